Context: an optimization exercise on an open-source flow, tuned for small area and a short achievable clock period. The choices shown serve that exercise and are no tape-out recipe. Where RTL was checked, it was by simulation tests only, not by an equivalence proof against the original. The runs stand in the order in which they began. Some may have run side by side, so a run need not build on the results above it, and the first need not be the original design. The series may have gaps, and a smaller design here may also do less where the tests do not look. The RTL of runs 2 and 3 was laid out without a check of its function. The flow treats the clock pin as an ideal source. Dropping or thinning the clock tree relies on that and would not hold on a real chip. Power figures rest on the tool's default switching activity, not on a simulated workload.

--- design/flow/config.mk ---
export PLATFORM = sky130hd
export DESIGN_NAME = Top_level
export DESIGN_NICKNAME = Top_level
export VERILOG_FILES = /design/flow/design.v
export SDC_FILE = /design/flow/constraint.sdc
export NUM_CORES = 4
export LEC_CHECK = 0
export CAP_MARGIN = 20
export CORE_MARGIN = 2
export CORE_UTILIZATION = 40
export PLACE_DENSITY = 0.6
export SETUP_SLACK_MARGIN = 0.5
export SLEW_MARGIN = 20
--- design/flow/constraint.sdc ---
create_clock -name core_clock -period 15.0 [get_ports {clk}]
set_input_delay 3.0000 -clock core_clock [delete_from_list [all_inputs] [get_ports {clk}]]
set_output_delay 3.0000 -clock core_clock [all_outputs]
set_load 0.01 [all_outputs]
--- design/flow/design.v ---
module Adder #(
    parameter N = 32
)(
    input [N-1:0] a, b,
    output [N-1:0] out
);
    assign out = a + b;
endmodule
module Mux2To1 #(
    parameter N = 32
)(
    input [N-1:0] a0, a1,
    input sel,
    output [N-1:0] out
);
    assign out = sel ? a1 : a0;
endmodule
module Register #(
    parameter N = 32
)(
    input clk, rst,
    input [N-1:0] in1,
    input [N-1:0] in2,
    input ld, clr,
    output reg [N-1:0] out1,
    output reg [N-1:0] out2
);
    always @(posedge clk or posedge rst) begin
        if (rst) begin
            out1 <= {N{1'b0}};
            out2 <= {N{1'b0}};
        end
        else if (clr) begin
            out1 <= {N{1'b0}};
            out2 <= {N{1'b0}};
        end
        else if (ld) begin
            out1 <= in1;
            out2 <= in2;
        end
    end
endmodule
module ALU(
    input [31:0] in1, in2,
    input C_in,   
    input [3:0] exe_cmd,
    output reg [31:0] result,
    output reg [3:0] status  
);
    always @(*) begin
        status[3] = 1'b0;  
        status[2] = 1'b0;  
        status[1] = 1'b0;  
        status[0] = 1'b0;  
        case(exe_cmd)
            4'b0001: begin  
                result = in2;
            end
            4'b1001: begin  
                result = ~in2;
            end
            4'b0010: begin  
                {status[1], result} = in1 + in2;
                status[0] = (in1[31] == in2[31] && result[31] != in1[31]);  
            end
            4'b0011: begin  
                {status[1], result} = in1 + in2 + C_in;
                status[0] = (in1[31] == in2[31] && result[31] != in1[31]);  
            end
            4'b0100: begin  
                result = in1 - in2;
                status[1] = (in1 >= in2);  
                status[0] = (in1[31] != in2[31] && result[31] != in1[31]);  
            end
            4'b0101: begin  
                result = in1 - in2 - (C_in ? 0 : 1);
                status[1] = (in1 >= in2) && (C_in || in1 > in2);  
                status[0] = (in1[31] != in2[31] && result[31] != in1[31]);  
            end
            4'b0110: begin  
                result = in1 & in2;
            end
            4'b0111: begin  
                result = in1 | in2;
            end
            4'b1000: begin  
                result = in1 ^ in2;
            end
            default: begin
                result = 32'b0;
            end
        endcase
        status[3] = result[31];
        status[2] = (result == 32'b0);
    end
endmodule
module ConditionCheck(
    input [3:0] cond,
    input [3:0] status_bits,  
    output reg condition_met
);
    wire N, Z, C, V;
    assign N = status_bits[3];
    assign Z = status_bits[2];
    assign C = status_bits[1];
    assign V = status_bits[0];
    always @(*) begin
        case(cond)
            4'b0000: condition_met = Z;                  
            4'b0001: condition_met = ~Z;                 
            4'b0010: condition_met = C;                  
            4'b0011: condition_met = ~C;                 
            4'b0100: condition_met = N;                  
            4'b0101: condition_met = ~N;                 
            4'b0110: condition_met = V;                  
            4'b0111: condition_met = ~V;                 
            4'b1000: condition_met = C & ~Z;             
            4'b1001: condition_met = ~C | Z;             
            4'b1010: condition_met = N == V;             
            4'b1011: condition_met = N != V;             
            4'b1100: condition_met = ~Z & (N == V);      
            4'b1101: condition_met = Z | (N != V);       
            4'b1110: condition_met = 1'b1;               
            default: condition_met = 1'b0;               
        endcase
    end
endmodule
module ControlUnit(
    input [1:0] mode,
    input [3:0] opcode,
    input S_in,
    output reg [3:0] exe_cmd,
    output reg mem_read, mem_write,
    output reg wb_enable, branch_taken,
    output reg status_update
);
    always @(*) begin
        exe_cmd = 4'b0000;
        mem_read = 1'b0;
        mem_write = 1'b0;
        wb_enable = 1'b0;
        branch_taken = 1'b0;
        status_update = 1'b0;
        case(mode)
            2'b00: begin
                case(opcode)
                    4'b1101: begin  
                        exe_cmd = 4'b0001;
                        wb_enable = 1'b1;
                        status_update = S_in;
                    end
                    4'b1111: begin  
                        exe_cmd = 4'b1001;
                        wb_enable = 1'b1;
                        status_update = S_in;
                    end
                    4'b0100: begin  
                        exe_cmd = 4'b0010;
                        wb_enable = 1'b1;
                        status_update = S_in;
                    end
                    4'b0101: begin  
                        exe_cmd = 4'b0011;
                        wb_enable = 1'b1;
                        status_update = S_in;
                    end
                    4'b0010: begin  
                        exe_cmd = 4'b0100;
                        wb_enable = 1'b1;
                        status_update = S_in;
                    end
                    4'b0110: begin  
                        exe_cmd = 4'b0101;
                        wb_enable = 1'b1;
                        status_update = S_in;
                    end
                    4'b0000: begin  
                        exe_cmd = 4'b0110;
                        wb_enable = 1'b1;
                        status_update = S_in;
                    end
                    4'b1100: begin  
                        exe_cmd = 4'b0111;
                        wb_enable = 1'b1;
                        status_update = S_in;
                    end
                    4'b0001: begin  
                        exe_cmd = 4'b1000;
                        wb_enable = 1'b1;
                        status_update = S_in;
                    end
                    4'b1010: begin  
                        exe_cmd = 4'b0100;  
                        status_update = 1'b1;  
                    end
                    4'b1000: begin  
                        exe_cmd = 4'b0110;  
                        status_update = 1'b1;  
                    end
                endcase
            end
            2'b01: begin
                exe_cmd = 4'b0010;  
                if (S_in) begin  
                    mem_read = 1'b1;
                    wb_enable = 1'b1;
                end else begin  
                    mem_write = 1'b1;
                end
            end
            2'b10: begin
                branch_taken = 1'b1;
            end
        endcase
    end
endmodule
module Val2Generator(
    input [11:0] shift_operand,
    input [31:0] val_rm,
    input imm,
    input mem_command,  
    output reg [31:0] val2
);
    wire [7:0] imm_8;
    wire [3:0] rotate_imm;
    wire [4:0] shift_imm;
    wire [1:0] shift;
    assign imm_8 = shift_operand[7:0];
    assign rotate_imm = shift_operand[11:8];
    assign shift_imm = shift_operand[11:7];
    assign shift = shift_operand[6:5];
    reg [31:0] rotated_imm;
    integer i;
    always @(*) begin
        if (mem_command) begin
            val2 = {20'b0, shift_operand};
        end
        else if (imm) begin
            rotated_imm = {24'b0, imm_8};
            for (i = 0; i < 15; i = i + 1) begin
                if (i < rotate_imm) begin
                    rotated_imm = {rotated_imm[1:0], rotated_imm[31:2]};
                    rotated_imm = {rotated_imm[1:0], rotated_imm[31:2]};
                end
            end
            val2 = rotated_imm;
        end
        else begin
            case(shift)
                2'b00: val2 = val_rm << shift_imm;  
                2'b01: val2 = val_rm >> shift_imm;  
                2'b10: val2 = $signed(val_rm) >>> shift_imm;  
                2'b11: begin  
                    val2 = val_rm;
                    for (i = 0; i < 31; i = i + 1) begin
                        if (i < shift_imm)
                            val2 = {val2[0], val2[31:1]};
                    end
                end
            endcase
        end
    end
endmodule
module EXE_stage(
    input clk, rst,
    input [31:0] pc_in,
    input [31:0] val_rn, val_rm,
    input [3:0] exe_cmd,
    input mem_read, mem_write,
    input [23:0] signed_imm_24,
    input [11:0] shift_operand,
    input imm,
    input C_in,  
    output [31:0] alu_result,
    output [31:0] branch_address,
    output [3:0] status_bits
);
    wire [31:0] val2;
    wire mem_command;
    assign mem_command = mem_read | mem_write;
    Val2Generator val2_gen(
        .shift_operand(shift_operand),
        .val_rm(val_rm),
        .imm(imm),
        .mem_command(mem_command),
        .val2(val2)
    );
    ALU alu(
        .in1(val_rn),
        .in2(val2),
        .C_in(C_in),
        .exe_cmd(exe_cmd),
        .result(alu_result),
        .status(status_bits)
    );
    wire [31:0] sign_extended_imm;
    assign sign_extended_imm = {{8{signed_imm_24[23]}}, signed_imm_24} << 2;
    assign branch_address = pc_in + sign_extended_imm;
endmodule
module EXE_stage_reg(
    input clk, rst,
    input freeze,
    input [31:0] pc_in,
    input [31:0] alu_result_in,
    input [31:0] val_rm_in,
    input mem_read_in, mem_write_in, wb_enable_in,
    input [3:0] dest_reg_in,
    output reg [31:0] pc_out,
    output reg [31:0] alu_result_out,
    output reg [31:0] val_rm_out,
    output reg mem_read_out, mem_write_out, wb_enable_out,
    output reg [3:0] dest_reg_out
);
    always @(posedge clk or posedge rst) begin
        if (rst) begin
            pc_out <= 32'b0;
            alu_result_out <= 32'b0;
            val_rm_out <= 32'b0;
            mem_read_out <= 1'b0;
            mem_write_out <= 1'b0;
            wb_enable_out <= 1'b0;
            dest_reg_out <= 4'b0;
        end
        else if (~freeze) begin
            pc_out <= pc_in;
            alu_result_out <= alu_result_in;
            val_rm_out <= val_rm_in;
            mem_read_out <= mem_read_in;
            mem_write_out <= mem_write_in;
            wb_enable_out <= wb_enable_in;
            dest_reg_out <= dest_reg_in;
        end
    end
endmodule
module HazardDetectionUnit(
    input [3:0] src1,         
    input [3:0] src2,         
    input [3:0] exe_dest,     
    input [3:0] mem_dest,     
    input exe_wb_en,          
    input mem_wb_en,          
    input exe_mem_read,       
    input two_src,            
    output reg hazard_detected  
);
    always @(*) begin
        hazard_detected = 1'b0;
        if (exe_mem_read && exe_wb_en && 
            ((exe_dest == src1) || (exe_dest == src2 && two_src))) begin
            hazard_detected = 1'b1;
        end
        else if (exe_wb_en && exe_dest != 4'b0 && 
                ((exe_dest == src1) || (exe_dest == src2 && two_src))) begin
            hazard_detected = 1'b1;
        end
        else if (mem_wb_en && mem_dest != 4'b0 && 
                ((mem_dest == src1) || (mem_dest == src2 && two_src))) begin
            hazard_detected = 1'b1;
        end
    end
endmodule
module RegisterFile(
    input clk, rst,
    input [3:0] src1, src2, dest,
    input [31:0] write_val,
    input write_en,
    output [31:0] reg1, reg2
);
    reg [31:0] registers [0:14];
    integer i;
    assign reg1 = (src1 == 0 || src1 == 15) ? 32'b0 : registers[src1];
    assign reg2 = (src2 == 0 || src2 == 15) ? 32'b0 : registers[src2];
    always @(negedge clk or posedge rst) begin
        if (rst) begin
            for (i = 0; i < 15; i = i + 1) begin
                registers[i] <= i;
            end
        end else if (write_en && dest != 0 && dest != 15) begin
            registers[dest] <= write_val;
        end
    end
endmodule
module ID_stage(
    input clk, rst,
    input [31:0] pc_in,
    input [31:0] instruction,
    input [31:0] wb_value,
    input [3:0] wb_dest,
    input wb_en,
    input [3:0] status_bits,
    output [31:0] pc_out,
    output [31:0] val_rn, val_rm,
    output [3:0] exe_cmd,
    output mem_read, mem_write,
    output wb_enable,
    output branch_taken,
    output status_update,
    output [3:0] dest_reg,
    output [11:0] shift_operand,
    output [23:0] signed_imm_24,
    output imm,
    output two_src,               
    output [3:0] src1, src2       
);
    wire [3:0] rn, rm, rd;
    wire [1:0] mode;
    wire [3:0] opcode;
    wire S;
    wire [3:0] cond;
    wire [3:0] control_exe_cmd;
    wire control_mem_read, control_mem_write;
    wire control_wb_enable, control_branch_taken;
    wire control_status_update;
    wire condition_met;
    assign cond = instruction[31:28];
    assign mode = instruction[27:26];
    assign imm = instruction[25];
    assign opcode = instruction[24:21];
    assign S = instruction[20];
    assign rn = instruction[19:16];
    assign rd = instruction[15:12];
    assign rm = (control_mem_write) ? rd : instruction[3:0];  
    assign shift_operand = instruction[11:0];
    assign signed_imm_24 = instruction[23:0];
    ControlUnit control_unit(
        .mode(mode),
        .opcode(opcode),
        .S_in(S),
        .exe_cmd(control_exe_cmd),
        .mem_read(control_mem_read),
        .mem_write(control_mem_write),
        .wb_enable(control_wb_enable),
        .branch_taken(control_branch_taken),
        .status_update(control_status_update)
    );
    ConditionCheck cond_check(
        .cond(cond),
        .status_bits(status_bits),
        .condition_met(condition_met)
    );
    RegisterFile reg_file(
        .clk(clk),
        .rst(rst),
        .src1(rn),
        .src2(rm),
        .dest(wb_dest),
        .write_val(wb_value),
        .write_en(wb_en),
        .reg1(val_rn),
        .reg2(val_rm)
    );
    assign exe_cmd = condition_met ? control_exe_cmd : 4'b0;
    assign mem_read = condition_met ? control_mem_read : 1'b0;
    assign mem_write = condition_met ? control_mem_write : 1'b0;
    assign wb_enable = condition_met ? control_wb_enable : 1'b0;
    assign branch_taken = condition_met ? control_branch_taken : 1'b0;
    assign status_update = condition_met ? control_status_update : 1'b0;
    assign dest_reg = rd;
    assign pc_out = pc_in;
    assign src1 = rn;
    assign src2 = rm;
    assign two_src = (mode == 2'b00 && opcode != 4'b1101 && opcode != 4'b1111) ||  
                     (mode == 2'b01 && ~S);  
endmodule
module ID_stage_reg (
    input clk, rst, flush,
    input [31:0] pc_in,
    input [31:0] val_rn_in, val_rm_in,
    input [3:0] exe_cmd_in,
    input mem_read_in, mem_write_in,
    input wb_enable_in,
    input branch_taken_in,
    input status_update_in,
    input [3:0] dest_reg_in,
    input [11:0] shift_operand_in,
    input [23:0] signed_imm_24_in,
    input imm_in,
    input [3:0] src1_in, src2_in,
    output reg [31:0] pc_out,
    output reg [31:0] val_rn_out, val_rm_out,
    output reg [3:0] exe_cmd_out,
    output reg mem_read_out, mem_write_out,
    output reg wb_enable_out,
    output reg branch_taken_out,
    output reg status_update_out,
    output reg [3:0] dest_reg_out,
    output reg [11:0] shift_operand_out,
    output reg [23:0] signed_imm_24_out,
    output reg imm_out,
    output reg [3:0] src1_out, src2_out
);
    always @(posedge clk or posedge rst) begin
        if (rst) begin
            pc_out <= 32'b0;
            val_rn_out <= 32'b0;
            val_rm_out <= 32'b0;
            exe_cmd_out <= 4'b0;
            mem_read_out <= 1'b0;
            mem_write_out <= 1'b0;
            wb_enable_out <= 1'b0;
            branch_taken_out <= 1'b0;
            status_update_out <= 1'b0;
            dest_reg_out <= 4'b0;
            shift_operand_out <= 12'b0;
            signed_imm_24_out <= 24'b0;
            imm_out <= 1'b0;
            src1_out <= 4'b0;
            src2_out <= 4'b0;
        end else if (flush) begin
            pc_out <= 32'b0;
            val_rn_out <= 32'b0;
            val_rm_out <= 32'b0;
            exe_cmd_out <= 4'b0;
            mem_read_out <= 1'b0;
            mem_write_out <= 1'b0;
            wb_enable_out <= 1'b0;
            branch_taken_out <= 1'b0;
            status_update_out <= 1'b0;
            dest_reg_out <= 4'b0;
            shift_operand_out <= 12'b0;
            signed_imm_24_out <= 24'b0;
            imm_out <= 1'b0;
            src1_out <= 4'b0;
            src2_out <= 4'b0;
        end else begin
            pc_out <= pc_in;
            val_rn_out <= val_rn_in;
            val_rm_out <= val_rm_in;
            exe_cmd_out <= exe_cmd_in;
            mem_read_out <= mem_read_in;
            mem_write_out <= mem_write_in;
            wb_enable_out <= wb_enable_in;
            branch_taken_out <= branch_taken_in;
            status_update_out <= status_update_in;
            dest_reg_out <= dest_reg_in;
            shift_operand_out <= shift_operand_in;
            signed_imm_24_out <= signed_imm_24_in;
            imm_out <= imm_in;
            src1_out <= src1_in;
            src2_out <= src2_in;
        end
    end
endmodule
module IF_stage(
    input clk, rst,
    input branchTaken, freeze,
    input [31:0] instructionin,
    input [31:0] branchAddress, 
    output [31:0] pc,
    output [31:0] instruction,
    output [31:0] pcpipe
);
    wire [31:0] pcRegIn, pcRegOut, pcAdderOut, IFRegout, instructionout;
    Mux2To1 #(32) pcMux(
        .a0(pcAdderOut),
        .a1(branchAddress),
        .sel(branchTaken),
        .out(pcRegIn)
    );
    Register #(32) PCReg(
        .clk(clk),
        .rst(rst),
        .in1(pcRegIn),
        .in2(),
        .ld(~freeze),
        .clr(1'b0),
        .out1(pcRegOut),
        .out2()
    );
    Adder #(32) PCAdder(
        .a(pcRegOut),
        .b(32'd1),
        .out(pcAdderOut)
    );
     assign pc = pcRegOut;
     assign pcpipe = pcAdderOut;
     assign instruction = instructionin;
endmodule
module IF_stage_reg(
    input clk, rst, freeze, flush,
    input [31:0] branchAddress, 
    input [31:0] pcin, 
    input [31:0] instructionin, 
    output [31:0] pc,
    output [31:0] instruction
);
    wire [31:0] IFRegout, instructionout;
Register #(32) IFReg(
        .clk(clk),
        .rst(rst),
        .in1(pcin),
        .in2(instructionin),
        .ld(~freeze),
        .clr(flush),
        .out1(IFRegout),
        .out2(instructionout)
    );
     assign instruction = instructionout;
     assign pc = IFRegout;
    endmodule
module MEM_stage_reg(
    input clk, rst,
    input [31:0] alu_result_in,
    input [31:0] mem_data_in,
    input mem_read_in, wb_enable_in,
    input [3:0] dest_reg_in,
    output reg [31:0] alu_result_out,
    output reg [31:0] mem_data_out,
    output reg mem_read_out, wb_enable_out,
    output reg [3:0] dest_reg_out
);
    always @(posedge clk or posedge rst) begin
        if (rst) begin
            alu_result_out <= 32'b0;
            mem_data_out <= 32'b0;
            mem_read_out <= 1'b0;
            wb_enable_out <= 1'b0;
            dest_reg_out <= 4'b0;
        end
        else begin
            alu_result_out <= alu_result_in;
            mem_data_out <= mem_data_in;
            mem_read_out <= mem_read_in;
            wb_enable_out <= wb_enable_in;
            dest_reg_out <= dest_reg_in;
        end
    end
endmodule
module WB_stage(
    input [31:0] alu_result,
    input [31:0] mem_data,
    input mem_read,
    output [31:0] wb_value
);
    Mux2To1 #(32) wbMux(
        .a0(alu_result),
        .a1(mem_data),
        .sel(mem_read),
        .out(wb_value)
    );
endmodule
module Top_level(
    input clk, rst,
    output [31:0] imem_addr,
    input  [31:0] imem_data,
    output [31:0] dmem_addr,
    output [31:0] dmem_wdata,
    output dmem_we,
    output dmem_re,
    input  [31:0] dmem_rdata,
    output wb_en,
    output [3:0] wb_dest,
    output [31:0] wb_value
);
    wire hazard_detected;
    wire freeze;
    wire [31:0] pc, instruction, pc_plus_one, pc_if_reg_out, instruction_if_reg_out;
    wire [31:0] id_pc_out;
    wire [31:0] val_rn, val_rm;
    wire [3:0] exe_cmd;
    wire mem_read, mem_write, wb_enable, branch_taken, status_update;
    wire [3:0] dest_reg;
    wire [11:0] shift_operand;
    wire [23:0] signed_imm_24;
    wire imm, two_src;
    wire [3:0] src1, src2;
    wire [31:0] alu_result, branch_addr_calc;
    wire [3:0] status_bits;  
    wire [31:0] id_reg_pc_out, id_reg_val_rn_out, id_reg_val_rm_out;
    wire [3:0] id_reg_exe_cmd_out;
    wire id_reg_mem_read_out, id_reg_mem_write_out, id_reg_wb_enable_out;
    wire id_reg_branch_taken_out, id_reg_status_update_out;
    wire [3:0] id_reg_dest_reg_out;
    wire [11:0] id_reg_shift_operand_out;
    wire [23:0] id_reg_signed_imm_24_out;
    wire id_reg_imm_out;
    wire [3:0] id_reg_src1_out, id_reg_src2_out;
    wire [31:0] exe_reg_pc_out, exe_reg_alu_result_out, exe_reg_val_rm_out;
    wire exe_reg_mem_read_out, exe_reg_mem_write_out, exe_reg_wb_enable_out;
    wire [3:0] exe_reg_dest_reg_out;
    wire [31:0] mem_reg_alu_result_out, mem_reg_mem_data_out;
    wire mem_reg_mem_read_out, mem_reg_wb_enable_out;
    wire [3:0] mem_reg_dest_reg_out;
    wire [31:0] wb_value_int;
    wire exe_branch_taken = id_reg_branch_taken_out;
    assign freeze = hazard_detected & ~exe_branch_taken;
    reg [3:0] status_reg;
    always @(posedge clk or posedge rst) begin
        if (rst)
            status_reg <= 4'b0;
        else if (id_reg_status_update_out)
            status_reg <= status_bits;
    end
    wire [3:0] id_status = id_reg_status_update_out ? status_bits : status_reg;
    HazardDetectionUnit hazard_unit(
        .src1(src1),
        .src2(src2),
        .exe_dest(id_reg_dest_reg_out),
        .mem_dest(exe_reg_dest_reg_out),
        .exe_wb_en(id_reg_wb_enable_out),
        .mem_wb_en(exe_reg_wb_enable_out),
        .exe_mem_read(id_reg_mem_read_out),
        .two_src(two_src),
        .hazard_detected(hazard_detected)
    );
    IF_stage if_stage(
        .clk(clk),
        .rst(rst),
        .branchTaken(exe_branch_taken),
        .freeze(freeze),
        .instructionin(imem_data),
        .branchAddress(branch_addr_calc),
        .pc(pc),
        .instruction(instruction),
        .pcpipe(pc_plus_one)
    );
    IF_stage_reg if_reg(
        .clk(clk),
        .rst(rst),
        .freeze(freeze),
        .flush(exe_branch_taken),
        .branchAddress(branch_addr_calc),
        .pcin(pc_plus_one),
        .instructionin(instruction),
        .pc(pc_if_reg_out),
        .instruction(instruction_if_reg_out)
    );
    ID_stage id_stage(
        .clk(clk),
        .rst(rst),
        .pc_in(pc_if_reg_out),
        .instruction(instruction_if_reg_out),
        .wb_value(wb_value_int),
        .wb_dest(mem_reg_dest_reg_out),
        .wb_en(mem_reg_wb_enable_out),
        .status_bits(id_status),
        .pc_out(id_pc_out),
        .val_rn(val_rn),
        .val_rm(val_rm),
        .exe_cmd(exe_cmd),
        .mem_read(mem_read),
        .mem_write(mem_write),
        .wb_enable(wb_enable),
        .branch_taken(branch_taken),
        .status_update(status_update),
        .dest_reg(dest_reg),
        .shift_operand(shift_operand),
        .signed_imm_24(signed_imm_24),
        .imm(imm),
        .two_src(two_src),
        .src1(src1),
        .src2(src2)
    );
    ID_stage_reg id_reg(
        .clk(clk),
        .rst(rst),
        .flush(hazard_detected | exe_branch_taken),
        .pc_in(id_pc_out),
        .val_rn_in(val_rn),
        .val_rm_in(val_rm),
        .exe_cmd_in(exe_cmd),
        .mem_read_in(mem_read),
        .mem_write_in(mem_write),
        .wb_enable_in(wb_enable),
        .branch_taken_in(branch_taken),
        .status_update_in(status_update),
        .dest_reg_in(dest_reg),
        .shift_operand_in(shift_operand),
        .signed_imm_24_in(signed_imm_24),
        .imm_in(imm),
        .src1_in(src1),
        .src2_in(src2),
        .pc_out(id_reg_pc_out),
        .val_rn_out(id_reg_val_rn_out),
        .val_rm_out(id_reg_val_rm_out),
        .exe_cmd_out(id_reg_exe_cmd_out),
        .mem_read_out(id_reg_mem_read_out),
        .mem_write_out(id_reg_mem_write_out),
        .wb_enable_out(id_reg_wb_enable_out),
        .branch_taken_out(id_reg_branch_taken_out),
        .status_update_out(id_reg_status_update_out),
        .dest_reg_out(id_reg_dest_reg_out),
        .shift_operand_out(id_reg_shift_operand_out),
        .signed_imm_24_out(id_reg_signed_imm_24_out),
        .imm_out(id_reg_imm_out),
        .src1_out(id_reg_src1_out),
        .src2_out(id_reg_src2_out)
    );
    EXE_stage exe_stage(
        .clk(clk),
        .rst(rst),
        .pc_in(id_reg_pc_out),
        .val_rn(id_reg_val_rn_out),
        .val_rm(id_reg_val_rm_out),
        .exe_cmd(id_reg_exe_cmd_out),
        .mem_read(id_reg_mem_read_out),
        .mem_write(id_reg_mem_write_out),
        .signed_imm_24(id_reg_signed_imm_24_out),
        .shift_operand(id_reg_shift_operand_out),
        .imm(id_reg_imm_out),
        .C_in(status_reg[1]),  
        .alu_result(alu_result),
        .branch_address(branch_addr_calc),
        .status_bits(status_bits)
    );
    EXE_stage_reg exe_reg(
        .clk(clk),
        .rst(rst),
        .freeze(1'b0),
        .pc_in(id_reg_pc_out),
        .alu_result_in(alu_result),
        .val_rm_in(id_reg_val_rm_out),
        .mem_read_in(id_reg_mem_read_out),
        .mem_write_in(id_reg_mem_write_out),
        .wb_enable_in(id_reg_wb_enable_out),
        .dest_reg_in(id_reg_dest_reg_out),
        .pc_out(exe_reg_pc_out),
        .alu_result_out(exe_reg_alu_result_out),
        .val_rm_out(exe_reg_val_rm_out),
        .mem_read_out(exe_reg_mem_read_out),
        .mem_write_out(exe_reg_mem_write_out),
        .wb_enable_out(exe_reg_wb_enable_out),
        .dest_reg_out(exe_reg_dest_reg_out)
    );
    assign dmem_addr  = exe_reg_alu_result_out;
    assign dmem_wdata = exe_reg_val_rm_out;
    assign dmem_we    = exe_reg_mem_write_out;
    assign dmem_re    = exe_reg_mem_read_out;
    MEM_stage_reg mem_reg(
        .clk(clk),
        .rst(rst),
        .alu_result_in(exe_reg_alu_result_out),
        .mem_data_in(dmem_rdata),
        .mem_read_in(exe_reg_mem_read_out),
        .wb_enable_in(exe_reg_wb_enable_out),
        .dest_reg_in(exe_reg_dest_reg_out),
        .alu_result_out(mem_reg_alu_result_out),
        .mem_data_out(mem_reg_mem_data_out),
        .mem_read_out(mem_reg_mem_read_out),
        .wb_enable_out(mem_reg_wb_enable_out),
        .dest_reg_out(mem_reg_dest_reg_out)
    );
    WB_stage wb_stage(
        .alu_result(mem_reg_alu_result_out),
        .mem_data(mem_reg_mem_data_out),
        .mem_read(mem_reg_mem_read_out),
        .wb_value(wb_value_int)
    );
    assign imem_addr = pc;
    assign wb_en     = mem_reg_wb_enable_out;
    assign wb_dest   = mem_reg_dest_reg_out;
    assign wb_value  = wb_value_int;
endmodule
--- design/flow/run.sh ---
#!/bin/bash
# synth_recipe.tcl (not shown) runs the flow's synth.tcl, then flattens the netlist and writes it again
# the make line also repeats each setting of config.mk as NAME=value (left out here)
make -C /OpenROAD-flow-scripts/flow DESIGN_CONFIG=/design/flow/config.mk WORK_HOME=/design/flow/orfs CLKGATE_MAP_FILE= SYNTH_SCRIPT=/design/flow/synth_recipe.tcl finish
==> impl_metrics.csv, run 1 <==
group,metric,value,unit
final_layout,regMostFlops,"id_stage.reg_file.registers",
synth,synthesis.nets,7269,
synth,synth_edf_count,0,
worst_setup_path,r2r_setup_slack,950,ps
timing,worst_slew_pin_slew,1320,ps
min_path,hold_depth,0,
floorplan,rows,139,
min_path,min_from,"id_reg.mem_write_out",
clocking,cts-root-buf,"clkbuf_16",
worst_setup_path,worst_ep_required_time,15570,ps
global_routing,grt_usage,0.411,
clocking,cts_max_level,3,
place,numPortBuffers,200,
clocking,worst_skew_pair.late_latency,780,ps
synth,netlist_instances,7069,
global_routing,grt_pass1_wl,442000,um
final_layout,largest_reg_flops,448,
timing,drv_slew,0,
final_layout,final_core_util,0.458,
timing,setup_viol,0,
floorplan,die_h,385,um
clocking,cts_hold_buf,0,
detailed_routing,final_antenna_net_count,0,
synth,async_flop_share,1.00,
worst_setup_path,rr_worst_depth,40,
final_layout,final_common_cell,"nor2_1",
synth,yosysSeqAreaShare,0.353,
power_and_ir_drop,ir_worst_vdd,0.149,mV
synth,synthFlopType,"dfrtn_1",
synth,ys_types,146,
outcome,outcome,"complete, no violations",
final_layout,mostFrequentLayoutCells,"nor2_1, nand2_1, a21oi_1",
detailed_routing,wirelength,312000,um
detailed_routing,dr.pass1.iters,7,
worst_setup_path,slowest_delay,930,ps
floorplan,coreArea,0.144,sq mm
worst_setup_path,startpoint,"id_reg.signed_imm_24_out[7]",
place,place_hpwl,216000,um
timing,period_minus_slack,14050,ps
timing,clock_skew,116,ps
clocking,cts-buffers-inserted,93,
clocking,clockBufferDepth,3,
floorplan,ios,201,
global_routing,grt-ovfl-total,0,
worst_setup_path,worstPathMaxFanout,61,
floorplan,die_x,385,um
power_and_ir_drop,powerDensity,310,mW/mm^2
floorplan,start_util,0.404,
timing,relSlewSlack,0.114,
clocking,post-cts-setup-buffers,0,
global_routing,grt_pass1_vias,59000,
timing,grt_setup_unrepaired,"false",
clocking,clk_pin_slew_worst_paths,60,ps
clocking,cts_tree,"built",
synth,yosys_warnings,12,
timing,final_hold_viol_count,0,
worst_setup_path,r2r_end,"id_reg.mem_read_out",
synth,synth_seq_cells,819,
detailed_routing,vias,62200,
job,maxCapViolCount,0,
global_routing,grt_max_degree,149,
power_and_ir_drop,finalPower,20.4,mW
min_path,hold_path.class,"flop to flop",
final_layout,layout.nets,7276,
place,gp_congestion,1.08,
detailed_routing,viasPerCell,6.86,
floorplan,die_area,0.148,sq mm
final_layout,final_layout_size_suffix_gt1_frac,0.105,
worst_setup_path,worst-setup-path-type,"flop to flop",
clocking,cts-resized-gates,0,
worst_setup_path,critPathCaptureType,"flop",
clocking,cts_sinks,819,
global_routing,antenna_found_initial,24,
detailed_routing,dr.first_iter.drc_count,8972,
worst_setup_path,r2r-start,"id_reg.signed_imm_24_out[7]",
synth,syn_area,0.0581,sq mm
power_and_ir_drop,leakagePower,27.2,nW
final_layout,syn_to_final_growth,13.4,%
worst_setup_path,crit_path_start_kind,"flop",
synth,synth.avg_cell_area,8.22,sq um
worst_setup_path,arrival,14620,ps
timing,post-route-period-util,0.937,
detailed_routing,drc,0,
detailed_routing,wl_per_cell,34.4,um
min_path,min_to,"exe_reg.mem_write_out",
timing,fmax,71.2,MHz
worst_setup_path,cp_slowest_cell,"dfrtp_4",
[how the worst max path moves through the flow]
stage,to,slack (ps),cells past startpoint
after floorplan,id_stage.reg_file.registers[10][0],-6410,1
after global placement,id_reg.exe_cmd_out[3],1760,39
after detailed placement,id_reg.mem_read_out,1750,40
after CTS,id_reg.mem_read_out,1620,40
after global routing,id_reg.mem_read_out,520,40
final,id_reg.mem_read_out,950,40
[cells in the mapped netlist (38+ instances only)]
library cell    n  share of area
nor2_1        877          0.057
nand2_1       687          0.044
a21oi_1       667          0.057
o21ai_0       499          0.043
clkbuf_1      434          0.028
dfrtn_1       420           0.18
dfrtp_1       371           0.16
a221oi_1      246          0.037
inv_1         209          0.014
a22oi_1       171          0.022
a31oi_1       149          0.016
mux2i_1       149          0.026
a22o_1        143          0.022
ha_1          131          0.028
xnor2_1       127          0.019
nand3_1       124          0.011
nor3_1        116          0.010
a211oi_1       94          0.012
and3_1         92         0.0099
o211ai_1       88          0.011
o22ai_1        72         0.0078
xor2_1         69          0.010
nand2b_1       57         0.0061
buf_2          55         0.0047
o21ai_1        42         0.0036
or3_1          42         0.0045
a21o_1         39         0.0050
buf_1          38         0.0025
nand4_1        38         0.0041
[power by group]
group          internal (mW)  switching, mW  total, mW  leakage [nW]
clock network           1.39           1.07       2.46          1.72
logic                   4.29           9.70       14.0          14.9
registers               3.05          0.941       3.99          10.6
[layer usage]
metal	global-route usage	vias up	wire, um
met5	0	-	209
li1	-	26200	-
met3	0.122	1296	36300
met1	0.517	30200	118000
met4	0.286	24	27000
met2	0.605	4457	131000
[metrics by stage]
stage          hold slack, ps  setup slack (ps)  cells   TNS, ps  instance area (sq um)
6_report                  345               952   9070         0                  65800
3_3_place_gp              367              1760   8856         0                  62400
5_1_grt                   342               524   9061         0                  65800
3_5_place_dp              376              1750   8856         0                  62400
2_1_floorplan             348             -6410   7069  -2789920                  58100
4_1_cts                   334              1620   9058         0                  65800
[final cells by class]
type / instances / area (sq um)
multi-input combinational: 5455 / 34600
tap: 1903 / 2380
sequential: 819 / 20600
clock buffer: 131 / 2700
clock inverter: 72 / 678
inverter: 212 / 800
antenna: 11 / 27.5
timing repair buffer: 467 / 4120
fill: 14100 / 78000
[cell families after synthesis]
kind of cell               Yosys count  share of synthesized area
AOI/OAI and AO/OA                 2659                      0.312
and+or+nand+nor                   2266                      0.179
DFF                                819                      0.353
buffers and inverters              795                     0.0590
muxes                              199                     0.0375
xor gates and xnor gates           196                     0.0296
adders and majority gates          135                     0.0294
[critical path: cells and delay by family (launching register included)]
kind	cells	cell delay (ps)
AND/OR/NAND/NOR	13	3950
buffers and inverters	2	450
flip-flops	1	930
multiplexers	1	230
AO/OA/AOI/OAI	23	7830
adder cells (fa/ha/maj)	1	410
==> run 2, diff against run 1 <==
==> design/flow/design.v (replaced) <==
module Top_level(
    input clk, rst,
    output [31:0] imem_addr,
    input  [31:0] imem_data,
    output [31:0] dmem_addr,
    output [31:0] dmem_wdata,
    output dmem_we,
    output dmem_re,
    input  [31:0] dmem_rdata,
    output wb_en,
    output [3:0] wb_dest,
    output [31:0] wb_value
);
    reg  [31:0] pc;
    reg  [31:0] d_pc;           
    reg  [31:0] d_ins;          
    reg  [31:0] e_a;            
    reg  [31:0] e_b;            
    reg  [31:0] e_rm;           
    reg  [3:0]  e_cmd;          
    reg  [3:0]  e_cond;
    reg  [3:0]  e_dest;
    reg         e_wb, e_mr, e_mw, e_br, e_su, e_hz;
    reg  [31:0] m_alu, m_st;
    reg         m_wb, m_mr, m_mw, m_hz;
    reg  [3:0]  m_dest;
    reg         w_en;
    reg  [3:0]  w_dest;
    reg  [31:0] w_val;
    reg  [3:0]  status;         
    reg  [31:0] rf [1:14];
    reg  [14:1] rf_v;           
    wire [3:0] cond = d_ins[31:28];
    wire [1:0] mode = d_ins[27:26];
    wire       ins_i = d_ins[25];
    wire [3:0] opc  = d_ins[24:21];
    wire       ins_s = d_ins[20];
    wire [3:0] rn   = d_ins[19:16];
    wire [3:0] rd   = d_ins[15:12];
    wire is_dp  = (mode == 2'b00);
    wire is_mem = (mode == 2'b01);
    wire is_br  = (mode == 2'b10);
    wire is_str = is_mem & ~ins_s;
    reg       c_wb, c_su, c_inv;
    reg [3:0] c_cmd;
    always @(*) begin
        c_wb  = 1'b0;
        c_su  = 1'b0;
        c_inv = 1'b0;
        c_cmd = 4'b1000;
        if (is_dp) begin
            case (opc)
                4'b1101: begin c_cmd = 4'b0000; c_wb = 1'b1; c_su = ins_s; end  
                4'b1111: begin c_cmd = 4'b0000; c_inv = 1'b1; c_wb = 1'b1; c_su = ins_s; end  
                4'b0100: begin c_cmd = 4'b1000; c_wb = 1'b1; c_su = ins_s; end  
                4'b0101: begin c_cmd = 4'b1001; c_wb = 1'b1; c_su = ins_s; end  
                4'b0010: begin c_cmd = 4'b1010; c_inv = 1'b1; c_wb = 1'b1; c_su = ins_s; end  
                4'b0110: begin c_cmd = 4'b1011; c_inv = 1'b1; c_wb = 1'b1; c_su = ins_s; end  
                4'b0000: begin c_cmd = 4'b0001; c_wb = 1'b1; c_su = ins_s; end  
                4'b1100: begin c_cmd = 4'b0010; c_wb = 1'b1; c_su = ins_s; end  
                4'b0001: begin c_cmd = 4'b0011; c_wb = 1'b1; c_su = ins_s; end  
                4'b1010: begin c_cmd = 4'b1010; c_inv = 1'b1; c_su = 1'b1; end     
                4'b1000: begin c_cmd = 4'b0001; c_su = 1'b1; end                
                default: ;
            endcase
        end else if (is_mem) begin
            c_wb = ins_s;
        end
    end
    wire c_mr = is_mem & ins_s;
    wire c_mw = is_str;
    wire [3:0] src1 = rn;
    wire [3:0] src2 = is_str ? rd : d_ins[3:0];
    wire two_src = (is_dp & (opc != 4'b1101) & (opc != 4'b1111)) | is_str;
    function [31:0] rf_read;
        input [3:0] a;
        begin
            if (a == 4'd0 || a == 4'd15)
                rf_read = 32'b0;
            else if (rf_v[a])
                rf_read = rf[a];
            else
                rf_read = {28'b0, a};
        end
    endfunction
    wire [31:0] val_rn = rf_read(src1);
    wire [31:0] val_rm = rf_read(src2);
    reg [31:0] val2;
    wire [4:0] sh_amt = d_ins[11:7];
    wire [2:0] rot    = d_ins[10:8];
    always @(*) begin
        if (is_mem)
            val2 = {20'b0, d_ins[11:0]};
        else if (ins_i)
            val2 = {24'b0, d_ins[7:0], 24'b0, d_ins[7:0]} >> {rot, 2'b00};
        else case (d_ins[6:5])
            2'b00: val2 = val_rm << sh_amt;
            2'b01: val2 = val_rm >> sh_amt;
            2'b10: val2 = $signed(val_rm) >>> sh_amt;
            default: val2 = {val_rm, val_rm} >> sh_amt;
        endcase
    end
    wire [31:0] val2x = c_inv ? ~val2 : val2;
    wire [31:0] br_target = d_pc + {{6{d_ins[23]}}, d_ins[23:0], 2'b01};
    wire N = status[3], Z = status[2], C = status[1], V = status[0];
    reg cmet;
    always @(*) begin
        case (e_cond)
            4'b0000: cmet = Z;
            4'b0001: cmet = ~Z;
            4'b0010: cmet = C;
            4'b0011: cmet = ~C;
            4'b0100: cmet = N;
            4'b0101: cmet = ~N;
            4'b0110: cmet = V;
            4'b0111: cmet = ~V;
            4'b1000: cmet = C & ~Z;
            4'b1001: cmet = ~C | Z;
            4'b1010: cmet = (N == V);
            4'b1011: cmet = (N != V);
            4'b1100: cmet = ~Z & (N == V);
            4'b1101: cmet = Z | (N != V);
            4'b1110: cmet = 1'b1;
            default: cmet = 1'b0;
        endcase
    end
    wire x_wb = e_wb & cmet;
    wire x_mr = e_mr & cmet;
    wire x_mw = e_mw & cmet;
    wire x_br = e_br & cmet;
    wire x_su = e_su & cmet;
    wire        arith = e_cmd[3];
    wire        sub   = e_cmd[1];
    wire [31:0] b     = e_b;
    wire        cin   = e_cmd[0] ? C : sub;
    wire [33:0] sum34 = {1'b0, e_a, 1'b1} + {1'b0, b, cin};
    wire [31:0] sum   = sum34[32:1];
    wire        cout  = sum34[33];
    reg  [31:0] lres;
    always @(*) begin
        case (e_cmd[2:0])
            3'b000:  lres = b;
            3'b001:  lres = e_a & b;
            3'b010:  lres = e_a | b;
            default: lres = e_a ^ b;
        endcase
    end
    wire [31:0] res = arith ? sum : lres;
    wire [3:0] flags = {res[31], (res == 32'b0),
                        arith & cout,
                        arith & (e_a[31] == b[31]) & (sum[31] != e_a[31])};
    wire exe_hit = (e_dest == src1) | ((e_dest == src2) & two_src);
    wire mem_hit = (m_dest == src1) | ((m_dest == src2) & two_src);
    wire hazard  = (e_hz & cmet & exe_hit) | (m_hz & mem_hit);
    wire bubble  = hazard | x_br;
    wire [31:0] wbv = m_mr ? dmem_rdata : m_alu;
    wire rf_we = m_wb & (m_dest != 4'd0) & (m_dest != 4'd15);
    always @(posedge clk or posedge rst) begin
        if (rst) begin
            pc     <= 32'b0;
            d_ins  <= 32'b0;
            e_wb <= 1'b0; e_mr <= 1'b0; e_mw <= 1'b0; e_br <= 1'b0; e_su <= 1'b0; e_hz <= 1'b0;
            m_wb <= 1'b0; m_mr <= 1'b0; m_mw <= 1'b0; m_hz <= 1'b0;
            w_en   <= 1'b0;
            status <= 4'b0;
            rf_v   <= 14'b0;
        end else begin
            if (x_br)
                pc <= e_a;
            else if (~hazard)
                pc <= pc + 32'd1;
            if (x_br)
                d_ins <= 32'b0;
            else if (~hazard)
                d_ins <= imem_data;
            if (bubble) begin
                e_wb <= 1'b0; e_mr <= 1'b0; e_mw <= 1'b0; e_br <= 1'b0; e_su <= 1'b0; e_hz <= 1'b0;
            end else begin
                e_wb <= c_wb;
                e_mr <= c_mr;
                e_mw <= c_mw;
                e_br <= is_br;
                e_su <= c_su;
                e_hz <= c_wb & (c_mr | (rd != 4'd0));
            end
            m_wb <= x_wb;
            m_mr <= x_mr;
            m_mw <= x_mw;
            m_hz <= x_wb & (e_dest != 4'd0);
            w_en <= m_wb;
            if (x_su)
                status <= flags;
            if (rf_we)
                rf_v[m_dest] <= 1'b1;
        end
    end
    always @(posedge clk) begin
        if (~hazard & ~x_br)
            d_pc <= pc;
        e_a    <= is_br ? br_target : val_rn;
        e_b    <= val2x;
        e_rm   <= val_rm;
        e_cmd  <= c_cmd;
        e_cond <= cond;
        e_dest <= rd;
        m_alu  <= res;
        m_st   <= e_rm;
        m_dest <= e_dest;
        w_dest <= m_dest;
        w_val  <= wbv;
        if (rf_we)
            rf[m_dest] <= wbv;
    end
    assign imem_addr  = pc;
    assign dmem_addr  = m_alu;
    assign dmem_wdata = m_st;
    assign dmem_we    = m_mw;
    assign dmem_re    = m_mr;
    assign wb_en      = w_en;
    assign wb_dest    = w_dest;
    assign wb_value   = w_val;
endmodule
==> run 2 against run 1 <==
Compared with the run above: still clean; power is 30% lower; sequential power is 12% lower; critical path depth is 24 lower; sequential cell count is 35 lower; non-clock buffer count is 177 lower; utilization is 0.27 points higher; first-iteration DRC count is 37% lower; register-to-register slack better by 7100 ps; clock skew is 71 ps lower; final cell count is 36% lower; critical path type unchanged; largest cell class unchanged.
==> impl_metrics.csv, run 2 <==
group,metric,value,unit
timing,fmax,144,MHz
place,numPortBuffers,200,
final_layout,fin_cells,5804,
floorplan,rows,122,
synth,synthesis.nets,4347,
power_and_ir_drop,switching_share,0.511,
timing,grt_setup_unrepaired,"false",
outcome,outcome,"complete, no violations",
worst_setup_path,worst-setup-path-type,"flop to flop",
global_routing,grt_usage,0.316,
synth,ys_types,114,
detailed_routing,final_antenna_net_count,0,
final_layout,largest_reg_flops,448,
timing,worst_slew_pin_slew,1230,ps
timing,setup_ws,8040,ps
synth,synth_top_area_share,0.321,
synth,synth_edf_count,480,
floorplan,die_area,0.115,sq mm
global_routing,grt_use_met1,0.425,
place,dpl-instance-area,0.0481,sq mm
clocking,cts_hold_buf,0,
place,pre_cts_slack,8370,ps
min_path,hold_path.class,"flop to flop",
synth,netlist_instances,4167,
global_routing,top_usage_layer,"met2",
global_routing,grt_pass1_vias,35700,
power_and_ir_drop,intPower,7.03,mW
floorplan,die_x,339,um
timing,setup_viol,0,
floorplan,die_h,339,um
power_and_ir_drop,leakagePower,18.9,nW
power_and_ir_drop,comb_power_share,0.602,
floorplan,ios,201,
global_routing,grtUsageMet3,0.0817,
worst_setup_path,critPathCaptureType,"flop",
power_and_ir_drop,powerDensity,281,mW/mm^2
clocking,cts_sinks,784,
final_layout,layout.nets,4421,
global_routing,grt-ovfl-total,0,
detailed_routing,vias,37700,
final_layout,final_common_cell,"edfxtp_1",
clocking,cts-buffers-inserted,86,
detailed_routing,dr.pass1.iters,8,
clocking,cts_tree,"built",
global_routing,grtUsageMet2,0.471,
final_layout,stdcell_area,0.0511,sq mm
timing,period_minus_slack,6960,ps
synth,synthFlopType,"edfxtp_1",
place,place_inst,5641,
synth,syn_area,0.0449,sq mm
job,maxCapViolCount,0,
power_and_ir_drop,netSwitchingPower,7.35,mW
final_layout,regMostFlops,"rf",
synth,synth.most_common_cell,"edfxtp_1",
detailed_routing,wirelength,187000,um
floorplan,start_util,0.404,
worst_setup_path,r2r_setup_slack,8040,ps
final_layout,mostFrequentLayoutCells,"edfxtp_1, nand2_1, a21oi_1",
power_and_ir_drop,ir_worst_vdd,0.166,mV
detailed_routing,viasPerCell,6.50,
timing,clock_skew,44.8,ps
detailed_routing,wl_per_cell,32.2,um
place,gp_congestion,1.05,
global_routing,grt_pass1_wl,265000,um
final_layout,n_fill_cell,10200,
detailed_routing,drc,0,
clocking,worst_skew_pair.late_latency,710,ps
synth,yosysSeqAreaShare,0.467,
timing,drv_slew,0,
clocking,clockBufferDepth,3,
floorplan,coreArea,0.111,sq mm
final_layout,syn_to_final_growth,13.9,%
worst_setup_path,worst_ep_required_time,15570,ps
worst_setup_path,arrival,7520,ps
timing,fin_tns_setup,0,ps
global_routing,antenna_found_initial,11,
detailed_routing,dr.first_iter.drc_count,5618,
synth,yosys_warnings,1,
clocking,cts-resized-gates,0,
timing,post-route-period-util,0.464,
worst_setup_path,worstPathMaxFanout,38,
synth,yosysTopAreaCell,"edfxtp_1",
synth,synth.top_cells.by_count,"edfxtp_1, nand2_1, a21oi_1, o21ai_0, nor2_1",
place,place_hpwl,129000,um
timing,final_hold_viol_count,0,
final_layout,final_layout_size_suffix_gt1_frac,0.126,
power_and_ir_drop,power_frac_clock,0.154,
synth,synth_seq_cells,784,
worst_setup_path,crit_path_start_kind,"flop",
clocking,clk_pin_slew_worst_paths,60,ps
synth,synth.avg_cell_area,10.8,sq um
global_routing,grt_max_degree,95,
synth,async_flop_share,0.119,
clocking,cts_max_level,3,
power_and_ir_drop,seqPwrFrac,0.244,
timing,relSlewSlack,0.179,
clocking,post-cts-setup-buffers,0,
clocking,cts-root-buf,"clkbuf_16",
final_layout,final_core_util,0.461,
synth,synth_area_leaders,"edfxtp_1, dfxtp_1, mux4_2",
## run 2: worst max-delay path, stage by stage, from the launching register on
cell and delay (ps):
dfrtp_1 620, or3b_4 710, a21boi_4 570, buf_4 560, inv_4 300, ha_1 300
a22oi_2 610, nand2_1 320, nor3_4 170, buf_4 410, a22oi_1 270, mux2_2 370
mux2i_1 610, mux2i_1 180, a221oi_1 400, a31oi_1 160, xnor2_1 150
## run 2: final cells by class
| class | count | area [sq um] | area share |
|---|---|---|---|
| Timing Repair Buffer | 290 | 2690 | 0.0526 |
| Clock inverter | 37 | 541 | 0.0106 |
| Clock buffer | 123 | 2400 | 0.0470 |
| Antenna cell | 3 | 7.51 | 0.000147 |
| Sequential cell | 784 | 21000 | 0.411 |
| Multi-Input combinational cell | 2923 | 22000 | 0.431 |
| Inverter | 156 | 593 | 0.0116 |
| Tap cell | 1488 | 1860 | 0.0364 |
## run 2: per-stage QoR
step	power [mW]	hold slack, ps
final	14.4	322
after global routing	14.8	326
after CTS	14.1	321
after detailed placement	11.8	312
after global placement	11.8	312
after floorplan	8.49	310
## run 2: final timing paths
path / from / end / depth (start not counted)
max reg2reg: d_ins[26] / e_b[8] / 16
min reg2reg: e_rm[12] / m_st[12] / 0
min: e_rm[12] / m_st[12] / 0
min in group asynchronous: rst / pc[19] / 2
max: d_ins[26] / e_b[8] / 16
max in group asynchronous: rst / d_ins[9] / 3
## run 2: kinds of logic after synthesis
logic type / Yosys count / share of synthesized area
fa+ha+maj: 114 / 0.0320
mux: 416 / 0.134
flops: 784 / 0.467
compound gates: 1209 / 0.188
buf+inv: 460 / 0.0438
xor+xnor: 122 / 0.0238
simple gates: 1062 / 0.111
## run 2: metal layers
layer  routed length, um  vias up
met4               11100        6
met1               74600    18700
met2               80800     2380
met5                  40        -
met3               20300      501
li1                    -    16100
## run 2: power groups by stage
stage                     Sequential (mW)  Combinational, mW  Clock (mW)
after floorplan                      3.25               5.24           0
after global placement               3.53               8.29           0
after detailed placement             3.53               8.32           0
after CTS                            3.49               8.35        2.24
after global routing                 3.54               8.98        2.32
final                                3.50               8.65        2.22
==> run 3, diff against run 2 <==
--- a/design/flow/design.v
+++ b/design/flow/design.v
@@ -13,6 +13,6 @@
 );
     reg  [31:0] pc;
-    reg  [31:0] d_pc;           
     reg  [31:0] d_ins;          
+    reg  [3:0]  d_s2;           
     reg  [31:0] e_a;            
     reg  [31:0] e_b;            
@@ -31,4 +31,6 @@
     reg  [31:0] rf [1:14];
     reg  [14:1] rf_v;           
+    wire [3:0] f_s2 = (imem_data[27:26] == 2'b01 && !imem_data[20]) ?
+                      imem_data[15:12] : imem_data[3:0];
     wire [3:0] cond = d_ins[31:28];
     wire [1:0] mode = d_ins[27:26];
@@ -51,15 +53,15 @@
         if (is_dp) begin
             case (opc)
-                4'b1101: begin c_cmd = 4'b0000; c_wb = 1'b1; c_su = ins_s; end  
+                4'b1101: begin c_cmd = 4'b0000; c_wb = 1'b1; c_su = ins_s; end               
                 4'b1111: begin c_cmd = 4'b0000; c_inv = 1'b1; c_wb = 1'b1; c_su = ins_s; end  
-                4'b0100: begin c_cmd = 4'b1000; c_wb = 1'b1; c_su = ins_s; end  
-                4'b0101: begin c_cmd = 4'b1001; c_wb = 1'b1; c_su = ins_s; end  
+                4'b0100: begin c_cmd = 4'b1000; c_wb = 1'b1; c_su = ins_s; end               
+                4'b0101: begin c_cmd = 4'b1001; c_wb = 1'b1; c_su = ins_s; end               
                 4'b0010: begin c_cmd = 4'b1010; c_inv = 1'b1; c_wb = 1'b1; c_su = ins_s; end  
                 4'b0110: begin c_cmd = 4'b1011; c_inv = 1'b1; c_wb = 1'b1; c_su = ins_s; end  
-                4'b0000: begin c_cmd = 4'b0001; c_wb = 1'b1; c_su = ins_s; end  
-                4'b1100: begin c_cmd = 4'b0010; c_wb = 1'b1; c_su = ins_s; end  
-                4'b0001: begin c_cmd = 4'b0011; c_wb = 1'b1; c_su = ins_s; end  
-                4'b1010: begin c_cmd = 4'b1010; c_inv = 1'b1; c_su = 1'b1; end     
-                4'b1000: begin c_cmd = 4'b0001; c_su = 1'b1; end                
+                4'b0000: begin c_cmd = 4'b0001; c_wb = 1'b1; c_su = ins_s; end               
+                4'b1100: begin c_cmd = 4'b0010; c_wb = 1'b1; c_su = ins_s; end               
+                4'b0001: begin c_cmd = 4'b0011; c_wb = 1'b1; c_su = ins_s; end               
+                4'b1010: begin c_cmd = 4'b1010; c_inv = 1'b1; c_su = 1'b1; end               
+                4'b1000: begin c_cmd = 4'b0001; c_su = 1'b1; end                             
                 default: ;
             endcase
@@ -71,5 +73,5 @@
     wire c_mw = is_str;
     wire [3:0] src1 = rn;
-    wire [3:0] src2 = is_str ? rd : d_ins[3:0];
+    wire [3:0] src2 = d_s2;
     wire two_src = (is_dp & (opc != 4'b1101) & (opc != 4'b1111)) | is_str;
     function [31:0] rf_read;
@@ -86,21 +88,24 @@
     wire [31:0] val_rn = rf_read(src1);
     wire [31:0] val_rm = rf_read(src2);
-    reg [31:0] val2;
-    wire [4:0] sh_amt = d_ins[11:7];
-    wire [2:0] rot    = d_ins[10:8];
-    always @(*) begin
-        if (is_mem)
-            val2 = {20'b0, d_ins[11:0]};
-        else if (ins_i)
-            val2 = {24'b0, d_ins[7:0], 24'b0, d_ins[7:0]} >> {rot, 2'b00};
-        else case (d_ins[6:5])
-            2'b00: val2 = val_rm << sh_amt;
-            2'b01: val2 = val_rm >> sh_amt;
-            2'b10: val2 = $signed(val_rm) >>> sh_amt;
-            default: val2 = {val_rm, val_rm} >> sh_amt;
-        endcase
-    end
+    wire       ucnst = is_mem | ins_i;
+    wire [1:0] ty    = d_ins[6:5];
+    wire [4:0] amt   = d_ins[11:7];
+    wire [4:0] ramt  = is_mem ? 5'd0 : ins_i ? {d_ins[10:8], 2'b00} :
+                       (ty == 2'b00) ? (5'd0 - amt) : amt;
+    wire [31:0] rx   = ucnst ? {20'b0, d_ins[11:8] & {4{is_mem}}, d_ins[7:0]} : val_rm;
+    wire [31:0] rot  = {rx, rx} >> ramt;
+    reg  [31:0] keep;
+    integer i;
+    always @(*) begin
+        for (i = 0; i < 32; i = i + 1) begin
+            if (ucnst || ty == 2'b11) keep[i] = 1'b1;
+            else if (ty == 2'b00) keep[i] = (i >= amt);
+            else keep[i] = (i + amt < 32);
+        end
+    end
+    wire        fill  = ~ucnst & (ty == 2'b10) & val_rm[31];
+    wire [31:0] val2  = (rot & keep) | (~keep & {32{fill}});
     wire [31:0] val2x = c_inv ? ~val2 : val2;
-    wire [31:0] br_target = d_pc + {{6{d_ins[23]}}, d_ins[23:0], 2'b01};
+    wire [31:0] br_target = pc + {{6{d_ins[23]}}, d_ins[23:0], 2'b00};
     wire N = status[3], Z = status[2], C = status[1], V = status[0];
     reg cmet;
@@ -132,22 +137,27 @@
     wire        arith = e_cmd[3];
     wire        sub   = e_cmd[1];
+    wire [31:0] a     = e_a;
     wire [31:0] b     = e_b;
     wire        cin   = e_cmd[0] ? C : sub;
-    wire [33:0] sum34 = {1'b0, e_a, 1'b1} + {1'b0, b, cin};
+    wire [33:0] sum34 = {1'b0, a, 1'b1} + {1'b0, b, cin};
     wire [31:0] sum   = sum34[32:1];
     wire        cout  = sum34[33];
+    wire [31:0] p     = a ^ b;
+    wire [31:0] k     = {a[30:0] | b[30:0], cin};
+    wire        zsum  = (p == k);
     reg  [31:0] lres;
     always @(*) begin
-        case (e_cmd[2:0])
-            3'b000:  lres = b;
-            3'b001:  lres = e_a & b;
-            3'b010:  lres = e_a | b;
-            default: lres = e_a ^ b;
+        case (e_cmd[1:0])
+            2'b00:   lres = b;
+            2'b01:   lres = a & b;
+            2'b10:   lres = a | b;
+            default: lres = p;
         endcase
     end
     wire [31:0] res = arith ? sum : lres;
-    wire [3:0] flags = {res[31], (res == 32'b0),
+    wire [3:0] flags = {res[31],
+                        arith ? zsum : (lres == 32'b0),
                         arith & cout,
-                        arith & (e_a[31] == b[31]) & (sum[31] != e_a[31])};
+                        arith & (a[31] == b[31]) & (sum[31] != a[31])};
     wire exe_hit = (e_dest == src1) | ((e_dest == src2) & two_src);
     wire mem_hit = (m_dest == src1) | ((m_dest == src2) & two_src);
@@ -160,4 +170,5 @@
             pc     <= 32'b0;
             d_ins  <= 32'b0;
+            d_s2   <= 4'b0;
             e_wb <= 1'b0; e_mr <= 1'b0; e_mw <= 1'b0; e_br <= 1'b0; e_su <= 1'b0; e_hz <= 1'b0;
             m_wb <= 1'b0; m_mr <= 1'b0; m_mw <= 1'b0; m_hz <= 1'b0;
@@ -170,8 +181,11 @@
             else if (~hazard)
                 pc <= pc + 32'd1;
-            if (x_br)
+            if (x_br) begin
                 d_ins <= 32'b0;
-            else if (~hazard)
+                d_s2  <= 4'b0;
+            end else if (~hazard) begin
                 d_ins <= imem_data;
+                d_s2  <= f_s2;
+            end
             if (bubble) begin
                 e_wb <= 1'b0; e_mr <= 1'b0; e_mw <= 1'b0; e_br <= 1'b0; e_su <= 1'b0; e_hz <= 1'b0;
@@ -196,6 +210,4 @@
     end
     always @(posedge clk) begin
-        if (~hazard & ~x_br)
-            d_pc <= pc;
         e_a    <= is_br ? br_target : val_rn;
         e_b    <= val2x;
==> run 3 against run 2 <==
Compared with the run above: first-iteration DRC count down 29%; clock skew down 1.7 ps; worst setup slack better by 930 ps; sequential cell count down 28; final cell count down 11%; fmax up 15%; wire length down 24%; power down 25%; largest power group unchanged; highest routed layer unchanged.
==> impl_metrics.csv, run 3 <==
group,metric,value,unit
outcome,outcome,"complete, no violations",
synth,yosys_warnings,1,
detailed_routing,drc,0,
floorplan,rows,118,
floorplan,die_x,326,um
final_layout,stdcell_area,0.0479,sq mm
final_layout,final_common_cell,"edfxtp_1",
worst_setup_path,worst-setup-path-type,"flop to flop",
floorplan,ios,201,
clocking,post-cts-setup-buffers,0,
worst_setup_path,arrival,6600,ps
worst_setup_path,r2r_setup_slack,8980,ps
clocking,worst_skew_pair.late_latency,700,ps
synth,yosysSeqAreaShare,0.484,
detailed_routing,dr.pass1.iters,6,
floorplan,die_area,0.107,sq mm
worst_setup_path,r2r_end,"e_b[31]",
timing,post-route-period-util,0.401,
timing,setup_viol,0,
global_routing,grt-ovfl-total,0,
timing,grt_setup_unrepaired,"false",
timing,period_minus_slack,6020,ps
timing,drv_slew,0,
detailed_routing,wirelength,142000,um
power_and_ir_drop,ir_worst_vdd,0.134,mV
timing,relSlewSlack,0.228,
place,numPortBuffers,200,
synth,synth_edf_count,448,
final_layout,syn_to_final_growth,15.2,%
timing,clock_skew,43.1,ps
place,place_hpwl,97800,um
synth,ys_types,97,
synth,synth_seq_cells,756,
global_routing,antenna_found_initial,7,
clocking,clk_pin_slew_worst_paths,60,ps
worst_setup_path,rr_worst_depth,13,
synth,synth_top_area_share,0.324,
final_layout,final_core_util,0.464,
power_and_ir_drop,powerDensity,225,mW/mm^2
place,place_inst,5002,
detailed_routing,final_antenna_net_count,0,
synth,synth_area_leaders,"edfxtp_1, dfxtp_1, mux4_2",
timing,fin_tns_setup,0,ps
synth,yosysTopAreaCell,"edfxtp_1",
floorplan,die_h,326,um
place,gp_congestion,1.02,
final_layout,fin_cells,5162,
floorplan,coreArea,0.103,sq mm
final_layout,layout.nets,3893,
final_layout,regMostFlops,"rf",
synth,synth.avg_cell_area,11.5,sq um
global_routing,grt_max_degree,136,
clocking,cts_max_level,3,
min_path,hold_path.class,"flop to flop",
floorplan,start_util,0.402,
clocking,cts-resized-gates,0,
place,dpl-instance-area,0.0448,sq mm
place,pre_cts_slack,9030,ps
global_routing,grt_pass1_vias,29500,
clocking,cts-buffers-inserted,85,
detailed_routing,wl_per_cell,27.6,um
synth,netlist_instances,3604,
detailed_routing,vias,31100,
timing,setup_ws,8980,ps
timing,fmax,166,MHz
worst_setup_path,worst_ep_required_time,15570,ps
detailed_routing,viasPerCell,6.02,
synth,syn_area,0.0416,sq mm
worst_setup_path,critPathCaptureType,"flop",
timing,final_hold_viol_count,0,
global_routing,grt_pass1_wl,205000,um
final_layout,n_fill_cell,9371,
job,maxCapViolCount,0,
final_layout,largest_reg_flops,448,
worst_setup_path,crit_path_start_kind,"flop",
clocking,cts_sinks,756,
final_layout,final_layout_size_suffix_gt1_frac,0.152,
synth,synthesis.nets,3788,
synth,synth.top_cells.by_count,"edfxtp_1, nand2_1, nor2_1, mux2i_1, dfxtp_1",
worst_setup_path,worstPathMaxFanout,53,
min_path,min_to,"m_st[22]",
clocking,clockBufferDepth,3,
clocking,cts-root-buf,"clkbuf_16",
clocking,cts_hold_buf,0,
worst_setup_path,r2r-start,"d_s2[0]",
min_path,hold_depth,0,
power_and_ir_drop,leakagePower,18.1,nW
synth,synth.most_common_cell,"edfxtp_1",
global_routing,grt_usage,0.262,
power_and_ir_drop,finalPower,10.8,mW
final_layout,mostFrequentLayoutCells,"edfxtp_1, nand2_1, nor2_1",
timing,worst_slew_pin_slew,1160,ps
min_path,min_from,"e_rm[22]",
detailed_routing,dr.first_iter.drc_count,4008,
timing,holdWs,320,ps
clocking,cts_tree,"built",
synth,synthFlopType,"edfxtp_1",
synth,async_flop_share,0.128,
run 3: cell types whose count changed after synthesis, sizes merged, moves of 35 or more:
cell / delta
a22oi: -35
a211oi: -58
mux4: +41
clkbuf: -37
nor2: +43
mux2i: +56
o211a: -48
o211ai: -48
nand2: -179
o21ai: -53
a21oi: -95
run 3: how the worst max path moves through the flow:
stage / startpoint / end / slack (ps) / depth (start not counted)
floorplan: rst / d_ins[0] / 9470 / 1
global placement: d_s2[0] / e_b[17] / 8750 / 14
detailed placement: d_s2[0] / e_b[31] / 9030 / 13
CTS: d_s2[0] / e_b[31] / 9060 / 13
global route: d_s2[0] / e_b[25] / 8710 / 14
finish: d_s2[0] / e_b[31] / 8980 / 13
run 3: kinds of logic (layout without fill, tap and decap cells):
| kind of cell | count (synthesis) | after routing | share of synthesized area |
|---|---|---|---|
| buf+inv | 426 | 603 | 0.0435 |
| flops | 756 | 756 | 0.484 |
| compound gates | 732 | 732 | 0.117 |
| simple gates | 853 | 853 | 0.0959 |
| fa+ha+maj | 118 | 118 | 0.0359 |
| xor+xnor | 174 | 174 | 0.0367 |
| mux | 545 | 545 | 0.188 |
| other cells | 0 | 1 | 0 |
run 3: cell type report:
| type | count | area (sq um) | area share |
|---|---|---|---|
| sequential | 756 | 20100 | 0.420 |
| timing repair buffer | 271 | 2560 | 0.0534 |
| tap | 1380 | 1730 | 0.0360 |
| multi-input combinational | 2422 | 19700 | 0.412 |
| antenna | 1 | 2.50 | 0.0000522 |
| clock buffer | 107 | 2380 | 0.0496 |
| clock inverter | 52 | 721 | 0.0150 |
| inverter | 173 | 652 | 0.0136 |
run 3: metal layers:
| metal | track usage | share of wire | vias to the layer above |
|---|---|---|---|
| met1 | 0.358 | 0.41 | 15500 |
| met4 | 0.117 | 0.049 | 4 |
| met5 | 0 | 0.00018 | - |
| met2 | 0.411 | 0.45 | 1508 |
| met3 | 0.0444 | 0.087 | 310 |
| li1 | - | - | 13700 |
run 3: power by group:
part           total, mW  switching [mW]  internal, mW
registers           3.28           0.500          2.78
clock network       2.30           0.924          1.38
logic               5.21            3.19          2.02
total               10.8            4.61          6.18
run 3: worst max-delay path, stage by stage (launching register included):
cell      delay (ps)
dfrtp_4          850
buf_4            800
buf_4            750
mux2_2           410
mux4_2           480
a221oi_2         830
o22ai_1          220
o211ai_2         230
a31oi_1          110
a31oi_1          300
nor2_1           100
a211o_1          320
a31o_1           230
xnor2_1          120
==> run 4, diff against run 3 <==
--- a/design/flow/design.v
+++ b/design/flow/design.v
@@ -29,5 +29,5 @@
     reg  [31:0] w_val;
     reg  [3:0]  status;         
-    reg  [31:0] rf [1:14];
+    wire [31:0] wbv;            
     reg  [14:1] rf_v;           
     wire [3:0] f_s2 = (imem_data[27:26] == 2'b01 && !imem_data[20]) ?
@@ -75,14 +75,21 @@
     wire [3:0] src2 = d_s2;
     wire two_src = (is_dp & (opc != 4'b1101) & (opc != 4'b1111)) | is_str;
+    wire        rf_we = m_wb & (m_dest != 4'd0) & (m_dest != 4'd15);
+    wire [31:0] rfq [0:15];
+    assign rfq[0]  = 32'b0;
+    assign rfq[15] = 32'b0;
+    genvar g;
+    generate
+        for (g = 1; g < 15; g = g + 1) begin : R
+            reg [31:0] q;
+            always @(posedge clk)
+                if (m_wb && m_dest == g)
+                    q <= wbv;
+            assign rfq[g] = rf_v[g] ? q : g;
+        end
+    endgenerate
     function [31:0] rf_read;
-        input [3:0] a;
-        begin
-            if (a == 4'd0 || a == 4'd15)
-                rf_read = 32'b0;
-            else if (rf_v[a])
-                rf_read = rf[a];
-            else
-                rf_read = {28'b0, a};
-        end
+        input [3:0] ad;
+        rf_read = rfq[ad];
     endfunction
     wire [31:0] val_rn = rf_read(src1);
@@ -164,6 +171,5 @@
     wire hazard  = (e_hz & cmet & exe_hit) | (m_hz & mem_hit);
     wire bubble  = hazard | x_br;
-    wire [31:0] wbv = m_mr ? dmem_rdata : m_alu;
-    wire rf_we = m_wb & (m_dest != 4'd0) & (m_dest != 4'd15);
+    assign wbv = m_mr ? dmem_rdata : m_alu;
     always @(posedge clk or posedge rst) begin
         if (rst) begin
@@ -221,6 +227,4 @@
         w_dest <= m_dest;
         w_val  <= wbv;
-        if (rf_we)
-            rf[m_dest] <= wbv;
     end
     assign imem_addr  = pc;
==> design/flow/flow/run.sh (new file) <==
#!/bin/bash
# Standard ORFS layout (standard.sh), with timing repair aimed well
# below the clock period: the setup margin makes repair_timing work until
# paths are about 4 ns long, and the port buffers start as buf_2 so they can
# be resized.  All make output goes to flow_make.log.
set -euo pipefail
bash standard.sh \
    SETUP_SLACK_MARGIN=10.5 \
    "BUFFER_PORTS_ARGS=-buffer_cell sky130_fd_sc_hd__buf_2" \
    finish > flow_make.log 2>&1
==> design/flow/standard.sh (new file) <==
#!/bin/bash
# synth_recipe.tcl (not shown) runs the flow's synth.tcl, then flattens the netlist and writes it again
# the make line also repeats each setting of config.mk as NAME=value (left out here)
make -C /OpenROAD-flow-scripts/flow DESIGN_CONFIG=/design/flow/config.mk WORK_HOME=/design/flow/orfs CLKGATE_MAP_FILE= SYNTH_SCRIPT=/design/flow/synth_recipe.tcl "${@:-finish}"
removed: design/flow/run.sh
==> run 4 against run 3 <==
Compared with the run above: synthesized area fell by 4.3%; critical endpoint is now e_b[30]; final cell count rose by 2.5%; hold slack got worse by 2.4 ps; count of clock-buffer cells in the layout rose by 12.
==> impl_metrics.csv, run 4 <==
group,metric,value,unit
timing,fin_tns_setup,0,ps
power_and_ir_drop,intPower,5.67,mW
detailed_routing,drc,0,
worst_setup_path,crit_chain,"nor2b_1, buf_4, and3_1, nor4_1, nand4_1, a32oi_2, nand2_1, a2bb2oi_1, nand2_1, a2111oi_0, or3_1, xnor2_1",
synth,synth_area_leaders,"edfxtp_1, dfxtp_1, dfrtp_1",
timing,relSlewSlack,0.163,
outcome,outcome,"complete, no violations",
synth,netlist_instances,3781,
min_path,min_from,"e_rm[22]",
detailed_routing,wl_per_cell,32.8,um
clocking,worst_skew_pair.late_latency,690,ps
worst_setup_path,r2r-start,"rf_v[2]",
final_layout,layout.nets,4102,
synth,synth_edf_count,448,
detailed_routing,dr.pass1.iters,9,
global_routing,antenna_found_initial,15,
synth,syn_area,0.0398,sq mm
place,numPortBuffers,200,
power_and_ir_drop,ir_worst_vdd,0.106,mV
detailed_routing,met3_wirelength,21000,um
synth,synth_top_area_share,0.338,
timing,worst_slew_pin_slew,1250,ps
timing,setup_ws,10460,ps
global_routing,grt_pass1_wl,242000,um
detailed_routing,wl_met1,65300,um
power_and_ir_drop,comb_power_share,0.470,
worst_setup_path,worst_ep_required_time,15540,ps
synth,yosysSeqAreaShare,0.505,
power_and_ir_drop,powerDensity,227,mW/mm^2
detailed_routing,vias,34700,
place,pre_cts_slack,9960,ps
timing,period_minus_slack,4540,ps
floorplan,die_h,319,um
detailed_routing,viasPerCell,6.55,
final_layout,largest_reg_flops,448,
timing,clock_skew,36.0,ps
job,maxCapViolCount,0,
final_layout,final_core_util,0.460,
final_layout,final_common_cell,"edfxtp_1",
worst_setup_path,arrival,5090,ps
power_and_ir_drop,leakagePower,17.2,nW
global_routing,grt_usage,0.331,
worst_setup_path,startpoint,"rf_v[2]",
place,place_hpwl,120000,um
timing,final_hold_viol_count,0,
detailed_routing,wirelength,174000,um
synth,async_flop_share,0.128,
clocking,clk_pin_slew_worst_paths,60,ps
power_and_ir_drop,seqPwrFrac,0.321,
power_and_ir_drop,netSwitchingPower,4.63,mW
final_layout,regMostFlops,"R.q",
final_layout,final_layout_size_suffix_gt1_frac,0.165,
final_layout,mostFrequentLayoutCells,"edfxtp_1, nand2_1, dfxtp_1",
floorplan,die_x,319,um
detailed_routing,final_antenna_net_count,0,
timing,post-route-period-util,0.303,
power_and_ir_drop,finalPower,10.3,mW
synth,synth.most_common_cell,"edfxtp_1",
worst_setup_path,crit_family,"simple AND/OR/NAND/NOR gates",
detailed_routing,met2_length,74100,um
timing,grt_setup_unrepaired,"true",
synth,synthFlopType,"edfxtp_1",
clocking,cts_tree,"built",
final_layout,syn_to_final_growth,14.0,%
synth,synthesis.nets,3960,
clocking,cts-buffers-inserted,85,
timing,fmax,220,MHz
global_routing,grt_pass1_vias,32900,
worst_setup_path,crit_buf_inv,1,
floorplan,coreArea,0.0986,sq mm
synth,ys_types,106,
synth,yosysTopAreaCell,"edfxtp_1",
clocking,cts_max_level,3,
synth,yosys_warnings,1,
floorplan,rows,115,
detailed_routing,dr.first_iter.drc_count,5468,
worst_setup_path,cp_slowest_cell,"dfrtp_1",
power_and_ir_drop,switching_share,0.449,
worst_setup_path,critPathCaptureType,"flop",
timing,drv_slew,0,
place,gp_congestion,1.00,
final_layout,n_fill_cell,9184,
global_routing,grt-ovfl-total,0,
synth,synth.avg_cell_area,10.5,sq um
timing,setup_viol,0,
global_routing,grt_max_degree,104,
floorplan,die_area,0.102,sq mm
floorplan,ios,201,
floorplan,start_util,0.404,
detailed_routing,top_layer_used,"met5",
worst_setup_path,worstPathMaxFanout,13,
clocking,cts_sinks,756,
worst_setup_path,crit_path_start_kind,"flop",
synth,synth.top_cells.by_count,"edfxtp_1, nand2_1, dfxtp_1, clkbuf_1, nor2_1",
timing,holdWs,318,ps
worst_setup_path,crit_top_cell,"nand2_1",
worst_setup_path,worst-setup-path-type,"flop to flop",
clocking,clockBufferDepth,3,
min_path,hold_path.class,"flop to flop",
clocking,cts-root-buf,"clkbuf_16",
worst_setup_path,slowest_delay,690,ps
power_and_ir_drop,power_frac_clock,0.209,
synth,synth_seq_cells,756,
[run 4: cell types whose count changed after synthesis, moves of 55 or more]
cell and delta:
a22oi_1 +141, nand2_1 +60, nand3_1 +103, and3_1 +94
mux2i_1 -192, mux4_2 -145, mux2_2 -55, nor2_1 -68
[run 4: power by group through the flow]
stage                     Combinational (mW)  Sequential, mW  Clock, mW
after floorplan                         2.92            3.12          0
after global placement                  4.61            3.34          0
after detailed placement                4.61            3.34          0
after CTS                               4.65            3.30       2.16
after global routing                    5.09            3.33       2.25
final                                   4.84            3.31       2.15
[run 4: path summary, 6_finish.rpt]
path	to	slack [ps]	depth (start not counted)
setup / recovery	e_b[30]	10460	12
hold / removal	m_st[22]	320	0
max in group asynchronous	pc[9]	11270	4
hold reg to reg	m_st[22]	320	0
setup reg to reg	e_b[30]	10460	12
min in group asynchronous	d_ins[29]	2570	3
[run 4: cells by family (layout without fill, tap and decap cells)]
family,after synthesis,count (layout),share of synthesized area
AO/OA/AOI/OAI,1005,1005,0.181
XOR/XNOR,168,168,0.0370
adder cells (fa/ha/maj),113,113,0.0359
buffers and inverters,424,639,0.0439
flip-flops,756,756,0.505
multiplexers,140,140,0.0468
other,0,7,0
AND/OR/NAND/NOR,1175,1175,0.150
[run 4: area by class of cell]
| cell class | count | area, sq um | area share |
|---|---|---|---|
| Antenna cell | 7 | 17.5 | 0.000386 |
| Multi-Input combinational cell | 2601 | 18200 | 0.401 |
| Clock inverter | 41 | 372 | 0.00819 |
| Sequential cell | 756 | 20100 | 0.443 |
| Inverter | 153 | 578 | 0.0127 |
| Clock buffer | 119 | 2490 | 0.0549 |
| Timing Repair Buffer | 326 | 1980 | 0.0437 |
| Tap cell | 1287 | 1610 | 0.0355 |
[run 4: layer usage]
layer / GRT usage / up-vias
li1: - / 14700
met1: 0.417 / 16900
met2: 0.494 / 2441
met3: 0.0946 / 663
met4: 0.219 / 16
met5: 0 / -
[run 4: what timing repair did]
item / CTS / global route
hold buffers: 0 / 0
resized for setup: 10 / 25
buffers inserted: 4 / 9
pin swaps: 2 / 5
setup endpoints to repair: 33 / 34
[run 4: per-stage QoR]
stage               std cells  area [sq um]
global route             5285         45400
floorplan                3781         39800
CTS                      5274         45200
finish                   5290         45400
detailed placement       5110         42200
global placement         5110         42200
==> run 5, diff against run 4 <==
--- a/design/flow/design.v
+++ b/design/flow/design.v
@@ -17,5 +17,7 @@
     reg  [31:0] e_a;            
     reg  [31:0] e_b;            
-    reg  [31:0] e_rm;           
+    reg         e_inv;          
+    reg  [11:0] e_off;          
+    reg         e_memc;         
     reg  [3:0]  e_cmd;          
     reg  [3:0]  e_cond;
@@ -76,7 +78,5 @@
     wire two_src = (is_dp & (opc != 4'b1101) & (opc != 4'b1111)) | is_str;
     wire        rf_we = m_wb & (m_dest != 4'd0) & (m_dest != 4'd15);
-    wire [31:0] rfq [0:15];
-    assign rfq[0]  = 32'b0;
-    assign rfq[15] = 32'b0;
+    wire [31:0] rfq [1:14];
     genvar g;
     generate
@@ -86,19 +86,27 @@
                 if (m_wb && m_dest == g)
                     q <= wbv;
-            assign rfq[g] = rf_v[g] ? q : g;
+            assign rfq[g] = q;
         end
     endgenerate
     function [31:0] rf_read;
         input [3:0] ad;
-        rf_read = rfq[ad];
+        reg   [31:0] acc;
+        integer j;
+        begin
+            acc = 32'b0;
+            for (j = 1; j < 15; j = j + 1)
+                acc = acc | ({32{(ad == j) & rf_v[j]}} & rfq[j]);
+            rf_read = acc | {28'b0, (ad != 4'd0 && ad != 4'd15 && !rf_v[ad]) ? ad : 4'b0};
+        end
     endfunction
     wire [31:0] val_rn = rf_read(src1);
     wire [31:0] val_rm = rf_read(src2);
-    wire       ucnst = is_mem | ins_i;
+    wire       ucnst = (ins_i & ~is_mem) | is_br;
     wire [1:0] ty    = d_ins[6:5];
     wire [4:0] amt   = d_ins[11:7];
-    wire [4:0] ramt  = is_mem ? 5'd0 : ins_i ? {d_ins[10:8], 2'b00} :
+    wire [4:0] ramt  = (is_mem | is_br) ? 5'd0 : ins_i ? {d_ins[10:8], 2'b00} :
                        (ty == 2'b00) ? (5'd0 - amt) : amt;
-    wire [31:0] rx   = ucnst ? {20'b0, d_ins[11:8] & {4{is_mem}}, d_ins[7:0]} : val_rm;
+    wire [31:0] rx   = is_br ? {{6{d_ins[23]}}, d_ins[23:0], 2'b00} :
+                       ucnst ? {24'b0, d_ins[7:0]} : val_rm;
     wire [31:0] rot  = {rx, rx} >> ramt;
     reg  [31:0] keep;
@@ -106,13 +114,11 @@
     always @(*) begin
         for (i = 0; i < 32; i = i + 1) begin
-            if (ucnst || ty == 2'b11) keep[i] = 1'b1;
+            if (ucnst || is_mem || ty == 2'b11) keep[i] = 1'b1;
             else if (ty == 2'b00) keep[i] = (i >= amt);
             else keep[i] = (i + amt < 32);
         end
     end
-    wire        fill  = ~ucnst & (ty == 2'b10) & val_rm[31];
+    wire        fill  = ~ucnst & ~is_mem & (ty == 2'b10) & val_rm[31];
     wire [31:0] val2  = (rot & keep) | (~keep & {32{fill}});
-    wire [31:0] val2x = c_inv ? ~val2 : val2;
-    wire [31:0] br_target = pc + {{6{d_ins[23]}}, d_ins[23:0], 2'b00};
     wire N = status[3], Z = status[2], C = status[1], V = status[0];
     reg cmet;
@@ -145,5 +151,5 @@
     wire        sub   = e_cmd[1];
     wire [31:0] a     = e_a;
-    wire [31:0] b     = e_b;
+    wire [31:0] b     = e_memc ? {20'b0, e_off} : e_inv ? ~e_b : e_b;
     wire        cin   = e_cmd[0] ? C : sub;
     wire [33:0] sum34 = {1'b0, a, 1'b1} + {1'b0, b, cin};
@@ -175,5 +181,6 @@
         if (rst) begin
             pc     <= 32'b0;
-            d_ins  <= 32'b0;
+            d_ins[31:26] <= 6'b0;
+            d_ins[24:12] <= 13'b0;
             d_s2   <= 4'b0;
             e_wb <= 1'b0; e_mr <= 1'b0; e_mw <= 1'b0; e_br <= 1'b0; e_su <= 1'b0; e_hz <= 1'b0;
@@ -184,12 +191,14 @@
         end else begin
             if (x_br)
-                pc <= e_a;
+                pc <= sum;
             else if (~hazard)
                 pc <= pc + 32'd1;
             if (x_br) begin
-                d_ins <= 32'b0;
+                d_ins[31:26] <= 6'b0;
+                d_ins[24:12] <= 13'b0;
                 d_s2  <= 4'b0;
             end else if (~hazard) begin
-                d_ins <= imem_data;
+                d_ins[31:26] <= imem_data[31:26];
+                d_ins[24:12] <= imem_data[24:12];
                 d_s2  <= f_s2;
             end
@@ -216,12 +225,18 @@
     end
     always @(posedge clk) begin
-        e_a    <= is_br ? br_target : val_rn;
-        e_b    <= val2x;
-        e_rm   <= val_rm;
+        if (~x_br & ~hazard) begin
+            d_ins[25]   <= imem_data[25];
+            d_ins[11:0] <= imem_data[11:0];
+        end
+        e_a    <= is_br ? pc : val_rn;
+        e_b    <= val2;
+        e_inv  <= c_inv;
+        e_off  <= d_ins[11:0];
+        e_memc <= is_mem;
         e_cmd  <= c_cmd;
         e_cond <= cond;
         e_dest <= rd;
         m_alu  <= res;
-        m_st   <= e_rm;
+        m_st   <= e_b;
         m_dest <= e_dest;
         w_dest <= m_dest;
==> design/flow/flow/run.sh (replaced) <==
#!/bin/bash
# Standard ORFS layout (standard.sh, standard synthesis unchanged),
# with these changes:
#  * timing repair aims well below the clock period (setup margin 11 ns),
#    free to resize across cell footprints;
#  * port buffers start as buf_2, so they can be resized;
#  * clock tree: larger sink clusters (fewer, fully loaded leaf buffers) and
#    no dummy loads.
# All make output goes to flow_make.log; each ORFS step keeps its own log
# under orfs/logs.
set -euo pipefail
bash standard.sh \
    SETUP_SLACK_MARGIN=11 \
    MATCH_CELL_FOOTPRINT=0 \
    "BUFFER_PORTS_ARGS=-buffer_cell sky130_fd_sc_hd__buf_2" \
    "CTS_ARGS=-sink_clustering_enable -repair_clock_nets -dont_use_dummy_load -sink_clustering_size 22 -sink_clustering_max_diameter 100" \
    finish > flow_make.log 2>&1
==> run 5 against run 4 <==
Compared with the run above: still clean; wire length fell by 7.4%; combinational power decreased by 2%; sequential cell count fell by 18; final cell count fell by 9.5%; synthesized cell count fell by 9.9%; non-clock buffer count up 21; critical path type is now flop to output pin; largest power group unchanged; highest routed layer unchanged.
==> impl_metrics.csv, run 5 <==
group,metric,value,unit
outcome,outcome,"complete, no violations",
power_and_ir_drop,powerDensity,216,mW/mm^2
detailed_routing,viasPerCell,6.60,
detailed_routing,wirelength,161000,um
synth,async_flop_share,0.114,
synth,yosys_warnings,1,
synth,synthesis.nets,3567,
final_layout,final_layout_size_suffix_gt1_frac,0.194,
synth,synth.top_cells.by_count,"edfxtp_1, a22oi_1, nand2_1, dfxtp_1, clkbuf_1",
worst_setup_path,crit_buf_inv,1,
floorplan,start_util,0.402,
timing,setup_viol,0,
clocking,cts_max_level,2,
global_routing,grt_max_degree,56,
detailed_routing,top_layer_used,"met5",
worst_setup_path,r2r_end,"e_b[10]",
detailed_routing,wl_per_cell,33.6,um
worst_setup_path,worstPathMaxFanout,2,
min_path,hold_depth,0,
detailed_routing,vias,31600,
detailed_routing,met3_wirelength,18800,um
timing,relSlewSlack,0.344,
power_and_ir_drop,ir_worst_vdd,0.0817,mV
power_and_ir_drop,leakagePower,15.3,nW
synth,synthFlopType,"edfxtp_1",
detailed_routing,dr.first_iter.drc_count,4975,
clocking,cts_sinks,738,
worst_setup_path,crit_family,"flip-flops",
detailed_routing,met2_length,71400,um
worst_setup_path,worst-setup-path-type,"flop to output pin",
synth,synth.avg_cell_area,11.0,sq um
global_routing,antenna_found_initial,3,
power_and_ir_drop,finalPower,9.12,mW
global_routing,grt_pass1_wl,223000,um
global_routing,grt-ovfl-total,0,
final_layout,mostFrequentLayoutCells,"edfxtp_1, a22oi_1, nand2_1",
detailed_routing,wl_met1,59800,um
clocking,clk_pin_slew_worst_paths,90,ps
timing,post-route-period-util,0.284,
synth,synth_top_area_share,0.371,
synth,yosysTopAreaCell,"edfxtp_1",
synth,syn_area,0.0373,sq mm
floorplan,die_x,310,um
worst_setup_path,slowest_delay,500,ps
place,place_hpwl,104000,um
floorplan,ios,201,
clocking,clockBufferDepth,3,
place,numPortBuffers,200,
final_layout,multi_input_area,0.0163,sq mm
clocking,cts_tree,"built",
timing,clock_skew,27.8,ps
timing,worst_slew_pin_slew,980,ps
worst_setup_path,crit_path_start_kind,"flop",
floorplan,coreArea,0.0929,sq mm
final_layout,regArea,0.0200,sq mm
floorplan,die_area,0.0958,sq mm
synth,synth_seq_cells,738,
job,maxCapViolCount,0,
final_layout,regMostFlops,"R.q",
timing,fmax,235,MHz
floorplan,die_h,310,um
min_path,min_to,"m_st[12]",
clocking,worst_skew_pair.late_latency,620,ps
detailed_routing,dr.pass1.iters,10,
final_layout,n_fill_cell,8603,
worst_setup_path,worst_ep_required_time,12000,ps
final_layout,largest_reg_flops,448,
timing,grt_setup_unrepaired,"true",
global_routing,grt_usage,0.327,
synth,netlist_instances,3406,
synth,synth_area_leaders,"edfxtp_1, dfxtp_1, a22oi_1",
synth,yosysSeqAreaShare,0.530,
final_layout,syn_to_final_growth,13.3,%
timing,fin_tns_setup,0,ps
worst_setup_path,cp_slowest_cell,"dfrtp_2",
final_layout,final_core_util,0.455,
synth,synth.most_common_cell,"edfxtp_1",
worst_setup_path,crit_chain,"buf_6",
worst_setup_path,critPathCaptureType,"output pin",
place,gp_congestion,1.02,
clocking,cts-root-buf,"clkbuf_16",
final_layout,final_common_cell,"edfxtp_1",
worst_setup_path,rr_worst_depth,12,
final_layout,layout.nets,3693,
detailed_routing,final_antenna_net_count,0,
clocking,cts-buffers-inserted,40,
timing,final_hold_viol_count,0,
floorplan,rows,112,
synth,ys_types,89,
global_routing,grt_pass1_vias,29500,
timing,drv_slew,0,
worst_setup_path,arrival,1260,ps
synth,synth_edf_count,461,
timing,period_minus_slack,4260,ps
worst_setup_path,r2r_setup_slack,11080,ps
detailed_routing,drc,0,
min_path,min_from,"e_b[12]",
min_path,hold_path.class,"flop to flop",
worst_setup_path,r2r-start,"d_s2[1]",
[run 5: cells by family (layout without fill, tap and decap cells)]
logic type | after synthesis | count (layout) | synth area share
buffers and inverters | 426 | 550 | 0.0461
multiplexers | 150 | 150 | 0.0534
flip-flops | 738 | 738 | 0.530
adder cells (fa/ha/maj) | 95 | 95 | 0.0320
other | 0 | 1 | 0
XOR/XNOR | 149 | 149 | 0.0349
AND/OR/NAND/NOR | 882 | 882 | 0.119
AO/OA/AOI/OAI | 966 | 966 | 0.184
[run 5: how the worst max path moves through the flow]
stage | startpoint | endpoint | slack [ps] | depth (start not counted)
global placement | e_inv | m_alu[31] | 10340 | 14
CTS | m_mr | dmem_re | 10740 | 1
finish | pc[31] | imem_addr[31] | 10740 | 1
detailed placement | e_inv | m_alu[31] | 10310 | 14
global route | m_mr | dmem_re | 10730 | 1
floorplan | rst | d_ins[12] | 11030 | 1
[run 5: metrics by stage]
step	hold WS (ps)	cells	worst slack, ps	area (sq um)
global route	375	4784	10730	42300
detailed placement	360	4674	10310	39500
global placement	358	4674	10340	39500
CTS	366	4764	10740	41900
floorplan	329	3406	11030	37400
finish	365	4785	10740	42300
[run 5: cell type report]
| cell class | count | area share |
|---|---|---|
| antenna | 1 | 0.0000592 |
| clock buffer | 40 | 0.0237 |
| inverter | 163 | 0.0146 |
| multi-input combinational | 2242 | 0.385 |
| sequential | 738 | 0.472 |
| tap | 1254 | 0.0371 |
| timing repair buffer | 347 | 0.0668 |
[run 5: layer usage]
layer / vias to the layer above / track usage
li1: 13200 / -
met1: 15500 / 0.423
met5: - / 0
met2: 2370 / 0.509
met4: 4 / 0.184
met3: 498 / 0.0718
[run 5: report_power, final]
group,switching (mW),internal [mW],leakage (nW)
clock,0.665,0.478,0.493
sequential,0.459,2.79,6.86
combinational,3.07,1.67,7.98
[run 5: what timing repair did]
action                                  4_1_cts  5_1_grt
hold buffers                                  0        0
hold endpoints to repair                      0        0
buffers inserted                             50       20
endpoints found under the setup margin      220      202
gates resized for setup                     258       78
pin swaps                                     2        6
==> run 6, diff against run 5 <==
--- a/design/flow/flow/run.sh
+++ b/design/flow/flow/run.sh
@@ -5,6 +5,7 @@
 #    free to resize across cell footprints;
 #  * port buffers start as buf_2, so they can be resized;
-#  * clock tree: larger sink clusters (fewer, fully loaded leaf buffers) and
-#    no dummy loads.
+#  * clock tree: sink clusters of up to 22 flip-flops, no dummy loads, and
+#    the H-tree's root buffer removed (flow/cts_hook.tcl), so the clock port
+#    drives the tree's first 4 buffers directly.
 # All make output goes to flow_make.log; each ORFS step keeps its own log
 # under orfs/logs.
@@ -15,3 +16,4 @@
     "BUFFER_PORTS_ARGS=-buffer_cell sky130_fd_sc_hd__buf_2" \
     "CTS_ARGS=-sink_clustering_enable -repair_clock_nets -dont_use_dummy_load -sink_clustering_size 22 -sink_clustering_max_diameter 100" \
+    "PRE_CTS_TCL=$PWD/flow/cts_hook.tcl" \
     finish > flow_make.log 2>&1
==> design/flow/flow/cts_hook.tcl (new file) <==
proc drop_clock_root {} {
  set block [ord::get_db_block]
  set root [$block findInst clkbuf_0_clk]
  if {$root eq "NULL"} { puts "drop_clock_root: no root buffer"; return }
  set innet [[$root findITerm A] getNet]
  set outnet [[$root findITerm X] getNet]
  set loads {}
  foreach it [$outnet getITerms] { if {[$it getInst] ne $root} { lappend loads $it } }
  set bufs 1
  foreach it $loads {
    if {![string match "sky130_fd_sc_hd__clkbuf*" [[[$it getInst] getMaster] getName]]} { set bufs 0 }
  }
  if {[llength $loads] > 4 || !$bufs} {
    puts "drop_clock_root: root drives [llength $loads] pins, kept"
    return
  }
  foreach it $loads { $it disconnect; $it connect $innet }
  [$root findITerm A] disconnect
  [$root findITerm X] disconnect
  odb::dbInst_destroy $root
  odb::dbNet_destroy $outnet
  puts "drop_clock_root: clock port now drives [llength $loads] buffers"
}
rename clock_tree_synthesis my_cts_orig
proc clock_tree_synthesis {args} {
  my_cts_orig {*}$args
  drop_clock_root
}
==> run 6 against run 5 <==
Compared with the run above: power fell by 2.3%; design area fell by 1.7%; synthesized cell count did not move; final cell count fell by 0.25%; fmax rose by 5.0%; via count fell by 0.32%; sequential cell count did not move; clock skew rose by 2.8 ps.
==> impl_metrics.csv, run 6 <==
group,metric,value,unit
outcome,outcome,"complete, no violations",
worst_setup_path,worst-setup-path-type,"flop to output pin",
worst_setup_path,worstPathMaxFanout,2,
worst_setup_path,slowest_delay,500,ps
worst_setup_path,crit_family,"flip-flops",
synth,synth_area_leaders,"edfxtp_1, dfxtp_1, a22oi_1",
timing,period_minus_slack,4060,ps
clocking,cts_sinks,738,
final_layout,layout.nets,3677,
timing,final_hold_viol_count,0,
synth,synth_seq_cells,738,
final_layout,syn_to_final_growth,11.4,%
synth,synth_edf_count,461,
detailed_routing,viasPerCell,6.60,
synth,synth.most_common_cell,"edfxtp_1",
worst_setup_path,crit_path_start_kind,"flop",
global_routing,grt-ovfl-total,0,
floorplan,die_area,0.0958,sq mm
timing,drv_slew,0,
place,numPortBuffers,200,
clocking,clk_pin_slew_worst_paths,100,ps
place,dpl-instance-area,0.0395,sq mm
synth,synth_top_area_share,0.371,
timing,post-route-period-util,0.271,
floorplan,rows,112,
final_layout,final_common_cell,"edfxtp_1",
detailed_routing,final_antenna_net_count,0,
detailed_routing,wl_met1,59300,um
floorplan,die_h,310,um
job,maxCapViolCount,0,
detailed_routing,top_layer_used,"met5",
global_routing,antenna_found_initial,5,
global_routing,grt_pass1_wl,222000,um
final_layout,regMostFlops,"R.q",
synth,synth.avg_cell_area,11.0,sq um
detailed_routing,dr.pass1.iters,10,
worst_setup_path,arrival,1060,ps
synth,async_flop_share,0.114,
timing,fmax,246,MHz
detailed_routing,dr.first_iter.drc_count,5061,
timing,fin_tns_setup,0,ps
timing,grt_setup_unrepaired,"true",
final_layout,stdcell_area,0.0416,sq mm
worst_setup_path,worst_ep_required_time,12000,ps
worst_setup_path,critPathCaptureType,"output pin",
detailed_routing,drc,0,
synth,syn_area,0.0373,sq mm
final_layout,final_layout_size_suffix_gt1_frac,0.172,
synth,synthFlopType,"edfxtp_1",
detailed_routing,vias,31500,
place,place_hpwl,104000,um
synth,ys_types,89,
floorplan,die_x,310,um
place,gp_congestion,1.02,
timing,worst_slew_pin_slew,1150,ps
detailed_routing,wirelength,161000,um
global_routing,grt_max_degree,56,
power_and_ir_drop,leakagePower,15.1,nW
synth,synthesis.nets,3567,
floorplan,start_util,0.402,
synth,yosysSeqAreaShare,0.530,
power_and_ir_drop,ir_worst_vdd,0.0823,mV
timing,clock_skew,30.6,ps
floorplan,coreArea,0.0929,sq mm
final_layout,largest_reg_flops,448,
synth,synth.top_cells.by_count,"edfxtp_1, a22oi_1, nand2_1, dfxtp_1, clkbuf_1",
worst_setup_path,cp_slowest_cell,"dfrtp_2",
worst_setup_path,crit_chain,"buf_6",
global_routing,grt_pass1_vias,29300,
clocking,cts_hold_buf,0,
worst_setup_path,crit_buf_inv,1,
synth,yosysTopAreaCell,"edfxtp_1",
final_layout,mostFrequentLayoutCells,"edfxtp_1, a22oi_1, nand2_1",
timing,relSlewSlack,0.228,
final_layout,n_fill_cell,8665,
detailed_routing,met3_wirelength,19500,um
min_path,hold_path.class,"flop to flop",
detailed_routing,wl_per_cell,33.7,um
synth,yosys_warnings,1,
power_and_ir_drop,powerDensity,214,mW/mm^2
global_routing,grt_usage,0.325,
clocking,worst_skew_pair.late_latency,420,ps
detailed_routing,met2_length,71000,um
floorplan,ios,201,
timing,setup_viol,0,
synth,netlist_instances,3406,
## run 6: final cells by class
cell class                      instances  area [sq um]  share of cell area
Antenna cell                            5          12.5            0.000301
Clock buffer                           39           976              0.0235
Inverter                              163           619              0.0149
Multi-Input combinational cell       2243         16300               0.392
Sequential cell                       738         19900               0.478
Tap cell                             1254          1570              0.0377
Timing Repair Buffer                  331          2220              0.0535
## run 6: through the flow
stage | power, mW | util | hold WS (ps) | setup WS, ps | std cells
after global placement | 7.44 | 0.426 | 358 | 10340 | 4674
after CTS | 8.71 | 0.444 | 373 | 10930 | 4753
after detailed placement | 7.43 | 0.426 | 360 | 10310 | 4674
after floorplan | 5.62 | - | 329 | 11030 | 3406
final | 8.91 | 0.448 | 372 | 10940 | 4773
after global routing | 9.24 | 0.447 | 382 | 10910 | 4768
## run 6: worst paths after layout
kind / from / to / slack, ps / cells past startpoint
worst max-delay path: pc[28] / imem_addr[28] / 10940 / 1
worst min-delay path: e_b[12] / m_st[12] / 370 / 0
worst max register to register: d_s2[0] / e_b[23] / 10960 / 12
worst min register to register: e_b[12] / m_st[12] / 370 / 0
max in group asynchronous: rst / d_s2[3] / 11260 / 3
min in group asynchronous: rst / d_ins[21] / 2710 / 2
## run 6: layer usage
metal | global-route usage | up-vias
met5 | 0 | -
met4 | 0.190 | 6
met3 | 0.0667 | 481
met2 | 0.502 | 2382
met1 | 0.424 | 15400
li1 | - | 13200
## run 6: cell families after synthesis
kind of cell | Yosys count | synth area share
AND/OR/NAND/NOR | 882 | 0.119
adder cells (fa/ha/maj) | 95 | 0.0320
AO/OA/AOI/OAI | 966 | 0.184
flip-flops | 738 | 0.530
multiplexers | 150 | 0.0534
buffers and inverters | 426 | 0.0461
XOR/XNOR | 149 | 0.0349
## run 6: power breakdown
| group | internal, mW | switching [mW] |
|---|---|---|
| registers | 2.77 | 0.445 |
| logic | 1.53 | 3.06 |
| clock network | 0.466 | 0.645 |
## run 6: repair_timing
item / CTS / global route
pin swaps: 3 / 4
gates cloned: 0 / 1
gates resized for setup: 110 / 58
setup buffers: 40 / 14
setup endpoints to repair: 166 / 91
==> run 7, diff against run 6 <==
--- a/design/flow/flow/run.sh
+++ b/design/flow/flow/run.sh
@@ -2,6 +2,7 @@
 # Standard ORFS layout (standard.sh, standard synthesis unchanged),
 # with these changes:
-#  * timing repair aims well below the clock period (setup margin 11 ns),
+#  * timing repair aims well below the clock period (setup margin 11.1 ns),
 #    free to resize across cell footprints;
+#  * 55% core utilisation and 0.75 placement density (shorter wires);
 #  * port buffers start as buf_2, so they can be resized;
 #  * clock tree: sink clusters of up to 22 flip-flops, no dummy loads, and
@@ -12,6 +13,8 @@
 set -euo pipefail
 bash standard.sh \
-    SETUP_SLACK_MARGIN=11 \
+    SETUP_SLACK_MARGIN=11.1 \
     MATCH_CELL_FOOTPRINT=0 \
+    CORE_UTILIZATION=55 \
+    PLACE_DENSITY=0.75 \
     "BUFFER_PORTS_ARGS=-buffer_cell sky130_fd_sc_hd__buf_2" \
     "CTS_ARGS=-sink_clustering_enable -repair_clock_nets -dont_use_dummy_load -sink_clustering_size 22 -sink_clustering_max_diameter 100" \
==> run 7 against run 6 <==
Compared with the run above: still clean; power is 0.74% lower; synthesized area stayed put; first-iteration DRC count is 25% higher; sequential cell count stayed put; combinational power hardly changed; via count is 1.5% higher; wire length is 7.3% lower.
==> impl_metrics.csv, run 7 <==
group,metric,value,unit
synth,synth_seq_cells,738,
clocking,worst_skew_pair.late_latency,430,ps
final_layout,syn_to_final_growth,10.5,%
final_layout,diodes,0,
synth,synth.avg_cell_area,11.0,sq um
worst_setup_path,arrival,1040,ps
worst_setup_path,worstPathMaxFanout,2,
floorplan,rows,95,
global_routing,grt-ovfl-total,0,
global_routing,antenna_found_initial,12,
detailed_routing,vias,32000,
final_layout,final_core_util,0.614,
global_routing,grt_max_degree,60,
job,maxCapViolCount,0,
detailed_routing,wirelength,149000,um
synth,async_flop_share,0.114,
timing,period_minus_slack,4040,ps
outcome,outcome,"complete, no violations",
worst_setup_path,worst-setup-path-type,"flop to output pin",
worst_setup_path,slowest_delay,520,ps
min_path,hold_depth,0,
synth,synth_area_leaders,"edfxtp_1, dfxtp_1, a22oi_1",
worst_setup_path,r2r-start,"d_ins[27]",
synth,ys_types,89,
final_layout,largest_reg_flops,448,
worst_setup_path,rr_worst_depth,12,
detailed_routing,wl_per_cell,33.9,um
synth,yosysSeqAreaShare,0.530,
synth,synth_edf_count,461,
synth,synth.most_common_cell,"edfxtp_1",
synth,synthFlopType,"edfxtp_1",
min_path,min_to,"e_cond[0]",
global_routing,grt_usage,0.415,
synth,netlist_instances,3406,
power_and_ir_drop,powerDensity,214,mW/mm^2
worst_setup_path,critPathCaptureType,"output pin",
timing,setup_viol,0,
power_and_ir_drop,leakagePower,15.2,nW
worst_setup_path,cp_slowest_cell,"dfrtp_4",
final_layout,multi_input_area,0.0163,sq mm
detailed_routing,dr.first_iter.drc_count,6329,
floorplan,die_h,265,um
synth,synth.top_cells.by_count,"edfxtp_1, a22oi_1, nand2_1, dfxtp_1, clkbuf_1",
timing,holdWs,376,ps
timing,final_hold_viol_count,0,
final_layout,fin_cells,4396,
worst_setup_path,crit_buf_inv,1,
worst_setup_path,crit_family,"flip-flops",
floorplan,ios,201,
detailed_routing,final_antenna_net_count,0,
timing,relSlewSlack,0.268,
place,place_hpwl,95300,um
timing,clock_skew,76.9,ps
timing,worst_slew_pin_slew,1090,ps
synth,synth_top_area_share,0.371,
worst_setup_path,r2r_end,"e_b[12]",
final_layout,final_common_cell,"edfxtp_1",
place,numPortBuffers,200,
floorplan,die_area,0.0700,sq mm
global_routing,grt_pass1_vias,29800,
timing,fin_tns_setup,0,ps
final_layout,n_fill_cell,5285,
timing,post-route-period-util,0.269,
clocking,cts_hold_buf,0,
worst_setup_path,crit_path_start_kind,"flop",
clocking,clk_pin_slew_worst_paths,90,ps
detailed_routing,drc,0,
final_layout,final_layout_size_suffix_gt1_frac,0.172,
min_path,hold_path.class,"flop to flop",
final_layout,layout.nets,3686,
place,gp_congestion,1.05,
global_routing,grt_pass1_wl,210000,um
worst_setup_path,worst_ep_required_time,12000,ps
min_path,min_from,"d_ins[28]",
final_layout,regArea,0.0199,sq mm
detailed_routing,dr.pass1.iters,11,
synth,yosys_warnings,1,
worst_setup_path,r2r_setup_slack,11130,ps
final_layout,regMostFlops,"R.q",
detailed_routing,viasPerCell,7.27,
timing,drv_slew,0,
synth,syn_area,0.0373,sq mm
power_and_ir_drop,ir_worst_vdd,0.0995,mV
worst_setup_path,crit_chain,"buf_6",
floorplan,die_x,265,um
place,place_inst,4288,
synth,synthesis.nets,3567,
clocking,cts_sinks,738,
timing,fmax,248,MHz
final_layout,mostFrequentLayoutCells,"edfxtp_1, a22oi_1, nand2_1",
timing,grt_setup_unrepaired,"true",
floorplan,coreArea,0.0672,sq mm
power_and_ir_drop,finalPower,8.85,mW
synth,yosysTopAreaCell,"edfxtp_1",
floorplan,start_util,0.556,
==> run 7: cell counts after synthesis <==
Identical to the previous run, type by type.
==> run 7: cells by family after synthesis <==
kind of cell,after synthesis,synth area share
adders and majority gates,95,0.0320
xor gates and xnor gates,149,0.0349
buffers and inverters,426,0.0461
muxes,150,0.0534
AOI/OAI and AO/OA,966,0.184
DFF,738,0.530
and+or+nand+nor,882,0.119
==> run 7: repair_timing <==
| item | CTS | global route |
|---|---|---|
| setup endpoints to repair | 185 | 101 |
| gates resized for setup | 120 | 57 |
| setup buffers | 54 | 14 |
| pin swaps | 2 | 4 |
==> run 7: final cells by class <==
cell class	instances	area share
sequential	738	0.483
clock buffer	40	0.0243
multi-input combinational	2242	0.394
timing repair buffer	340	0.0575
tap	873	0.0265
inverter	163	0.0150
==> run 7: routing by layer <==
layer / vias to the layer above / wire, um / GRT usage
li1: 13200 / - / -
met1: 15100 / 51700 / 0.537
met2: 2937 / 62000 / 0.604
met3: 735 / 23500 / 0.136
met4: 16 / 11700 / 0.258
met5: - / 89 / 0
==> run 7: worst register-to-register path: stages (launching register included) <==
cell     delay (ps)
dfrtp_1         430
inv_1            80
ha_1            370
nor2b_1         660
nor2_1          160
buf_4           280
or2_2           400
nand2_1         140
o32ai_1         140
mux4_2          550
or2_1           250
a32oi_1         170
o31ai_1         110
==> run 7: metrics by stage <==
stage | worst slack, ps | area (sq um)
6_report | 10960 | 41300
5_1_grt | 10950 | 41300
4_1_cts | 10960 | 40900
3_5_place_dp | 10360 | 39000
3_3_place_gp | 10410 | 39000
2_1_floorplan | 11030 | 37400
==> run 7: worst max-delay path by stage <==
| stage | startpoint | end | slack, ps | cells past startpoint |
|---|---|---|---|---|
| finish | m_mr | dmem_re | 10960 | 1 |
| global route | m_mr | dmem_re | 10950 | 1 |
| CTS | m_mr | dmem_re | 10960 | 1 |
| detailed placement | e_inv | status[3] | 10360 | 12 |
| global placement | e_inv | status[3] | 10410 | 13 |
| floorplan | rst | d_ins[12] | 11030 | 1 |
==> run 7: power by group <==
group	switching [mW]	internal [mW]	total, mW
Combinational	3.00	1.56	4.57
Clock	0.627	0.477	1.10
Sequential	0.404	2.77	3.18

==> port drivers added, routing unchanged <==
The flow's constraints put no driver on any port. The routed layouts listed below were extracted and timed again, unchanged, in two steps.
Step 1 assumes that a clkbuf_16 drives the clock port and a buf_2 every other input.
Step 2 moves the port delays by t, midway between the first and last clock arrival at a register: inputs arrive t later, outputs are due t later. That takes back most of the time a late clock gives input paths.
a / b / c = ideal ports / drivers / drivers and shift; a / b = the first two.
| run | t (ns) | slack for setup (ns) | clock arrival spread, ns | worst data-port slew with drivers (ns) |
|---|---|---|---|---|
| run 2 | 0.765 | 8.045 / 8.045 / 8.045 | 0.047 / 0.048 | 0.06 |
| run 3 | 0.745 | 8.978 / 8.978 / 8.978 | 0.044 / 0.044 | 0.08 |
| run 4 | 0.746 | 10.459 / 10.458 / 10.280 | 0.036 / 0.036 | 0.05 |
| run 5 | 0.677 | 10.737 / 10.666 / 10.592 | 0.038 / 0.038 | 0.04 |
| run 6 | 0.532 | 10.942 / 10.815 / 10.816 | 0.037 / 0.037 | 0.04 |
| run 7 | 0.527 | 10.962 / 10.831 / 10.761 | 0.077 / 0.077 | 0.05 |
After both steps setup and hold are still met in every run listed. For run 7, which loses most, drivers alone change the setup slack by -0.131 ns; drivers and shift together by -0.201 ns. The worst setup slack also covers recovery checks on asynchronous resets.
